This is an optimization exercise on Yosys and OpenROAD, whose aim is small area, a short achievable clock period and few clock cycles, not a production implementation.
Function was checked by simulation only, so behaviour that the tests miss may differ from the original.
The runs stand in the order in which they began. Some may have run side by side, so a run need not build on the results above it, and the first need not be the original design.
Not every run is shown, and edits may drop behaviour that the tests do not exercise.
Power is estimated from default activity; no workload was simulated.

<file path="design/flow/config.mk">
export PLATFORM = sky130hd
export DESIGN_NAME = FemtoRV32
export DESIGN_NICKNAME = FemtoRV32
export VERILOG_FILES = /design/flow/design.v
export SDC_FILE = /design/flow/constraint.sdc
export NUM_CORES = 4
export LEC_CHECK = 0
export CAP_MARGIN = 20
export CORE_MARGIN = 2
export CORE_UTILIZATION = 45
export SETUP_SLACK_MARGIN = 0.3
export SLEW_MARGIN = 20
</file>
<file path="design/flow/constraint.sdc">
create_clock -name core_clock -period 14.0 [get_ports {clk}]
set_input_delay 2.8000 -clock core_clock [delete_from_list [all_inputs] [get_ports {clk}]]
set_output_delay 2.8000 -clock core_clock [all_outputs]
set_load 0.01 [all_outputs]
</file>
<file path="design/flow/design.v">
module FemtoRV32(
   input          clk,
   output [31:0] mem_addr,   
   output [31:0] mem_wdata,  
   output  [3:0] mem_wmask,  
   input  [31:0] mem_rdata,  
   output        mem_rstrb,  
   input         mem_rbusy,  
   input         mem_wbusy,  
   input         reset       
);
   parameter RESET_ADDR       = 32'h00000000;
   parameter ADDR_WIDTH       = 24;
   localparam ADDR_PAD = {(32-ADDR_WIDTH){1'b0}};  
   wire [4:0] rdId = instr[11:7];
   (* onehot *)
   wire [7:0] funct3Is = 8'b00000001 << instr[14:12];
   wire [31:0] Uimm={    instr[31],   instr[30:12], {12{1'b0}}};
   wire [31:0] Iimm={{21{instr[31]}}, instr[30:20]};
   /*verilator lint_off UNUSED*/  
   wire [31:0] Simm={{21{instr[31]}}, instr[30:25],instr[11:7]};
   wire [31:0] Bimm={{20{instr[31]}}, instr[7],instr[30:25],instr[11:8],1'b0};
   wire [31:0] Jimm={{12{instr[31]}}, instr[19:12],instr[20],instr[30:21],1'b0};
   /*verilator lint_on UNUSED*/
   wire isLoad    =  (instr[6:2] == 5'b00000);  
   wire isALUimm  =  (instr[6:2] == 5'b00100);  
   wire isAUIPC   =  (instr[6:2] == 5'b00101);  
   wire isStore   =  (instr[6:2] == 5'b01000);  
   wire isALUreg  =  (instr[6:2] == 5'b01100);  
   wire isLUI     =  (instr[6:2] == 5'b01101);  
   wire isBranch  =  (instr[6:2] == 5'b11000);  
   wire isJALR    =  (instr[6:2] == 5'b11001);  
   wire isJAL     =  (instr[6:2] == 5'b11011);  
   wire isALU = isALUimm | isALUreg;
   reg [31:0] rs1;
   reg [31:0] rs2;
   reg [31:0] registerFile [31:0];
   always @(posedge clk) begin
     if (writeBack)
       if (rdId != 0)
         registerFile[rdId] <= writeBackData;
   end
   wire [31:0] aluIn1 = rs1;
   wire [31:0] aluIn2 = isALUreg | isBranch ? rs2 : Iimm;
   wire aluWr;                
   wire [31:0] aluPlus = aluIn1 + aluIn2;
   wire [32:0] aluMinus = {1'b1, ~aluIn2} + {1'b0,aluIn1} + 33'b1;
   wire        LT  = (aluIn1[31] ^ aluIn2[31]) ? aluIn1[31] : aluMinus[32];
   wire        LTU = aluMinus[32];
   wire        EQ  = (aluMinus[31:0] == 0);
   wire [31:0] shifter_in = funct3Is[1] ?
     {aluIn1[ 0], aluIn1[ 1], aluIn1[ 2], aluIn1[ 3], aluIn1[ 4], aluIn1[ 5], 
      aluIn1[ 6], aluIn1[ 7], aluIn1[ 8], aluIn1[ 9], aluIn1[10], aluIn1[11], 
      aluIn1[12], aluIn1[13], aluIn1[14], aluIn1[15], aluIn1[16], aluIn1[17], 
      aluIn1[18], aluIn1[19], aluIn1[20], aluIn1[21], aluIn1[22], aluIn1[23],
      aluIn1[24], aluIn1[25], aluIn1[26], aluIn1[27], aluIn1[28], aluIn1[29], 
      aluIn1[30], aluIn1[31]} : aluIn1;
   /*verilator lint_off WIDTH*/
   wire [31:0] shifter = 
               $signed({instr[30] & aluIn1[31], shifter_in}) >>> aluIn2[4:0];
   /*verilator lint_on WIDTH*/
   wire [31:0] leftshift = {
     shifter[ 0], shifter[ 1], shifter[ 2], shifter[ 3], shifter[ 4], 
     shifter[ 5], shifter[ 6], shifter[ 7], shifter[ 8], shifter[ 9], 
     shifter[10], shifter[11], shifter[12], shifter[13], shifter[14], 
     shifter[15], shifter[16], shifter[17], shifter[18], shifter[19], 
     shifter[20], shifter[21], shifter[22], shifter[23], shifter[24], 
     shifter[25], shifter[26], shifter[27], shifter[28], shifter[29], 
     shifter[30], shifter[31]};
   wire funcM     = instr[25];
   wire isDivide  = isALUreg & funcM & instr[14];  
   wire aluBusy   = |quotient_msk;  
   wire isMULH   = funct3Is[1];
   wire isMULHSU = funct3Is[2];
   wire sign1 = aluIn1[31] &  isMULH;
   wire sign2 = aluIn2[31] & (isMULH | isMULHSU);
   wire signed [32:0] signed1 = {sign1, aluIn1};
   wire signed [32:0] signed2 = {sign2, aluIn2};
   wire signed [63:0] multiply = signed1 * signed2;
   wire [31:0] aluOut_base =
     (funct3Is[0]  ? instr[30] & instr[5] ? aluMinus[31:0] : aluPlus : 32'b0) |
     (funct3Is[1]  ? leftshift                                       : 32'b0) |
     (funct3Is[2]  ? {31'b0, LT}                                     : 32'b0) |
     (funct3Is[3]  ? {31'b0, LTU}                                    : 32'b0) |
     (funct3Is[4]  ? aluIn1 ^ aluIn2                                 : 32'b0) |
     (funct3Is[5]  ? shifter                                         : 32'b0) |
     (funct3Is[6]  ? aluIn1 | aluIn2                                 : 32'b0) |
     (funct3Is[7]  ? aluIn1 & aluIn2                                 : 32'b0) ;
   wire [31:0] aluOut_muldiv =
     (  funct3Is[0]   ?  multiply[31: 0] : 32'b0) |  
     ( |funct3Is[3:1] ?  multiply[63:32] : 32'b0) |  
     (  instr[14]     ?  div_sign ? -divResult : divResult : 32'b0) ; 
   wire [31:0] aluOut = isALUreg & funcM ? aluOut_muldiv : aluOut_base;
   reg [31:0] dividend;
   reg [62:0] divisor;
   reg [31:0] quotient;
   reg [31:0] quotient_msk;
   wire divstep_do = divisor <= {31'b0, dividend};
   wire [31:0] dividendN     = divstep_do ? dividend - divisor[31:0] : dividend;
   wire [31:0] quotientN     = divstep_do ? quotient | quotient_msk  : quotient;
   wire div_sign = ~instr[12] & (instr[13] ? aluIn1[31] : 
                    (aluIn1[31] != aluIn2[31]) & |aluIn2);
   always @(posedge clk) begin
      if (isDivide & aluWr) begin
	 dividend <=   ~instr[12] & aluIn1[31] ? -aluIn1 : aluIn1;
	 divisor  <= {(~instr[12] & aluIn2[31] ? -aluIn2 : aluIn2), 31'b0};
	 quotient <= 0;
	 quotient_msk <= 1 << 31;
      end else begin
	 dividend     <= dividendN;
	 divisor      <= divisor >> 1;
	 quotient     <= quotientN;
	 quotient_msk <= quotient_msk >> 1;
      end
   end
   reg  [31:0] divResult;
   always @(posedge clk) divResult <= instr[13] ? dividendN : quotientN;
   wire predicate =
        funct3Is[0] &  EQ  |  
        funct3Is[1] & !EQ  |  
        funct3Is[4] &  LT  |  
        funct3Is[5] & !LT  |  
        funct3Is[6] &  LTU |  
        funct3Is[7] & !LTU ;  
   reg  [ADDR_WIDTH-1:0] PC;  
   reg  [31:2] instr;         
   wire [ADDR_WIDTH-1:0] PCplus4 = PC + 4;
   wire [ADDR_WIDTH-1:0] PCplusImm = PC + ( instr[3] ? Jimm[ADDR_WIDTH-1:0] :
                                            instr[4] ? Uimm[ADDR_WIDTH-1:0] :
                                                       Bimm[ADDR_WIDTH-1:0] );
   wire [ADDR_WIDTH-1:0] loadstore_addr = rs1[ADDR_WIDTH-1:0] +
                   (instr[5] ? Simm[ADDR_WIDTH-1:0] : Iimm[ADDR_WIDTH-1:0]);
   assign mem_addr = {ADDR_PAD,
                       state[WAIT_INSTR_bit] | state[FETCH_INSTR_bit] ?
                       PC : loadstore_addr
                     };
   wire [31:0] writeBackData  =
      (isLUI               ? Uimm                 : 32'b0) |   
      (isALU               ? aluOut               : 32'b0) |   
      (isAUIPC             ? {ADDR_PAD,PCplusImm} : 32'b0) |   
      (isJALR   | isJAL    ? {ADDR_PAD,PCplus4  } : 32'b0) |   
      (isLoad              ? LOAD_data            : 32'b0);    
   wire mem_byteAccess     = instr[13:12] == 2'b00;  
   wire mem_halfwordAccess = instr[13:12] == 2'b01;  
   wire LOAD_sign =
        !instr[14] & (mem_byteAccess ? LOAD_byte[7] : LOAD_halfword[15]);
   wire [31:0] LOAD_data =
         mem_byteAccess ? {{24{LOAD_sign}},     LOAD_byte} :
     mem_halfwordAccess ? {{16{LOAD_sign}}, LOAD_halfword} :
                          mem_rdata ;
   wire [15:0] LOAD_halfword =
               loadstore_addr[1] ? mem_rdata[31:16] : mem_rdata[15:0];
   wire  [7:0] LOAD_byte =
               loadstore_addr[0] ? LOAD_halfword[15:8] : LOAD_halfword[7:0];
   assign mem_wdata[ 7: 0] = rs2[7:0];
   assign mem_wdata[15: 8] = loadstore_addr[0] ? rs2[7:0]  : rs2[15: 8];
   assign mem_wdata[23:16] = loadstore_addr[1] ? rs2[7:0]  : rs2[23:16];
   assign mem_wdata[31:24] = loadstore_addr[0] ? rs2[7:0]  :
                             loadstore_addr[1] ? rs2[15:8] : rs2[31:24];
   wire [3:0] STORE_wmask =
              mem_byteAccess      ?
                    (loadstore_addr[1] ?
                          (loadstore_addr[0] ? 4'b1000 : 4'b0100) :
                          (loadstore_addr[0] ? 4'b0010 : 4'b0001)
                    ) :
              mem_halfwordAccess ?
                    (loadstore_addr[1] ? 4'b1100 : 4'b0011) :
              4'b1111;
   localparam FETCH_INSTR_bit     = 0;
   localparam WAIT_INSTR_bit      = 1;
   localparam EXECUTE_bit         = 2;
   localparam WAIT_ALU_OR_MEM_bit = 3;
   localparam NB_STATES           = 4;
   localparam FETCH_INSTR     = 1 << FETCH_INSTR_bit;
   localparam WAIT_INSTR      = 1 << WAIT_INSTR_bit;
   localparam EXECUTE         = 1 << EXECUTE_bit;
   localparam WAIT_ALU_OR_MEM = 1 << WAIT_ALU_OR_MEM_bit;
   (* onehot *)
   reg [NB_STATES-1:0] state;
   wire writeBack = ~(isBranch | isStore ) &
                    (state[EXECUTE_bit] | state[WAIT_ALU_OR_MEM_bit]);
   assign mem_rstrb = state[EXECUTE_bit] & isLoad | state[FETCH_INSTR_bit];
   assign mem_wmask = {4{state[EXECUTE_bit] & isStore}} & STORE_wmask;
   assign aluWr = state[EXECUTE_bit] & isALU;
   wire jumpToPCplusImm = isJAL | (isBranch & predicate);
   wire needToWait = isLoad | isStore | isDivide;
   wire [ADDR_WIDTH-1:0] PC_new = 
			 isJALR           ? {aluPlus[ADDR_WIDTH-1:1],1'b0} :
                         jumpToPCplusImm  ? PCplusImm :
                         PCplus4;
   always @(posedge clk) begin
      if(!reset) begin
         state      <= WAIT_ALU_OR_MEM;  
         PC         <= RESET_ADDR[ADDR_WIDTH-1:0];
      end else
      case(1'b1)
        state[WAIT_INSTR_bit]: begin
           if(!mem_rbusy) begin  
              rs1 <= (mem_rdata[19:15] == 5'd0) ? 32'b0 :
                     registerFile[mem_rdata[19:15]];
              rs2 <= (mem_rdata[24:20] == 5'd0) ? 32'b0 :
                     registerFile[mem_rdata[24:20]];
              instr <= mem_rdata[31:2];  
              state <= EXECUTE;          
           end
        end
        state[EXECUTE_bit]: begin
           PC <= PC_new;
           state <= needToWait ? WAIT_ALU_OR_MEM : FETCH_INSTR;
        end
        state[WAIT_ALU_OR_MEM_bit]: begin
           if(!aluBusy & !mem_rbusy & !mem_wbusy) state <= FETCH_INSTR;
        end
        default: begin  
          state <= WAIT_INSTR;
        end
      endcase
   end
endmodule
</file>
<file path="design/flow/run.sh">
#!/bin/bash
# synth_recipe.tcl (not shown) runs the flow's synth.tcl, then flattens the netlist and writes it again
# the make line also repeats each setting of config.mk as NAME=value (left out here)
make -C /OpenROAD-flow-scripts/flow DESIGN_CONFIG=/design/flow/config.mk WORK_HOME=/design/flow/orfs CLKGATE_MAP_FILE= SYNTH_SCRIPT=/design/flow/synth_recipe.tcl finish
</file>
==> results.tsv, run 1 <==
stage	metric	value	unit
run_status	run status	no timing/DRC/antenna violations	
global_routing	number of antenna violations at the first check in global routing	29	
placed_design	detailed placer's ending HPWL	319000	µm
cells_and_area	final std cell area, no fill	0.123	mm²
detailed_routing	DRC violation count after routing	0	
cells_and_area	final layout net count	11343	
die	Die Footprint	0.252	mm²
pwr	sequential share of power	0.177	
critical_path	cell depth of the worst setup path	36	
critical_path	cell family contributing the most delay on the critical path	adder cells	
flow_run	max cap viols	0	
cells_and_area	area grow syn2layout	9.90	%
cells_and_area	Final Util	0.498	
detailed_routing	Via-to-Cell Ratio	6.32	
pwr	power after layout	25.5	mW
logic_synthesis	#FFs+latches synth	1336	
cts	CTS Buf Count	148	
critical_path	reg-to-reg critical path endpoint	registerFile[13][16]$_DFFE_PP_	
critical_path	Critical Path Sink Type	register	
logic_synthesis	flip-flop cell with the highest count after synthesis	sky130_fd_sc_hd__edfxtp_1	
cts	number of hold buffers added after CTS	0	
timing	final-report hold violation count	0	
cts	CTS-repair resized insts	0	
die	Placeable Area	0.246	mm²
timing	RSZ-0062 raised after global routing	no	
critical_path	cell with the most instances on the worst path	sky130_fd_sc_hd__fa_1	
global_routing	global route total overflow	0	
placed_design	placed instance count	12915	
logic_synthesis	sequential-to-total area share from yosys stat	0.340	
logic_synthesis	Avg Synthesized Cell Area	11.4	µm²
critical_path	Buf+Inv Stages, Crit Path	10	
logic_synthesis	async set or reset register ratio after synthesis	0	
pwr	worst supply voltage drop on vdd	648	µV
detailed_routing	Post-Route M1 WL	166000	µm
detailed_routing	topmost layer with routed signal wires	met5	
worst_hold_path	HP Start	divisor[33]$_DFF_P_	
global_routing	global-route total usage across every layer	0.363	
critical_path	Worst path slowest cell	sky130_fd_sc_hd__xor2_1	
pwr	Switching Share	0.511	
die	number of rows in the core area	182	
critical_path	Critical R2R Launch	instr[5]$_DFFE_PP_	
cts	number of H-tree levels	4	
logic_synthesis	Synth Warn #	1	
global_routing	pin count of the biggest net entering global routing	151	
worst_hold_path	type of the most critical hold path	register to register	
cts	Setup Buffers After CTS	0	
detailed_routing	First DRT Iteration DRCs	10428	
timing	Slew @ Worst Pin	1.23	ns
timing	post-route setup TNS	0	ns
global_routing	via count of the first global-routing pass	84865	
timing	worst clock skew	0.136	ns
detailed_routing	antenna-violating nets left	0	
cts	clock tree root buffer cell	sky130_fd_sc_hd__clkbuf_16	
timing	time the worst path needs with I/O delays and setup	13.03	ns
placed_design	worst slack at placement	1.38	ns
logic_synthesis	post-synth design cell area	0.112	mm²
timing	slack of the critical path	0.971	ns
critical_path	Worst Path Required	14.58	ns
logic_synthesis	number of enable-type register cells in the synthesized netlist	1118	
detailed_routing	routed via count	83403	
timing	Max-slew headroom	0.182	
pwr	relative contribution of combinational cells to total power	0.661	
logic_synthesis	synth unique cells	108	
cells_and_area	Final Instance Count excl. Fillers	13202	
timing	worst hold-check slack	0.414	ns
die	die extent in x	502	µm
critical_path	FF-to-FF setup slack	0.97	ns
die	die height	502	µm
global_routing	wire length of the first global-routing pass	639000	µm
timing	setup violation total in the final timing report	0	
critical_path	worst r2r path cells	36	
pwr	standby leakage power	48.8	nW
timing	max-slew violation count	0	
detailed_routing	Detail Route met2 WL	209000	µm
placed_design	instance area at placement	0.117	mm²
critical_path	data arrival time of the critical path	13.61	ns
detailed_routing	total detailed-routing wirelength	455000	µm
pwr	pwr/cell area	208	mW/mm²
cts	clock-pin transition on the worst setup and hold timing paths	0.10	ns
placed_design	routability congestion estimate from global placement	1.07	
worst_hold_path	hold path depth	2	
critical_path	peak per-stage delay on the critical path	0.94	ns
timing	final period utilization	0.931	
placed_design	quantity of I/O buffers inserted on ports	96	
detailed_routing	number of detailed-route iterations in the first pass	8	
pwr	clock network power share	0.162	
logic_synthesis	Post-Syn Instances	9764	
detailed_routing	routed wl met3	40900	µm
cts	TritonCTS clock tree	built	
critical_path	type of element launching the critical path	register	
critical_path	biggest fanout along the worst timing path	32	
die	initial core utilization	0.453	
detailed_routing	WL/cell	34.5	µm
cells_and_area	layout cells sized above 1	0.142	
cts	Clock Tree Buf Depth	3	
timing	f_max	76.7	MHz
pwr	switching power summed over all nets	13.0	mW
worst_hold_path	end point of the most critical hold path	divisor[32]$_DFF_P_	
cts	Clock Sink Count	1336	
critical_path	WS Path Type	register to register	
cts	clock insertion delay at the later pin of the skew report	0.90	ns
pwr	Internal	12.5	mW
die	boundary pin count	105	
==> cell families after synthesis <==
group / Yosys count / share of synthesized area
and+or+nand+nor: 2441 / 0.0930
buffers and inverters: 1957 / 0.0670
adders and majority gates: 1550 / 0.250
DFF: 1336 / 0.340
AOI/OAI and AO/OA: 1301 / 0.0750
muxes: 895 / 0.153
xor gates and xnor gates: 283 / 0.0223
other: 1 / 0.0000336
==> sequential cells by signal, indices dropped and copies added (netlist names) <==
| register | cells |
|---|---|
| PC | 23 |
| divResult | 32 |
| dividend | 32 |
| divisor | 63 |
| instr | 30 |
| quotient | 32 |
| quotient_msk | 32 |
| registerFile | 1024 |
| rs1 | 32 |
| rs2 | 32 |
| state | 4 |
==> cells in the mapped netlist, types with 13 or more instances <==
master / n / share of area
sky130_fd_sc_hd__or3_1: 20 / 0.0011
sky130_fd_sc_hd__nor4_1: 33 / 0.0018
sky130_fd_sc_hd__o21bai_1: 32 / 0.0022
sky130_fd_sc_hd__a21oi_1: 364 / 0.016
sky130_fd_sc_hd__a221oi_1: 49 / 0.0038
sky130_fd_sc_hd__nand2_1: 1106 / 0.037
sky130_fd_sc_hd__nor3_1: 76 / 0.0034
sky130_fd_sc_hd__or4_1: 14 / 0.00094
sky130_fd_sc_hd__mux2i_1: 201 / 0.018
sky130_fd_sc_hd__xnor2_1: 202 / 0.016
sky130_fd_sc_hd__edfxtp_1: 1118 / 0.30
sky130_fd_sc_hd__mux4_2: 643 / 0.13
sky130_fd_sc_hd__a21o_1: 87 / 0.0059
sky130_fd_sc_hd__fa_1: 1130 / 0.20
sky130_fd_sc_hd__and3_1: 33 / 0.0018
sky130_fd_sc_hd__buf_1: 111 / 0.0037
sky130_fd_sc_hd__a22o_1: 16 / 0.0013
sky130_fd_sc_hd__nor2b_1: 32 / 0.0018
sky130_fd_sc_hd__o21ai_0: 320 / 0.014
sky130_fd_sc_hd__o221ai_1: 22 / 0.0017
sky130_fd_sc_hd__o22ai_1: 36 / 0.0020
sky130_fd_sc_hd__or2_2: 15 / 0.00084
sky130_fd_sc_hd__and2_1: 63 / 0.0035
sky130_fd_sc_hd__a31oi_1: 43 / 0.0024
sky130_fd_sc_hd__o31ai_1: 37 / 0.0025
sky130_fd_sc_hd__inv_1: 1331 / 0.045
sky130_fd_sc_hd__a221o_1: 14 / 0.0013
sky130_fd_sc_hd__nand4_1: 38 / 0.0021
sky130_fd_sc_hd__dfxtp_1: 218 / 0.039
sky130_fd_sc_hd__nor2_1: 836 / 0.028
sky130_fd_sc_hd__buf_4: 18 / 0.0012
sky130_fd_sc_hd__clkbuf_1: 456 / 0.015
sky130_fd_sc_hd__ha_1: 420 / 0.047
sky130_fd_sc_hd__buf_2: 13 / 0.00058
sky130_fd_sc_hd__a211oi_1: 51 / 0.0034
sky130_fd_sc_hd__a22oi_1: 14 / 0.00094
sky130_fd_sc_hd__nand2b_1: 49 / 0.0027
sky130_fd_sc_hd__nand3_1: 77 / 0.0035
sky130_fd_sc_hd__o211ai_1: 30 / 0.0020
sky130_fd_sc_hd__o21a_1: 38 / 0.0026
sky130_fd_sc_hd__xor2_1: 80 / 0.0063
sky130_fd_sc_hd__mux2_2: 47 / 0.0047
==> power groups by stage <==
stage,registers [mW],clock network (mW),logic [mW]
2_1_floorplan,4.56,0,10.1
3_3_place_gp,4.60,0,16.2
3_5_place_dp,4.60,0,16.2
4_1_cts,4.52,4.18,16.3
5_1_grt,4.53,4.34,18.0
6_report,4.52,4.14,16.9
==> how the worst max path moves through the flow <==
| stage | slack, ns | from | endpoint |
|---|---|---|---|
| 2_1_floorplan | 1.41 | instr[2]$_DFFE_PP_ | registerFile[0][24]$_DFFE_PP_ |
| 3_3_place_gp | 1.14 | instr[3]$_DFFE_PP_ | registerFile[26][26]$_DFFE_PP_ |
| 3_5_place_dp | 1.38 | instr[3]$_DFFE_PP_ | registerFile[6][11]$_DFFE_PP_ |
| 4_1_cts | 1.30 | instr[3]$_DFFE_PP_ | registerFile[24][11]$_DFFE_PP_ |
| 5_1_grt | 0.85 | instr[5]$_DFFE_PP_ | registerFile[5][16]$_DFFE_PP_ |
| 6_report | 0.97 | instr[5]$_DFFE_PP_ | registerFile[13][16]$_DFFE_PP_ |
==> cells in the final DEF, fill, tap and decap left out, drive strengths merged, types with 40 or more instances in the layout <==
master and instances:
nand3 77, buf 322, edfxtp 1118, xnor2 202, clkinv 71, nor3 76, a221oi 50, nand2b 49
nand2 1106, ha 420, dfxtp 218, clkbuf 177, xor2 81, a21oi 369, mux2 49, conb 40
and2 63, nor2 836, a21o 87, inv 1349, mux4 643, mux2i 203, o21ai 333, a31oi 44
fa 1130, clkdlybuf4s50 86, a211oi 53
==> worst register-to-register path: cells and delay by family (launching register included) <==
family | cells | cell delay [ns]
adders and majority gates | 10 | 4.69
and+or+nand+nor | 7 | 2.86
buffers and inverters | 10 | 2.02
AOI/OAI and AO/OA | 8 | 1.95
xor gates and xnor gates | 1 | 0.94
DFF | 1 | 0.32
==> metal layers <==
layer	track usage	vias to the layer above
met1	0.453	43450
met3	0.0685	1382
li1	-	33604
met4	0.246	20
met5	0	-
met2	0.573	4947
==> final cells by class <==
cell class	count	area, µm²
clock inverter	94	1280
multi-input combinational	6510	66900
timing repair buffer	408	3430
inverter	1353	5080
tap	3312	4140
clock buffer	177	3850
antenna	12	30.0
sequential	1336	37900
fill	21864	124000
Testbench counts, summed over its fixed seeds: cycles 402,223.
==> inputs of run 2 (changes only) <==
==> design/flow/design.v (replaced) <==
module FemtoRV32(
   input          clk,
   output [31:0] mem_addr,   
   output [31:0] mem_wdata,  
   output  [3:0] mem_wmask,  
   input  [31:0] mem_rdata,  
   output        mem_rstrb,  
   input         mem_rbusy,  
   input         mem_wbusy,  
   input         reset       
);
   wire go = ~mem_rbusy & ~mem_wbusy;
   reg         ex;       
   reg         rr;       
   reg         wv;       
   reg  [23:2] pcW;      
   reg  [23:2] pcE;      
   reg  [31:2] instr;
   reg  [31:0] rs1;
   reg  [31:0] rs2;
   reg         pend_ld;  
   reg         pend_md;  
   reg   [4:0] prd;      
   reg   [2:0] pf3;      
   reg   [1:0] pa;       
   wire [4:0] rdId = instr[11:7];
   wire [7:0] funct3Is = 8'b00000001 << instr[14:12];
   wire [31:0] Uimm={    instr[31],   instr[30:12], {12{1'b0}}};
   wire [31:0] Iimm={{21{instr[31]}}, instr[30:20]};
   wire [31:0] Simm={{21{instr[31]}}, instr[30:25],instr[11:7]};
   wire [31:0] Bimm={{20{instr[31]}}, instr[7],instr[30:25],instr[11:8],1'b0};
   wire [31:0] Jimm={{12{instr[31]}}, instr[19:12],instr[20],instr[30:21],1'b0};
   wire isLoad    =  (instr[6:2] == 5'b00000);
   wire isALUimm  =  (instr[6:2] == 5'b00100);
   wire isAUIPC   =  (instr[6:2] == 5'b00101);
   wire isStore   =  (instr[6:2] == 5'b01000);
   wire isALUreg  =  (instr[6:2] == 5'b01100);
   wire isLUI     =  (instr[6:2] == 5'b01101);
   wire isBranch  =  (instr[6:2] == 5'b11000);
   wire isJALR    =  (instr[6:2] == 5'b11001);
   wire isJAL     =  (instr[6:2] == 5'b11011);
   wire isALU = isALUimm | isALUreg;
   wire isMD  = isALUreg & instr[25];
   wire [31:0] aluIn1 = rs1;
   wire [31:0] aluIn2 = isALUreg | isBranch ? rs2 : Iimm;
   wire [31:0] aluPlus = aluIn1 + aluIn2;
   wire [32:0] aluMinus = {1'b1, ~aluIn2} + {1'b0,aluIn1} + 33'b1;
   wire        LT  = (aluIn1[31] ^ aluIn2[31]) ? aluIn1[31] : aluMinus[32];
   wire        LTU = aluMinus[32];
   wire        EQ  = (aluIn1 == aluIn2);
   wire [31:0] shifter_in = funct3Is[1] ?
     {aluIn1[ 0], aluIn1[ 1], aluIn1[ 2], aluIn1[ 3], aluIn1[ 4], aluIn1[ 5],
      aluIn1[ 6], aluIn1[ 7], aluIn1[ 8], aluIn1[ 9], aluIn1[10], aluIn1[11],
      aluIn1[12], aluIn1[13], aluIn1[14], aluIn1[15], aluIn1[16], aluIn1[17],
      aluIn1[18], aluIn1[19], aluIn1[20], aluIn1[21], aluIn1[22], aluIn1[23],
      aluIn1[24], aluIn1[25], aluIn1[26], aluIn1[27], aluIn1[28], aluIn1[29],
      aluIn1[30], aluIn1[31]} : aluIn1;
   /*verilator lint_off WIDTH*/
   wire [31:0] shifter =
               $signed({instr[30] & aluIn1[31], shifter_in}) >>> aluIn2[4:0];
   /*verilator lint_on WIDTH*/
   wire [31:0] leftshift = {
     shifter[ 0], shifter[ 1], shifter[ 2], shifter[ 3], shifter[ 4],
     shifter[ 5], shifter[ 6], shifter[ 7], shifter[ 8], shifter[ 9],
     shifter[10], shifter[11], shifter[12], shifter[13], shifter[14],
     shifter[15], shifter[16], shifter[17], shifter[18], shifter[19],
     shifter[20], shifter[21], shifter[22], shifter[23], shifter[24],
     shifter[25], shifter[26], shifter[27], shifter[28], shifter[29],
     shifter[30], shifter[31]};
   wire [31:0] aluOut =
     (funct3Is[0]  ? instr[30] & instr[5] ? aluMinus[31:0] : aluPlus : 32'b0) |
     (funct3Is[1]  ? leftshift                                       : 32'b0) |
     (funct3Is[2]  ? {31'b0, LT}                                     : 32'b0) |
     (funct3Is[3]  ? {31'b0, LTU}                                    : 32'b0) |
     (funct3Is[4]  ? aluIn1 ^ aluIn2                                 : 32'b0) |
     (funct3Is[5]  ? shifter                                         : 32'b0) |
     (funct3Is[6]  ? aluIn1 | aluIn2                                 : 32'b0) |
     (funct3Is[7]  ? aluIn1 & aluIn2                                 : 32'b0) ;
   wire predicate =
        funct3Is[0] &  EQ  |
        funct3Is[1] & !EQ  |
        funct3Is[4] &  LT  |
        funct3Is[5] & !LT  |
        funct3Is[6] &  LTU |
        funct3Is[7] & !LTU ;
   wire [23:0] pcEfull = {pcE, 2'b00};
   wire [23:0] PCplusImm = pcEfull + ( instr[3] ? Jimm[23:0] :
                                   instr[4] ? Uimm[23:0] :
                                              Bimm[23:0] );
   wire [23:0] loadstore_addr = rs1[23:0] +
                   (instr[5] ? Simm[23:0] : Iimm[23:0]);
   wire redirect = ex & (isJAL | isJALR | (isBranch & predicate));
   wire exLS     = ex & (isLoad | isStore);
   wire exLong   = ex & (isLoad | isStore | isMD);   
   reg  [33:0] hi;        
   reg   [5:0] cnt;       
   reg         mdDiv;     
   reg         msA, msB;  
   reg         dsgn;      
   wire mdBusy = |cnt;
   wire mdStart = go & ex & isMD;
   wire mFirst = ~mdBusy;
   wire mLast  = (cnt == 6'd1);
   wire sA = mFirst ? (instr[14:12] == 3'd1) : msA;
   wire signed [32:0] mA = {sA & rs1[31], rs1};
   wire signed [8:0]  mB = {mLast & msB & rs2[7], rs2[7:0]};
   wire signed [41:0] mP = mA * mB;
   wire signed [41:0] mSum = (mFirst ? 42'sd0 : {{8{hi[33]}}, hi}) + mP;
   wire [31:0] dR = hi[31:0];
   wire        dSkip = (cnt[5:3] != 3'd0) & (dR[31:24] == 8'd0) &
                       ({dR[23:0], rs1[31:24]} < rs2);
   wire [32:0] dRs   = {dR, rs1[31]};
   wire [33:0] dDiff = {1'b0, dRs} - {2'b0, rs2};
   wire        dGe   = ~dDiff[33];
   wire dSigned = ~instr[12];
   wire [31:0] dA = dSigned & rs1[31] ? -rs1 : rs1;
   wire [31:0] dB = dSigned & rs2[31] ? -rs2 : rs2;
   wire        dBz = (rs2 == 32'b0);
   always @(posedge clk) begin
      if (!reset) begin
         cnt <= 6'd0;
      end else if (mdStart) begin
         mdDiv <= instr[14];
         msA   <= (instr[14:12] == 3'd1);
         msB   <= (instr[14:12] == 3'd1) | (instr[14:12] == 3'd2);
         dsgn  <= dSigned & (instr[13] ? rs1[31] : (rs1[31] ^ rs2[31]) & ~dBz);
         if (instr[14]) begin
            rs2 <= dB;
            if (dBz) begin
               hi  <= {2'b0, dA};
               rs1 <= 32'hffffffff;
               cnt <= 6'd0;
            end else begin
               hi  <= 34'b0;
               rs1 <= dA;
               cnt <= 6'd32;
            end
         end else begin
            hi  <= mSum[41:8];
            rs2 <= {mSum[7:0], rs2[31:8]};
            cnt <= 6'd3;
         end
      end else if (mdBusy) begin
         if (mdDiv) begin
            if (dSkip) begin
               hi  <= {2'b0, dR[23:0], rs1[31:24]};
               rs1 <= {rs1[23:0], 8'b0};
               cnt <= cnt - 6'd8;
            end else begin
               hi  <= {2'b0, dGe ? dDiff[31:0] : dRs[31:0]};
               rs1 <= {rs1[30:0], dGe};
               cnt <= cnt - 6'd1;
            end
         end else begin
            hi  <= mSum[41:8];
            rs2 <= {mSum[7:0], rs2[31:8]};
            cnt <= cnt - 6'd1;
         end
      end else if (rdOp) begin
         rs1 <= fwd1 ? wbData : rf1;
         rs2 <= fwd2 ? wbData : rf2;
      end
   end
   wire [31:0] divSel = pf3[1] ? dR : rs1;
   wire [31:0] mdResult = mdDiv ? (dsgn ? -divSel : divSel) :
                          (pf3 == 3'd0) ? rs2 : hi[31:0];
   wire ld_byte = pf3[1:0] == 2'b00;
   wire ld_half = pf3[1:0] == 2'b01;
   wire [15:0] LOAD_halfword = pa[1] ? mem_rdata[31:16] : mem_rdata[15:0];
   wire  [7:0] LOAD_byte     = pa[0] ? LOAD_halfword[15:8] : LOAD_halfword[7:0];
   wire LOAD_sign = !pf3[2] & (ld_byte ? LOAD_byte[7] : LOAD_halfword[15]);
   wire [31:0] LOAD_data =
         ld_byte ? {{24{LOAD_sign}},     LOAD_byte} :
         ld_half ? {{16{LOAD_sign}}, LOAD_halfword} :
                   mem_rdata ;
   wire rCycle = rr & ~(pend_md & mdBusy);
   wire [31:0] exResult =
      (isLUI               ? Uimm                 : 32'b0) |
      (isALU               ? aluOut               : 32'b0) |
      (isAUIPC             ? {8'b0, PCplusImm}    : 32'b0) |
      (isJALR   | isJAL    ? {8'b0, pcW, 2'b00}   : 32'b0);    
   wire exWb = ex & ~(isBranch | isStore | isLoad | isMD);
   wire rWb  = rCycle & (pend_ld | pend_md);
   wire wbEn = exWb | rWb;                  
   wire [4:0]  wbRd   = rr ? prd : rdId;
   wire [31:0] wbData = rr ? (pend_ld ? LOAD_data : mdResult) : exResult;
   reg [31:0] registerFile [1:31];
   always @(posedge clk) begin
      if (go & wbEn & (wbRd != 5'd0))
         registerFile[wbRd] <= wbData;
   end
   wire latchDirect = (ex & ~exLong & ~redirect) | (~ex & ~rr & wv);
   wire latchPark   = exLong;
   wire rdOp = go & (latchDirect | rCycle);
   wire [4:0] ri1 = rr ? instr[19:15] : mem_rdata[19:15];
   wire [4:0] ri2 = rr ? instr[24:20] : mem_rdata[24:20];
   wire [31:0] rf1 = (ri1 == 5'd0) ? 32'b0 : registerFile[ri1];
   wire [31:0] rf2 = (ri2 == 5'd0) ? 32'b0 : registerFile[ri2];
   wire fwd1 = wbEn & (wbRd == ri1) & (ri1 != 5'd0);
   wire fwd2 = wbEn & (wbRd == ri2) & (ri2 != 5'd0);
   wire fetch = (ex & ~exLong) | rCycle | (~ex & ~rr);
   wire [23:0] pcW4 = {pcW, 2'b00} + 24'd4;
   wire [23:0] target = isJALR ? {aluPlus[23:1], 1'b0} : PCplusImm;
   wire [23:0] fetchAddr = redirect ? target : pcW4;
   assign mem_addr  = {8'b0, exLS ? loadstore_addr : fetchAddr};
   assign mem_rstrb = go & (fetch | (ex & isLoad));
   wire mem_byteAccess     = instr[13:12] == 2'b00;
   wire mem_halfwordAccess = instr[13:12] == 2'b01;
   wire [3:0] STORE_wmask =
              mem_byteAccess      ?
                    (loadstore_addr[1] ?
                          (loadstore_addr[0] ? 4'b1000 : 4'b0100) :
                          (loadstore_addr[0] ? 4'b0010 : 4'b0001)
                    ) :
              mem_halfwordAccess ?
                    (loadstore_addr[1] ? 4'b1100 : 4'b0011) :
              4'b1111;
   assign mem_wmask = {4{go & ex & isStore}} & STORE_wmask;
   assign mem_wdata[ 7: 0] = rs2[7:0];
   assign mem_wdata[15: 8] = loadstore_addr[0] ? rs2[7:0]  : rs2[15: 8];
   assign mem_wdata[23:16] = loadstore_addr[1] ? rs2[7:0]  : rs2[23:16];
   assign mem_wdata[31:24] = loadstore_addr[0] ? rs2[7:0]  :
                             loadstore_addr[1] ? rs2[15:8] : rs2[31:24];
   always @(posedge clk) begin
      if (!reset) begin
         ex      <= 1'b0;
         rr      <= 1'b0;
         wv      <= 1'b0;
         pend_ld <= 1'b0;
         pend_md <= 1'b0;
         pcW     <= 22'h3fffff;    
      end else if (go) begin
         if (fetch) pcW <= fetchAddr[23:2];
         wv <= fetch;
         if (latchDirect | latchPark) begin
            instr <= mem_rdata[31:2];
            pcE   <= pcW;
         end
         if (latchPark) begin
            prd     <= rdId;
            pf3     <= instr[14:12];
            pa      <= loadstore_addr[1:0];
            pend_ld <= isLoad;
            pend_md <= isMD;
         end else if (rCycle) begin
            pend_ld <= 1'b0;
            pend_md <= 1'b0;
         end
         ex <= latchDirect | rCycle;
         rr <= latchPark | (rr & ~rCycle);
      end
   end
endmodule
==> results.tsv, run 2 <==
stage	metric	value	unit	change
run_status	run status	no timing/DRC/antenna violations		
global_routing	via count of the first global-routing pass	72254		-15%
logic_synthesis	flip-flop cell with the highest count after synthesis	sky130_fd_sc_hd__edfxtp_1		
logic_synthesis	async set or reset register ratio after synthesis	0		unchanged
cells_and_area	largest register by flop count	registerFile		
timing	time the worst path needs with I/O delays and setup	11.54	ns	-1.49 ns
timing	post-route setup TNS	0	ns	unchanged
detailed_routing	antenna-violating nets left	0		unchanged
detailed_routing	First DRT Iteration DRCs	11292		+8.3%
critical_path	data arrival time of the critical path	8.74	ns	-4.87 ns
timing	worst clock skew	0.0352	ns	-0.101 ns
logic_synthesis	post-synth design cell area	0.0870	mm²	-22%
logic_synthesis	Avg Synthesized Cell Area	10.2	µm²	-11%
cells_and_area	final layout net count	9058		-20%
critical_path	type of element launching the critical path	register		
detailed_routing	WL/cell	37.0	µm	+7.2%
critical_path	Worst path slowest cell	sky130_fd_sc_hd__or3b_1		
global_routing	wire length of the first global-routing pass	565000	µm	-12%
placed_design	quantity of I/O buffers inserted on ports	96		unchanged
critical_path	WS Path Type	register to output port		
worst_hold_path	type of the most critical hold path	register to register		
timing	RSZ-0062 raised after global routing	no		
global_routing	global-route total usage across every layer	0.408		+0.0455
detailed_routing	total detailed-routing wirelength	409000	µm	-10%
critical_path	crit-path cells	or3b_1 -> nor2_2 -> buf_4 -> a21o_1 -> inv_1 -> ha_1 -> inv_1 -> a21oi_1 -> o21ai_0 -> a21oi_1 -> o221ai_1 -> nor3_2 -> a211oi_1 -> o31ai_2 -> xnor2_2 -> a211o_1 -> nand2_2 -> mux2_2 -> o21ai_0 -> clkdlybuf4s50_1		
cts	clock-pin transition on the worst setup and hold timing paths	0.06	ns	-0.04 ns
logic_synthesis	Synth Warn #	1		unchanged
cells_and_area	area grow syn2layout	10.2	%	
detailed_routing	routed via count	75750		-9.2%
timing	f_max	86.6	MHz	+13%
cts	Clock Sink Count	1189		-11%
logic_synthesis	number of enable-type register cells in the synthesized netlist	1156		+3.4%
critical_path	worst r2r path cells	24		-33%
cts	Clock Tree Buf Depth	3		unchanged
cts	CTS-repair resized insts	0		unchanged
global_routing	pin count of the biggest net entering global routing	119		-21%
die	Die Footprint	0.197	mm²	-22%
logic_synthesis	synth unique cells	101		-6.5%
die	initial core utilization	0.452		-0.000564
logic_synthesis	most common cell in the synthesized netlist	sky130_fd_sc_hd__nand2_1		
cts	number of hold buffers added after CTS	0		unchanged
cts	CTS Buf Count	135		-8.8%
timing	Slew @ Worst Pin	1.30	ns	+0.0737 ns
cells_and_area	most frequent standard cell in the layout excluding fill and tap cells	sky130_fd_sc_hd__nand2_1		
logic_synthesis	sequential-to-total area share from yosys stat	0.406		+0.0665
timing	max-slew violation count	0		unchanged
die	die extent in x	444	µm	-12%
detailed_routing	Via-to-Cell Ratio	6.84		+8.3%
cells_and_area	leading registers by flop count	registerFile (992), hi (34)		
cells_and_area	Final Util	0.499		+0.000960
placed_design	routability congestion estimate from global placement	1.07		-0.13%
detailed_routing	Post-Route M1 WL	151000	µm	-8.8%
detailed_routing	number of detailed-route iterations in the first pass	6		-2
die	Placeable Area	0.192	mm²	-22%
flow_run	max cap viols	0		unchanged
cts	TritonCTS clock tree	built		
logic_synthesis	cell type contributing the most total cell area after synthesis	sky130_fd_sc_hd__edfxtp_1		
detailed_routing	topmost layer with routed signal wires	met5		
logic_synthesis	#FFs+latches synth	1189		-11%
logic_synthesis	share of Yosys cell area claimed by the top area cell type	0.399		+0.0980
timing	setup violation total in the final timing report	0		unchanged
cts	number of H-tree levels	4		unchanged
cts	clock insertion delay at the later pin of the skew report	0.82	ns	-0.08 ns
placed_design	detailed placer's ending HPWL	277000	µm	-13%
logic_synthesis	Post-Syn Instances	8555		-12%
detailed_routing	DRC violation count after routing	0		unchanged
timing	final period utilization	0.824		-0.106
die	number of rows in the core area	161		-12%
logic_synthesis	Area contributors post-synth	sky130_fd_sc_hd__edfxtp_1, sky130_fd_sc_hd__mux4_2, sky130_fd_sc_hd__fa_1		
critical_path	biggest fanout along the worst timing path	23		-28%
cts	Setup Buffers After CTS	0		unchanged
logic_synthesis	most used standard cells in the synthesized netlist	sky130_fd_sc_hd__nand2_1, sky130_fd_sc_hd__edfxtp_1, sky130_fd_sc_hd__nor2_1		
critical_path	Critical Path Sink Type	output port		
critical_path	peak per-stage delay on the critical path	0.81	ns	-0.13 ns
cells_and_area	max reg flops	992		-3.1%
critical_path	Worst Path Required	11.20	ns	-3.38 ns
detailed_routing	Detail Route met2 WL	179000	µm	-15%
timing	final-report hold violation count	0		unchanged
critical_path	Critical R2R Launch	rs2[0]$_DFFE_PP_		
timing	Max-slew headroom	0.124		-0.0583
critical_path	crit path launch	instr[3]$_DFFE_PP_		
critical_path	FF-to-FF setup slack	5.12	ns	+4.15 ns
cells_and_area	layout cells sized above 1	0.120		-0.0222
cts	clock tree root buffer cell	sky130_fd_sc_hd__clkbuf_16		
global_routing	number of antenna violations at the first check in global routing	24		-17%
critical_path	termination of the worst setup path	mem_addr[18]		
detailed_routing	routed wl met3	48000	µm	+17%
critical_path	reg-to-reg critical path endpoint	hi[29]$_DFFE_PP_		
die	die height	444	µm	-12%
die	boundary pin count	105		unchanged
cells_and_area	most used cells in the layout excluding fill and tap cells	sky130_fd_sc_hd__nand2_1, sky130_fd_sc_hd__edfxtp_1, sky130_fd_sc_hd__nor2_1		
global_routing	global route total overflow	0		unchanged
## run 2: changes by cell type in the layout (fill, tap and decap cells not counted), sizes merged, moves of 78 or more
cell,delta
fa,-851
inv,-837
nand3,+402
mux4,-268
nand2,+243
dfxtp,-185
a311oi,+172
nor2,-164
ha,-105
mux2i,-78
o21ai,+78
## run 2: worst min-delay path by stage
stage                          from                end  slack, ns  cells past startpoint
2_1_floorplan  pcW[17]$_SDFFE_PN1P_  pcE[17]$_DFFE_PP_       0.41                      0
3_3_place_gp        wv$_SDFFE_PN0P_    wv$_SDFFE_PN0P_       0.46                      2
3_5_place_dp        wv$_SDFFE_PN0P_    wv$_SDFFE_PN0P_       0.47                      2
4_1_cts             wv$_SDFFE_PN0P_    wv$_SDFFE_PN0P_       0.47                      2
5_1_grt             wv$_SDFFE_PN0P_    wv$_SDFFE_PN0P_       0.51                      2
6_report            wv$_SDFFE_PN0P_    wv$_SDFFE_PN0P_       0.48                      2
## run 2: stage by stage
stage                     instances  cell area (µm²)  hold WS [ns]  worst slack [ns]
after floorplan                8562            87100         0.406              6.09
after global placement        10814            91400         0.458              3.63
after detailed placement      10815            91400         0.467              3.48
after CTS                     11061            95900         0.475              2.59
after global routing          11064            95900         0.511              2.19
final                         11075            96000         0.478              2.46
## run 2: critical path: cells and delay by family, from the launching register on
| family | cells | cell delay [ns] |
|---|---|---|
| flops | 1 | 0.68 |
| xor+xnor | 1 | 0.21 |
| buf+inv | 4 | 1.34 |
| compound gates | 9 | 2.58 |
| mux | 1 | 0.43 |
| fa+ha+maj | 1 | 0.53 |
| simple gates | 4 | 2.09 |
## run 2: layout make-up
type / instances / area [µm²]
Fill cell: 17376 / 96400
Multi-Input combinational cell: 6184 / 47700
Sequential cell: 1189 / 35400
Clock buffer: 172 / 3560
Timing Repair Buffer: 391 / 3250
Tap cell: 2526 / 3160
Inverter: 527 / 1980
Clock inverter: 74 / 887
Antenna cell: 12 / 30.0
## run 2: routing by layer
metal  vias up  global-route usage
met1     37866               0.523
li1      31139                   -
met3      1295               0.111
met2      5426               0.613
met5         -                   0
met4        24               0.256
## run 2: kinds of logic after synthesis
logic type               after synthesis  share of synthesized area
adder cells (fa/ha/maj)              594                      0.109
multiplexers                         530                      0.115
other                                  1                  0.0000431
AO/OA/AOI/OAI                       1834                      0.141
AND/OR/NAND/NOR                     2944                      0.146
XOR/XNOR                             274                     0.0277
buffers and inverters               1189                     0.0533
flip-flops                          1189                      0.406
Testbench counts for the RTL of run 2, summed over its fixed seeds: cycles 164,664.
Power of run 2 is not shown: the default activity estimate is doubtful for this run.
==> inputs of run 3 (changes only) <==
--- a/design/flow/design.v
+++ b/design/flow/design.v
@@ -29,22 +29,40 @@
    wire [31:0] Iimm={{21{instr[31]}}, instr[30:20]};
-   wire [31:0] Simm={{21{instr[31]}}, instr[30:25],instr[11:7]};
    wire [31:0] Bimm={{20{instr[31]}}, instr[7],instr[30:25],instr[11:8],1'b0};
    wire [31:0] Jimm={{12{instr[31]}}, instr[19:12],instr[20],instr[30:21],1'b0};
-   wire isLoad    =  (instr[6:2] == 5'b00000);
-   wire isALUimm  =  (instr[6:2] == 5'b00100);
-   wire isAUIPC   =  (instr[6:2] == 5'b00101);
-   wire isStore   =  (instr[6:2] == 5'b01000);
-   wire isALUreg  =  (instr[6:2] == 5'b01100);
-   wire isLUI     =  (instr[6:2] == 5'b01101);
-   wire isBranch  =  (instr[6:2] == 5'b11000);
-   wire isJALR    =  (instr[6:2] == 5'b11001);
-   wire isJAL     =  (instr[6:2] == 5'b11011);
-   wire isALU = isALUimm | isALUreg;
-   wire isMD  = isALUreg & instr[25];
+   wire [31:2] nI = rr ? instr : mem_rdata[31:2];
+   wire nLoad    = (nI[6:2] == 5'b00000);
+   wire nALUimm  = (nI[6:2] == 5'b00100);
+   wire nStore   = (nI[6:2] == 5'b01000);
+   wire nALUreg  = (nI[6:2] == 5'b01100);
+   wire nBranch  = (nI[6:2] == 5'b11000);
+   wire nMD      = nALUreg & nI[25];
+   reg isLoad, isAUIPC, isStore, isALUreg, isLUI, isBranch, isJALR, isJAL;
+   reg isALU, isMD, aluSub, selRs2, exLongI, exWbI;
+   always @(posedge clk) begin
+      if (rdOp) begin
+         isLoad   <= nLoad;
+         isAUIPC  <= (nI[6:2] == 5'b00101);
+         isStore  <= nStore;
+         isALUreg <= nALUreg;
+         isLUI    <= (nI[6:2] == 5'b01101);
+         isBranch <= nBranch;
+         isJALR   <= (nI[6:2] == 5'b11001);
+         isJAL    <= (nI[6:2] == 5'b11011);
+         isALU    <= nALUimm | nALUreg;
+         isMD     <= nMD;
+         aluSub   <= nBranch | (nALUimm | nALUreg) & (nI[13] & ~nI[14] |
+                     ~nI[14] & ~nI[13] & ~nI[12] & nI[30] & nI[5]);
+         selRs2   <= nALUreg | nBranch;
+         exLongI  <= nLoad | nStore | nMD;
+         exWbI    <= ~(nBranch | nStore | nLoad | nMD);
+      end
+   end
    wire [31:0] aluIn1 = rs1;
-   wire [31:0] aluIn2 = isALUreg | isBranch ? rs2 : Iimm;
-   wire [31:0] aluPlus = aluIn1 + aluIn2;
-   wire [32:0] aluMinus = {1'b1, ~aluIn2} + {1'b0,aluIn1} + 33'b1;
-   wire        LT  = (aluIn1[31] ^ aluIn2[31]) ? aluIn1[31] : aluMinus[32];
-   wire        LTU = aluMinus[32];
+   wire [31:0] aluIn2 = selRs2 ? rs2 :
+                        {Iimm[31:5], isStore ? instr[11:7] : instr[24:20]};
+   wire [32:0] aluSum = {1'b0, aluIn1} + {1'b0, aluIn2 ^ {32{aluSub}}} +
+                        {32'b0, aluSub};
+   wire [31:0] aluPlus = aluSum[31:0];
+   wire        LTU = ~aluSum[32];
+   wire        LT  = (aluIn1[31] ^ aluIn2[31]) ? aluIn1[31] : LTU;
    wire        EQ  = (aluIn1 == aluIn2);
@@ -70,3 +88,3 @@
    wire [31:0] aluOut =
-     (funct3Is[0]  ? instr[30] & instr[5] ? aluMinus[31:0] : aluPlus : 32'b0) |
+     (funct3Is[0]  ? aluPlus                                         : 32'b0) |
      (funct3Is[1]  ? leftshift                                       : 32'b0) |
@@ -89,7 +107,6 @@
                                               Bimm[23:0] );
-   wire [23:0] loadstore_addr = rs1[23:0] +
-                   (instr[5] ? Simm[23:0] : Iimm[23:0]);
+   wire [23:0] loadstore_addr = aluPlus[23:0];
    wire redirect = ex & (isJAL | isJALR | (isBranch & predicate));
    wire exLS     = ex & (isLoad | isStore);
-   wire exLong   = ex & (isLoad | isStore | isMD);   
+   wire exLong   = ex & exLongI;   
    reg  [33:0] hi;        
@@ -181,3 +198,3 @@
       (isJALR   | isJAL    ? {8'b0, pcW, 2'b00}   : 32'b0);    
-   wire exWb = ex & ~(isBranch | isStore | isLoad | isMD);
+   wire exWb = ex & exWbI;
    wire rWb  = rCycle & (pend_ld | pend_md);
@@ -196,4 +213,12 @@
    wire [4:0] ri2 = rr ? instr[24:20] : mem_rdata[24:20];
-   wire [31:0] rf1 = (ri1 == 5'd0) ? 32'b0 : registerFile[ri1];
-   wire [31:0] rf2 = (ri2 == 5'd0) ? 32'b0 : registerFile[ri2];
+   reg [31:0] rf1, rf2;
+   integer k;
+   always @* begin
+      rf1 = 32'b0;
+      rf2 = 32'b0;
+      for (k = 1; k < 32; k = k + 1) begin
+         rf1 = rf1 | ({32{ri1 == k}} & registerFile[k]);
+         rf2 = rf2 | ({32{ri2 == k}} & registerFile[k]);
+      end
+   end
    wire fwd1 = wbEn & (wbRd == ri1) & (ri1 != 5'd0);
==> design/flow/flow/run.sh (new file) <==
#!/bin/bash
# Standard layout, with timing repair aiming well below the 14 ns clock period
# (setup margin 8 ns), so that the achieved period is as short as the design allows.
set -euo pipefail
bash standard.sh SETUP_SLACK_MARGIN=8 finish > standard_make.log 2>&1
==> design/flow/standard.sh (new file) <==
#!/bin/bash
# synth_recipe.tcl (not shown) runs the flow's synth.tcl, then flattens the netlist and writes it again
# the make line also repeats each setting of config.mk as NAME=value (left out here)
make -C /OpenROAD-flow-scripts/flow DESIGN_CONFIG=/design/flow/config.mk WORK_HOME=/design/flow/orfs CLKGATE_MAP_FILE= SYNTH_SCRIPT=/design/flow/synth_recipe.tcl "${@:-finish}"
--- a/design/flow/config.mk
+++ b/design/flow/config.mk
@@ -10,3 +10,2 @@
 export CORE_UTILIZATION = 45
-export SETUP_SLACK_MARGIN = 0.3
 export SLEW_MARGIN = 20
removed: design/flow/run.sh
==> results.tsv, run 3 <==
stage	metric	value	unit	change
cts	clock-pin transition on the worst setup and hold timing paths	0.05	ns	about the same
cells_and_area	final layout net count	8636		-4.7%
logic_synthesis	Synth Warn #	1		unchanged
detailed_routing	antenna-violating nets left	0		unchanged
critical_path	peak per-stage delay on the critical path	0.42	ns	-0.39 ns
cells_and_area	leading registers by flop count	registerFile (992), hi (34)		
detailed_routing	number of detailed-route iterations in the first pass	10		+4
critical_path	Worst Path Required	11.20	ns	about the same
timing	Max-slew headroom	0.112		-0.0122
global_routing	number of antenna violations at the first check in global routing	45		+88%
timing	RSZ-0062 raised after global routing	yes		
cells_and_area	Final Instance Count excl. Fillers	10516		-5.0%
cells_and_area	largest register by flop count	registerFile		
flow_run	max cap viols	0		unchanged
critical_path	worst r2r path cells	29		+21%
die	initial core utilization	0.454		+0.00117
critical_path	FF-to-FF setup slack	7.10	ns	+1.98 ns
logic_synthesis	#FFs+latches synth	1202		+1.1%
cells_and_area	Reg area	0.0358	mm²	+1.1%
die	die extent in x	428	µm	-3.5%
die	Placeable Area	0.179	mm²	-7.2%
cts	clock tree root buffer cell	sky130_fd_sc_hd__clkbuf_16		
cells_and_area	layout cells sized above 1	0.180		+0.0601
timing	setup violation total in the final timing report	0		unchanged
placed_design	routability congestion estimate from global placement	1.08		+1.1%
worst_hold_path	end point of the most critical hold path	wv$_SDFFE_PN0P_		
critical_path	type of element launching the critical path	register		
cts	TritonCTS clock tree	built		
logic_synthesis	number of enable-type register cells in the synthesized netlist	1169		+1.1%
logic_synthesis	flip-flop cell with the highest count after synthesis	sky130_fd_sc_hd__edfxtp_1		
logic_synthesis	cell type contributing the most total cell area after synthesis	sky130_fd_sc_hd__edfxtp_1		
critical_path	reg-to-reg critical path endpoint	hi[30]$_DFFE_PP_		
critical_path	Critical R2R Launch	rs2[7]$_DFFE_PP_		
critical_path	WS Path Type	register to output port		
critical_path	Critical Path Sink Type	output port		
detailed_routing	Via-to-Cell Ratio	7.69		+12%
global_routing	global route total overflow	0		unchanged
critical_path	biggest fanout along the worst timing path	8		-65%
critical_path	Buf+Inv Stages, Crit Path	7		+3
logic_synthesis	async set or reset register ratio after synthesis	0		unchanged
logic_synthesis	Avg Synthesized Cell Area	10.4	µm²	+2.2%
timing	time the worst path needs with I/O delays and setup	7.99	ns	-3.55 ns
cells_and_area	most frequent standard cell in the layout excluding fill and tap cells	sky130_fd_sc_hd__edfxtp_1		
worst_hold_path	HP Start	wv$_SDFFE_PN0P_		
logic_synthesis	share of Yosys cell area claimed by the top area cell type	0.433		+0.0344
die	number of rows in the core area	155		-3.7%
critical_path	cell depth of the worst setup path	22		+10%
critical_path	crit-path cells	buf_6 -> buf_12 -> mux2_4 -> o21ai_4 -> buf_12 -> xnor2_4 -> inv_2 -> fa_2 -> nor2b_4 -> o21bai_4 -> a21oi_4 -> o31ai_4 -> o211a_1 -> or2_4 -> a211oi_4 -> nor2_4 -> buf_12 -> buf_12 -> mux2_4 -> nand2_2 -> o21ai_2 -> buf_2		
logic_synthesis	Area contributors post-synth	sky130_fd_sc_hd__edfxtp_1, sky130_fd_sc_hd__fa_1, sky130_fd_sc_hd__a22oi_1		
critical_path	cell family contributing the most delay on the critical path	compound AO/OA/AOI/OAI gates		
cts	Clock Sink Count	1202		+1.1%
logic_synthesis	most common cell in the synthesized netlist	sky130_fd_sc_hd__edfxtp_1		
detailed_routing	DRC violation count after routing	0		unchanged
logic_synthesis	post-synth design cell area	0.0810	mm²	-6.9%
run_status	run status	no timing/DRC/antenna violations		
cts	number of H-tree levels	4		unchanged
cells_and_area	most used cells in the layout excluding fill and tap cells	sky130_fd_sc_hd__edfxtp_1, sky130_fd_sc_hd__nand2_1, sky130_fd_sc_hd__a22oi_1		
placed_design	placed instance count	9989		-7.6%
timing	final-report hold violation count	0		unchanged
critical_path	cell with the most instances on the worst path	sky130_fd_sc_hd__buf_12		
logic_synthesis	most used standard cells in the synthesized netlist	sky130_fd_sc_hd__edfxtp_1, sky130_fd_sc_hd__nand2_1, sky130_fd_sc_hd__a22oi_1		
timing	f_max	125	MHz	+44%
die	Die Footprint	0.183	mm²	-6.9%
cts	CTS Buf Count	133		-1.5%
cells_and_area	area taken by multi-input logic gates	0.0446	mm²	-6.4%
global_routing	wire length of the first global-routing pass	613000	µm	+8.5%
cells_and_area	max reg flops	992		unchanged
detailed_routing	routed via count	80833		+6.7%
logic_synthesis	Post-Syn Instances	7795		-8.9%
placed_design	detailed placer's ending HPWL	281000	µm	+1.6%
cells_and_area	area grow syn2layout	19.0	%	
logic_synthesis	sequential-to-total area share from yosys stat	0.441		+0.0350
detailed_routing	total detailed-routing wirelength	459000	µm	+12%
timing	worst clock skew	0.0650	ns	+0.0298 ns
critical_path	Worst path slowest cell	sky130_fd_sc_hd__edfxtp_1		
cts	clock insertion delay at the later pin of the skew report	0.83	ns	about the same
placed_design	quantity of I/O buffers inserted on ports	96		unchanged
cts	Clock Tree Buf Depth	3		unchanged
cells_and_area	number of fill cells	15409		-11%
timing	final period utilization	0.571		-0.254
timing	Slew @ Worst Pin	1.32	ns	+0.0225 ns
detailed_routing	First DRT Iteration DRCs	17289		+53%
timing	post-route setup TNS	0	ns	unchanged
global_routing	global-route total usage across every layer	0.480		+0.0719
logic_synthesis	synth unique cells	112		+11%
critical_path	data arrival time of the critical path	5.19	ns	-3.55 ns
timing	max-slew violation count	0		unchanged
die	boundary pin count	105		unchanged
global_routing	pin count of the biggest net entering global routing	84		-29%
worst_hold_path	hold path depth	2		unchanged
worst_hold_path	type of the most critical hold path	register to register		
detailed_routing	WL/cell	43.6	µm	+18%
global_routing	via count of the first global-routing pass	74699		+3.4%
die	die height	428	µm	-3.5%
cts	number of hold buffers added after CTS	0		unchanged
[run 3: timing repair]
action | CTS | global route
pin swaps | 88 | 123
endpoints found under the hold margin | 0 | 0
cloned | 26 | 7
resized for setup | 672 | 266
setup buffers | 163 | 64
setup endpoints to repair | 1040 | 215
[run 3: through the flow]
| stage | util | hold WS [ns] | cell area [µm²] | setup WS, ns |
|---|---|---|---|---|
| 2_1_floorplan | - | 0.406 | 81700 | 7.05 |
| 3_3_place_gp | 0.482 | 0.435 | 86100 | 4.89 |
| 3_5_place_dp | 0.482 | 0.448 | 86100 | 4.83 |
| 4_1_cts | 0.530 | 0.493 | 94700 | 5.98 |
| 5_1_grt | 0.540 | 0.535 | 96400 | 5.92 |
| 6_report | 0.540 | 0.493 | 96400 | 6.01 |
[run 3: final cells by class]
class | instances | share of cell area
multi-input combinational | 5559 | 0.463
sequential | 1202 | 0.371
timing repair buffer | 675 | 0.0688
clock buffer | 153 | 0.0355
tap | 2355 | 0.0306
inverter | 457 | 0.0188
clock inverter | 85 | 0.0110
antenna | 26 | 0.000675
timing repair inverter | 4 | 0.000636
[run 3: worst max-delay path by stage]
stage,end,startpoint
2_1_floorplan,mem_addr[22],isStore$_DFFE_PP_
3_3_place_gp,mem_addr[22],isStore$_DFFE_PP_
3_5_place_dp,mem_addr[22],isStore$_DFFE_PP_
4_1_cts,mem_addr[22],selRs2$_DFFE_PP_
5_1_grt,mem_addr[5],isStore$_DFFE_PP_
6_report,mem_addr[5],isStore$_DFFE_PP_
[run 3: kinds of logic (layout without fill, tap and decap cells)]
logic type,Yosys count,after routing,share of synthesized area
AO/OA/AOI/OAI,2512,2512,0.224
XOR/XNOR,263,263,0.0284
adder cells (fa/ha/maj),568,568,0.113
buffers and inverters,1044,1374,0.0520
flip-flops,1202,1202,0.441
multiplexers,156,158,0.0213
other,1,34,0.0000463
AND/OR/NAND/NOR,2049,2050,0.120
[run 3: per-layer routing]
layer / track usage / wire length, µm
met3: 0.213 / 76000
met2: 0.665 / 182000
met5: 0.00364 / 405
met1: 0.570 / 151000
met4: 0.399 / 49700
[run 3: worst min-delay path, cell delays in order, from the launching register on]
cell and delay, ns:
sky130_fd_sc_hd__dfxtp_1 0.31, sky130_fd_sc_hd__o21ai_0 0.07, sky130_fd_sc_hd__a21oi_1 0.06
Testbench counts for the RTL of run 3, summed over its fixed seeds: cycles 164,664.
Power of run 3 is not shown: default switching activity piles up to over one toggle a cycle in this logic, so the estimate is an artifact.
==> inputs of run 4 (changes only) <==
--- a/design/flow/design.v
+++ b/design/flow/design.v
@@ -16,3 +16,2 @@
    reg  [23:2] pcW;      
-   reg  [23:2] pcE;      
    reg  [31:2] instr;
@@ -29,4 +28,2 @@
    wire [31:0] Iimm={{21{instr[31]}}, instr[30:20]};
-   wire [31:0] Bimm={{20{instr[31]}}, instr[7],instr[30:25],instr[11:8],1'b0};
-   wire [31:0] Jimm={{12{instr[31]}}, instr[19:12],instr[20],instr[30:21],1'b0};
    wire [31:2] nI = rr ? instr : mem_rdata[31:2];
@@ -40,3 +37,10 @@
    reg isALU, isMD, aluSub, selRs2, exLongI, exWbI;
+   reg [4:0]  imm5;     
+   reg [23:2] tgt;      
+   wire [23:0] nImm = nI[3] ? {{4{nI[31]}}, nI[19:12], nI[20], nI[30:21], 1'b0} :
+                      nI[4] ? {nI[23:12], 12'b0} :
+                              {{12{nI[31]}}, nI[7], nI[30:25], nI[11:8], 1'b0};
+   wire [23:0] nTgt = {pcW, 2'b00} + nImm;
    always @(posedge clk) begin
+      if (rdOp & ~brTakenNow) tgt <= nTgt[23:2];
       if (rdOp) begin
@@ -57,2 +61,3 @@
          exWbI    <= ~(nBranch | nStore | nLoad | nMD);
+         imm5     <= nStore ? nI[11:7] : nI[24:20];
       end
@@ -60,4 +65,3 @@
    wire [31:0] aluIn1 = rs1;
-   wire [31:0] aluIn2 = selRs2 ? rs2 :
-                        {Iimm[31:5], isStore ? instr[11:7] : instr[24:20]};
+   wire [31:0] aluIn2 = selRs2 ? rs2 : {Iimm[31:5], imm5};
    wire [32:0] aluSum = {1'b0, aluIn1} + {1'b0, aluIn2 ^ {32{aluSub}}} +
@@ -67,3 +71,6 @@
    wire        LT  = (aluIn1[31] ^ aluIn2[31]) ? aluIn1[31] : LTU;
-   wire        EQ  = (aluIn1 == aluIn2);
+   wire [32:0] bDiff = {1'b0, rs1} - {1'b0, rs2};
+   wire        bLTU  = bDiff[32];
+   wire        bLT   = (rs1[31] ^ rs2[31]) ? rs1[31] : bLTU;
+   wire        bEQ   = (rs1 == rs2);
    wire [31:0] shifter_in = funct3Is[1] ?
@@ -97,16 +104,28 @@
    wire predicate =
-        funct3Is[0] &  EQ  |
-        funct3Is[1] & !EQ  |
-        funct3Is[4] &  LT  |
-        funct3Is[5] & !LT  |
-        funct3Is[6] &  LTU |
-        funct3Is[7] & !LTU ;
-   wire [23:0] pcEfull = {pcE, 2'b00};
-   wire [23:0] PCplusImm = pcEfull + ( instr[3] ? Jimm[23:0] :
-                                   instr[4] ? Uimm[23:0] :
-                                              Bimm[23:0] );
-   wire [23:0] loadstore_addr = aluPlus[23:0];
-   wire redirect = ex & (isJAL | isJALR | (isBranch & predicate));
-   wire exLS     = ex & (isLoad | isStore);
-   wire exLong   = ex & exLongI;   
+        funct3Is[0] &  bEQ  |
+        funct3Is[1] & !bEQ  |
+        funct3Is[4] &  bLT  |
+        funct3Is[5] & !bLT  |
+        funct3Is[6] &  bLTU |
+        funct3Is[7] & !bLTU ;
+   wire [23:0] PCplusImm = {tgt, 2'b00};
+   wire [12:0] lsLo    = {1'b0, rs1[11:0]} + {1'b0, Iimm[11:5], imm5};
+   reg  [11:0] lsHiInc, lsHiDec;
+   integer q;
+   always @* begin
+      for (q = 0; q < 12; q = q + 1) begin
+         lsHiInc[q] = rs1[12+q] ^ ((rs1[23:12] & ((12'd1 << q) - 12'd1)) ==
+                                   ((12'd1 << q) - 12'd1));
+         lsHiDec[q] = rs1[12+q] ^ ((rs1[23:12] & ((12'd1 << q) - 12'd1)) == 12'd0);
+      end
+   end
+   wire [11:0] lsHi    = (instr[31] ^ lsLo[12]) ? (lsLo[12] ? lsHiInc : lsHiDec) :
+                                                  rs1[23:12];
+   wire [23:0] loadstore_addr = {lsHi, lsLo[11:0]};
+   reg  kill;
+   wire exV      = ex & ~kill;     
+   wire brTakenNow = exV & isBranch & predicate;
+   wire redirect = exV & (isJAL | isJALR) | kill;
+   wire exLS     = exV & (isLoad | isStore);
+   wire exLong   = exV & exLongI;   
    reg  [33:0] hi;        
@@ -116,4 +135,5 @@
    reg         dsgn;      
+   reg         dbneg;     
    wire mdBusy = |cnt;
-   wire mdStart = go & ex & isMD;
+   wire mdStart = go & exV & isMD;
    wire mFirst = ~mdBusy;
@@ -121,19 +141,62 @@
    wire sA = mFirst ? (instr[14:12] == 3'd1) : msA;
-   wire signed [32:0] mA = {sA & rs1[31], rs1};
-   wire signed [8:0]  mB = {mLast & msB & rs2[7], rs2[7:0]};
-   wire signed [41:0] mP = mA * mB;
-   wire signed [41:0] mSum = (mFirst ? 42'sd0 : {{8{hi[33]}}, hi}) + mP;
+   wire [32:0] mA = {sA & rs1[31], rs1};
+   wire        mS = mLast & msB & rs2[7];
+   wire [10:0] mb = {mS, mS, rs2[7:0], 1'b0};    
+   wire [34:0] mAe = {{2{mA[32]}}, mA};
+   wire [34:0] mA2 = {mA[32], mA, 1'b0};
+   reg  [34:0] pp [0:4];
+   reg   [4:0] pneg;
+   integer j;
+   always @* begin
+      for (j = 0; j < 5; j = j + 1) begin
+         pneg[j] = mb[2*j+2];
+         pp[j] = ((mb[2*j+1] ^ mb[2*j]) ? mAe :
+                  (mb[2*j+2] ^ mb[2*j+1]) ? mA2 : 35'b0) ^ {35{mb[2*j+2]}};
+         pp[j][34] = ~pp[j][34];
+      end
+   end
+   wire [33:0] hiS = mFirst ? 34'b0 : hi;
+   localparam [41:0] MK = - (42'h1 << 33) - (42'h1 << 34) - (42'h1 << 36)
+                          - (42'h1 << 38) - (42'h1 << 40);
+   wire [41:0] mO0 = {8'b0, ~hiS[33], hiS[32:0]};
+   wire [41:0] mO1 = {7'b0, pp[0]};
+   wire [41:0] mO2 = {5'b0, pp[1], 1'b0, pneg[0]};
+   wire [41:0] mO3 = {3'b0, pp[2], 1'b0, pneg[1], 2'b0};
+   wire [41:0] mO4 = {1'b0, pp[3], 1'b0, pneg[2], 4'b0};
+   wire [41:0] mO5 = {pp[4][33:0], 1'b0, pneg[3], 6'b0};
+   wire [41:0] mO6 = MK | {33'b0, pneg[4], 8'b0};
+   wire [41:0] mS1 = mO0 ^ mO1 ^ mO2;
+   wire [41:0] mM1 = mO0 & mO1 | mO0 & mO2 | mO1 & mO2;
+   wire [41:0] mC1 = {mM1[40:0], 1'b0};
+   wire [41:0] mS2 = mO3 ^ mO4 ^ mO5;
+   wire [41:0] mM2 = mO3 & mO4 | mO3 & mO5 | mO4 & mO5;
+   wire [41:0] mC2 = {mM2[40:0], 1'b0};
+   wire [41:0] mS3 = mS1 ^ mC1 ^ mS2;
+   wire [41:0] mM3 = mS1 & mC1 | mS1 & mS2 | mC1 & mS2;
+   wire [41:0] mC3 = {mM3[40:0], 1'b0};
+   wire [41:0] mS4 = mS3 ^ mC3 ^ mC2;
+   wire [41:0] mM4 = mS3 & mC3 | mS3 & mC2 | mC3 & mC2;
+   wire [41:0] mC4 = {mM4[40:0], 1'b0};
+   wire [41:0] mS5 = mS4 ^ mC4 ^ mO6;
+   wire [41:0] mM5 = mS4 & mC4 | mS4 & mO6 | mC4 & mO6;
+   wire [41:0] mC5 = {mM5[40:0], 1'b0};
+   wire [41:0] mSum = mS5 + mC5;
    wire [31:0] dR = hi[31:0];
-   wire        dSkip = (cnt[5:3] != 3'd0) & (dR[31:24] == 8'd0) &
-                       ({dR[23:0], rs1[31:24]} < rs2);
+   wire [33:0] dBop  = dbneg ? {2'b11, rs2} : ~{2'b00, rs2};
+   wire [33:0] dSkD  = {2'b00, dR[23:0], rs1[31:24]} + dBop + {33'b0, ~dbneg};
+   wire        dSkip = (cnt[5:3] != 3'd0) & (dR[31:24] == 8'd0) & dSkD[33];
    wire [32:0] dRs   = {dR, rs1[31]};
-   wire [33:0] dDiff = {1'b0, dRs} - {2'b0, rs2};
+   wire [33:0] dDiff = {1'b0, dRs} + dBop + {33'b0, ~dbneg};
    wire        dGe   = ~dDiff[33];
+   wire        dRemLast = pf3[1] & (dSkip ? (cnt == 6'd8) : (cnt == 6'd1));
+   wire [31:0] negRs1 = -rs1;
    wire dSigned = ~instr[12];
-   wire [31:0] dA = dSigned & rs1[31] ? -rs1 : rs1;
-   wire [31:0] dB = dSigned & rs2[31] ? -rs2 : rs2;
+   wire [31:0] dA = dSigned & rs1[31] ? negRs1 : rs1;
    wire        dBz = (rs2 == 32'b0);
+   wire [5:0] cntN = !reset ? 6'd0 :
+                     mdStart ? (instr[14] ? (dBz ? 6'd0 : 6'd32) : 6'd3) :
+                     mdBusy ? cnt - ((mdDiv & dSkip) ? 6'd8 : 6'd1) : cnt;
    always @(posedge clk) begin
+      cnt <= cntN;
       if (!reset) begin
-         cnt <= 6'd0;
       end else if (mdStart) begin
@@ -143,8 +206,6 @@
          dsgn  <= dSigned & (instr[13] ? rs1[31] : (rs1[31] ^ rs2[31]) & ~dBz);
+         dbneg <= dSigned & rs2[31];
          if (instr[14]) begin
-            rs2 <= dB;
             if (dBz) begin
-               hi  <= {2'b0, dA};
-               rs1 <= 32'hffffffff;
-               cnt <= 6'd0;
+               rs1 <= instr[13] ? dA : 32'hffffffff;
             end else begin
@@ -152,3 +213,2 @@
                rs1 <= dA;
-               cnt <= 6'd32;
             end
@@ -157,3 +217,2 @@
             rs2 <= {mSum[7:0], rs2[31:8]};
-            cnt <= 6'd3;
          end
@@ -163,8 +222,7 @@
                hi  <= {2'b0, dR[23:0], rs1[31:24]};
-               rs1 <= {rs1[23:0], 8'b0};
-               cnt <= cnt - 6'd8;
+               rs1 <= dRemLast ? {dR[23:0], rs1[31:24]} : {rs1[23:0], 8'b0};
             end else begin
                hi  <= {2'b0, dGe ? dDiff[31:0] : dRs[31:0]};
-               rs1 <= {rs1[30:0], dGe};
-               cnt <= cnt - 6'd1;
+               rs1 <= dRemLast ? (dGe ? dDiff[31:0] : dRs[31:0]) :
+                                 {rs1[30:0], dGe};
             end
@@ -173,5 +231,5 @@
             rs2 <= {mSum[7:0], rs2[31:8]};
-            cnt <= cnt - 6'd1;
          end
-      end else if (rdOp) begin
+      end
+      if (rdOp) begin
          rs1 <= fwd1 ? wbData : rf1;
@@ -180,4 +238,3 @@
    end
-   wire [31:0] divSel = pf3[1] ? dR : rs1;
-   wire [31:0] mdResult = mdDiv ? (dsgn ? -divSel : divSel) :
+   wire [31:0] mdResult = mdDiv ? (dsgn ? negRs1 : rs1) :
                           (pf3 == 3'd0) ? rs2 : hi[31:0];
@@ -198,3 +255,3 @@
       (isJALR   | isJAL    ? {8'b0, pcW, 2'b00}   : 32'b0);    
-   wire exWb = ex & exWbI;
+   wire exWb = exV & exWbI;
    wire rWb  = rCycle & (pend_ld | pend_md);
@@ -208,3 +265,3 @@
    end
-   wire latchDirect = (ex & ~exLong & ~redirect) | (~ex & ~rr & wv);
+   wire latchDirect = (exV & ~exLong & ~redirect) | (~ex & ~rr & wv);
    wire latchPark   = exLong;
@@ -225,8 +282,9 @@
    wire fwd2 = wbEn & (wbRd == ri2) & (ri2 != 5'd0);
-   wire fetch = (ex & ~exLong) | rCycle | (~ex & ~rr);
+   wire fetch = (exV & ~exLong) | rCycle | (~ex & ~rr) | kill;
    wire [23:0] pcW4 = {pcW, 2'b00} + 24'd4;
-   wire [23:0] target = isJALR ? {aluPlus[23:1], 1'b0} : PCplusImm;
-   wire [23:0] fetchAddr = redirect ? target : pcW4;
-   assign mem_addr  = {8'b0, exLS ? loadstore_addr : fetchAddr};
-   assign mem_rstrb = go & (fetch | (ex & isLoad));
+   wire useLS  = exV & (isJALR | isLoad | isStore);
+   wire useTgt = exV & isJAL | kill;
+   wire [23:0] fetchAddr = useLS ? loadstore_addr : useTgt ? PCplusImm : pcW4;
+   assign mem_addr  = {8'b0, fetchAddr};
+   assign mem_rstrb = go & rqWant;
    wire mem_byteAccess     = instr[13:12] == 2'b00;
@@ -242,8 +300,21 @@
               4'b1111;
-   assign mem_wmask = {4{go & ex & isStore}} & STORE_wmask;
-   assign mem_wdata[ 7: 0] = rs2[7:0];
-   assign mem_wdata[15: 8] = loadstore_addr[0] ? rs2[7:0]  : rs2[15: 8];
-   assign mem_wdata[23:16] = loadstore_addr[1] ? rs2[7:0]  : rs2[23:16];
-   assign mem_wdata[31:24] = loadstore_addr[0] ? rs2[7:0]  :
-                             loadstore_addr[1] ? rs2[15:8] : rs2[31:24];
+   assign mem_wmask = {4{go & wqWant}} & STORE_wmask;
+   assign mem_wdata = mem_byteAccess     ? {4{rs2[7:0]}}  :
+                      mem_halfwordAccess ? {2{rs2[15:0]}} : rs2;
+   reg rqWant, wqWant;
+   wire exN     = !reset ? 1'b0 : go ? latchDirect | rCycle : ex;
+   wire killN   = !reset ? 1'b0 : go ? brTakenNow : kill;
+   wire rrN     = !reset ? 1'b0 : go ? latchPark | (rr & ~rCycle) : rr;
+   wire pendMdN = !reset ? 1'b0 : go ? (latchPark ? isMD : ~rCycle & pend_md) :
+                                       pend_md;
+   wire rdOpN   = reset & rdOp;
+   wire nLongN  = rdOpN ? nLoad | nStore | nMD : exLongI;
+   wire nLoadN  = rdOpN ? nLoad : isLoad;
+   wire nStoreN = rdOpN ? nStore : isStore;
+   always @(posedge clk) begin
+      rqWant <= killN | (exN ? ~nLongN | nLoadN :
+                                ~rrN | ~(pendMdN & (cntN != 6'd0)));
+      wqWant <= ~killN & exN & nStoreN;
+      kill   <= killN;
+   end
    always @(posedge clk) begin
@@ -261,3 +332,2 @@
             instr <= mem_rdata[31:2];
-            pcE   <= pcW;
          end
--- a/design/flow/config.mk
+++ b/design/flow/config.mk
@@ -7,3 +7,3 @@
 export LEC_CHECK = 0
-export CAP_MARGIN = 20
+export CAP_MARGIN = 30
 export CORE_MARGIN = 2
==> results.tsv, run 4 <==
stage	metric	value	unit	change
global_routing	number of antenna violations at the first check in global routing	47		+4.4%
cells_and_area	most frequent standard cell in the layout excluding fill and tap cells	sky130_fd_sc_hd__edfxtp_1		
logic_synthesis	#FFs+latches synth	1211		+0.75%
worst_hold_path	type of the most critical hold path	register to register		
logic_synthesis	share of Yosys cell area claimed by the top area cell type	0.447		+0.0135
global_routing	pin count of the biggest net entering global routing	67		-20%
cells_and_area	final layout net count	8224		-4.8%
timing	final period utilization	0.501		-0.0701
logic_synthesis	cell type contributing the most total cell area after synthesis	sky130_fd_sc_hd__edfxtp_1		
critical_path	FF-to-FF setup slack	6.99	ns	-0.11 ns
critical_path	peak per-stage delay on the critical path	0.41	ns	about the same
critical_path	worst r2r path cells	47		+62%
cts	number of H-tree levels	4		unchanged
worst_hold_path	end point of the most critical hold path	wv$_SDFFE_PN0P_		
detailed_routing	antenna-violating nets left	0		unchanged
timing	slack of the critical path	6.99	ns	+0.981 ns
die	die height	423	µm	-1.3%
logic_synthesis	sequential-to-total area share from yosys stat	0.456		+0.0145
critical_path	WS Path Type	register to register		
logic_synthesis	flip-flop cell with the highest count after synthesis	sky130_fd_sc_hd__edfxtp_1		
detailed_routing	WL/cell	43.7	µm	+0.14%
detailed_routing	DRC violation count after routing	0		unchanged
cts	Clock Tree Buf Depth	3		unchanged
detailed_routing	First DRT Iteration DRCs	17364		+0.43%
worst_hold_path	HP Start	wv$_SDFFE_PN0P_		
logic_synthesis	most used standard cells in the synthesized netlist	sky130_fd_sc_hd__edfxtp_1, sky130_fd_sc_hd__nand2_1, sky130_fd_sc_hd__nor2_1		
cts	clock insertion delay at the later pin of the skew report	0.83	ns	about the same
placed_design	detailed placer's ending HPWL	268000	µm	-4.6%
timing	time the worst path needs with I/O delays and setup	7.01	ns	-0.981 ns
critical_path	cell with the most instances on the worst path	sky130_fd_sc_hd__buf_4		
cts	clock-pin transition on the worst setup and hold timing paths	0.07	ns	+0.02 ns
logic_synthesis	most common cell in the synthesized netlist	sky130_fd_sc_hd__edfxtp_1		
cts	number of hold buffers added after CTS	0		unchanged
flow_run	max cap viols	0		unchanged
critical_path	Critical R2R Launch	rs1[0]$_DFFE_PP_		
cells_and_area	most used cells in the layout excluding fill and tap cells	sky130_fd_sc_hd__edfxtp_1, sky130_fd_sc_hd__nand2_1, sky130_fd_sc_hd__a22oi_1		
critical_path	biggest fanout along the worst timing path	4		-4
critical_path	reg-to-reg critical path endpoint	pcW[15]$_SDFFE_PN1P_		
placed_design	worst slack at placement	6.25	ns	+1.42 ns
die	boundary pin count	105		unchanged
logic_synthesis	Avg Synthesized Cell Area	10.6	µm²	+1.5%
cells_and_area	largest register by flop count	registerFile		
cells_and_area	leading registers by flop count	registerFile (992), hi (34)		
die	Placeable Area	0.174	mm²	-2.5%
timing	post-route setup TNS	0	ns	unchanged
detailed_routing	routed via count	78944		-2.3%
die	number of rows in the core area	153		-1.3%
timing	RSZ-0062 raised after global routing	yes		
logic_synthesis	Synth Warn #	2		+1
detailed_routing	number of detailed-route iterations in the first pass	14		+4
global_routing	global route total overflow	0		unchanged
placed_design	routability congestion estimate from global placement	1.09		+1.2%
cts	CTS Buf Count	136		+2.3%
global_routing	wire length of the first global-routing pass	592000	µm	-3.4%
logic_synthesis	synth unique cells	92		-18%
run_status	run status	no timing/DRC/antenna violations		
timing	worst clock skew	0.0555	ns	-0.00947 ns
global_routing	global-route total usage across every layer	0.476		-0.00427
timing	Slew @ Worst Pin	1.33	ns	+0.0117 ns
critical_path	data arrival time of the critical path	7.74	ns	+2.55 ns
die	die extent in x	423	µm	-1.3%
critical_path	Worst path slowest cell	sky130_fd_sc_hd__edfxtp_1		
timing	Max-slew headroom	0.110		-0.00144
logic_synthesis	Post-Syn Instances	7484		-4.0%
critical_path	Worst Path Required	14.72	ns	+3.52 ns
placed_design	quantity of I/O buffers inserted on ports	96		unchanged
logic_synthesis	post-synth design cell area	0.0790	mm²	-2.5%
cts	Clock Sink Count	1211		+0.75%
critical_path	type of element launching the critical path	register		
die	initial core utilization	0.453		about the same
cells_and_area	area grow syn2layout	19.0	%	about the same
cts	clock tree root buffer cell	sky130_fd_sc_hd__clkbuf_16		
die	Die Footprint	0.179	mm²	-2.5%
timing	setup violation total in the final timing report	0		unchanged
global_routing	via count of the first global-routing pass	72487		-3.0%
timing	max-slew violation count	0		unchanged
logic_synthesis	Area contributors post-synth	sky130_fd_sc_hd__edfxtp_1, sky130_fd_sc_hd__ha_1, sky130_fd_sc_hd__a22oi_1		
worst_hold_path	hold path depth	2		unchanged
logic_synthesis	async set or reset register ratio after synthesis	0		unchanged
detailed_routing	Via-to-Cell Ratio	7.75		+0.89%
logic_synthesis	number of enable-type register cells in the synthesized netlist	1175		+0.51%
cells_and_area	max reg flops	992		unchanged
detailed_routing	total detailed-routing wirelength	445000	µm	-3.1%
cts	TritonCTS clock tree	built		
cells_and_area	layout cells sized above 1	0.178		-0.00189
timing	f_max	143	MHz	+14%
timing	final-report hold violation count	0		unchanged
critical_path	Critical Path Sink Type	register		
## run 4: changes by cell type in the layout (fill, tap and decap cells not counted), moves of 43 or more
cell,delta
sky130_fd_sc_hd__a22oi_1,-99
sky130_fd_sc_hd__a31oi_1,+79
sky130_fd_sc_hd__fa_1,-141
sky130_fd_sc_hd__inv_1,-68
sky130_fd_sc_hd__mux4_2,+50
sky130_fd_sc_hd__nand2_1,-96
sky130_fd_sc_hd__nand3_1,-82
sky130_fd_sc_hd__nand4_1,+51
sky130_fd_sc_hd__o211ai_1,-43
sky130_fd_sc_hd__xnor2_1,+143
## run 4: cell families (layout without fill, tap and decap cells)
logic type	Yosys count	in the layout	share of synthesized area
other cells	1	34	0.0000475
simple gates	1755	1757	0.105
buf+inv	964	1300	0.0474
compound gates	2463	2463	0.222
xor+xnor	412	412	0.0457
fa+ha+maj	456	456	0.0850
flops	1211	1211	0.456
mux	222	222	0.0397
## run 4: layout make-up
class / count / area (µm²)
diodes: 26 / 65.1
clock buffers: 161 / 3550
clock inverters: 74 / 855
fillers: 15040 / 80200
inverters: 383 / 1550
multi-input cells: 5318 / 42500
flip-flops and latches: 1211 / 36000
well taps: 2325 / 2910
repair buffers: 680 / 6520
repair inverters: 2 / 25.0
## run 4: worst max-delay path by stage
| stage | depth (start not counted) | slack [ns] | start | end |
|---|---|---|---|---|
| floorplan | 9 | 7.81 | mem_rdata[15] | registerFile[10][16]$_DFFE_PP_ |
| finish | 47 | 6.99 | rs1[0]$_DFFE_PP_ | pcW[15]$_SDFFE_PN1P_ |
| global placement | 25 | 6.28 | rs2[1]$_DFFE_PP_ | hi[33]$_DFFE_PP_ |
| CTS | 16 | 7.02 | rs1[0]$_DFFE_PP_ | mem_addr[17] |
| global route | 47 | 6.88 | rs1[0]$_DFFE_PP_ | pcW[15]$_SDFFE_PN1P_ |
| detailed placement | 22 | 6.25 | rs2[1]$_DFFE_PP_ | hi[33]$_DFFE_PP_ |
## run 4: per-stage QoR
| step | instance area, µm² | hold WS [ns] | cells | util |
|---|---|---|---|---|
| 5_1_grt | 94000 | 0.495 | 10155 | 0.539 |
| 4_1_cts | 92100 | 0.471 | 10069 | 0.528 |
| 3_3_place_gp | 84100 | 0.462 | 9630 | 0.483 |
| 6_report | 94000 | 0.479 | 10180 | 0.540 |
| 3_5_place_dp | 84200 | 0.462 | 9640 | 0.483 |
| 2_1_floorplan | 79400 | 0.443 | 7491 | - |
## run 4: routing by layer
| metal | wire, µm | up-vias | global-route usage |
|---|---|---|---|
| li1 | - | 29686 | - |
| met1 | 146000 | 37896 | 0.565 |
| met2 | 175000 | 8501 | 0.658 |
| met3 | 74100 | 2823 | 0.214 |
| met4 | 49400 | 38 | 0.391 |
| met5 | 402 | - | 0.00403 |
## run 4: worst max-delay path: cells and delay by family (launching register included)
kind	cells	cell delay (ns)
DFF	1	0.41
buffers and inverters	34	4.04
and+or+nand+nor	2	0.30
xor gates and xnor gates	1	0.19
AOI/OAI and AO/OA	7	1.17
adders and majority gates	2	0.50
muxes	1	0.27
## run 4: repair_timing
| action | 4_1_cts | 5_1_grt |
|---|---|---|
| gates cloned | 19 | 4 |
| setup buffers | 175 | 67 |
| gates resized for setup | 455 | 262 |
| pin swaps | 125 | 164 |
| endpoints found under the hold margin | 0 | 0 |
| setup endpoints to repair | 308 | 312 |
Testbench counts for the RTL of run 4, summed over its fixed seeds: cycles 169,644.
Power of run 4 is not shown: the default activity estimate is doubtful for this run.
==> inputs of run 5 (changes only) <==
--- a/design/flow/design.v
+++ b/design/flow/design.v
@@ -11,3 +11,4 @@
 );
-   wire go = ~mem_rbusy & ~mem_wbusy;
+   wire goIn = ~mem_rbusy & ~mem_wbusy;
+   wire go   = goIn & ~lsStall;
    reg         ex;       
@@ -112,2 +113,5 @@
    wire [12:0] lsLo    = {1'b0, rs1[11:0]} + {1'b0, Iimm[11:5], imm5};
+   reg         retry, dirUp;
+   wire        lsStall = exV & (isLoad | isStore | isJALR) & ~retry &
+                         (instr[31] ^ lsLo[12]);
    reg  [11:0] lsHiInc, lsHiDec;
@@ -121,4 +125,11 @@
    end
-   wire [11:0] lsHi    = (instr[31] ^ lsLo[12]) ? (lsLo[12] ? lsHiInc : lsHiDec) :
-                                                  rs1[23:12];
+   wire [11:0] lsHi    = retry ? (dirUp ? lsHiInc : lsHiDec) : rs1[23:12];
+   always @(posedge clk) begin
+      if (!reset) begin
+         retry <= 1'b0;
+      end else if (goIn) begin
+         retry <= lsStall;
+         dirUp <= lsLo[12];
+      end
+   end
    wire [23:0] loadstore_addr = {lsHi, lsLo[11:0]};
@@ -288,3 +299,5 @@
    assign mem_addr  = {8'b0, fetchAddr};
-   assign mem_rstrb = go & rqWant;
+   wire lsCand = exV & (isLoad | isStore | isJALR);
+   wire lsOK   = retry | ~(instr[31] ^ lsLo[12]);
+   assign mem_rstrb = goIn & rqWant & (~lsCand | lsOK);
    wire mem_byteAccess     = instr[13:12] == 2'b00;
@@ -300,3 +313,3 @@
               4'b1111;
-   assign mem_wmask = {4{go & wqWant}} & STORE_wmask;
+   assign mem_wmask = {4{goIn & wqWant & lsOK}} & STORE_wmask;
    assign mem_wdata = mem_byteAccess     ? {4{rs2[7:0]}}  :
--- a/design/flow/config.mk
+++ b/design/flow/config.mk
@@ -9,3 +9,4 @@
 export CORE_MARGIN = 2
-export CORE_UTILIZATION = 45
+export CORE_UTILIZATION = 38
 export SLEW_MARGIN = 20
+export TNS_END_PERCENT = 10
==> results.tsv, run 5 <==
stage	metric	value	unit	change
critical_path	data arrival time of the critical path	7.45	ns	-0.29 ns
timing	Max-slew headroom	0.203		+0.0931
global_routing	wire length of the first global-routing pass	593000	µm	about the same
detailed_routing	total detailed-routing wirelength	440000	µm	-0.92%
detailed_routing	WL/cell	42.5	µm	-2.7%
cts	clock-pin transition on the worst setup and hold timing paths	0.06	ns	about the same
worst_hold_path	type of the most critical hold path	register to register		
detailed_routing	number of detailed-route iterations in the first pass	13		-1
cells_and_area	number of fill cells	19228		+28%
logic_synthesis	flip-flop cell with the highest count after synthesis	sky130_fd_sc_hd__edfxtp_1		
cts	clock insertion delay at the later pin of the skew report	0.87	ns	+0.04 ns
placed_design	quantity of I/O buffers inserted on ports	96		unchanged
timing	RSZ-0062 raised after global routing	yes		
logic_synthesis	post-synth design cell area	0.0787	mm²	-0.40%
die	die extent in x	459	µm	+8.5%
logic_synthesis	#FFs+latches synth	1213		+0.17%
worst_hold_path	end point of the most critical hold path	wv$_SDFFE_PN0P_		
timing	worst clock skew	0.0911	ns	+0.0356 ns
critical_path	type of element launching the critical path	input port		
logic_synthesis	complex-gate fraction of the synthesized area	0.231		+0.00945
detailed_routing	Via-to-Cell Ratio	7.43		-4.1%
timing	time the worst path needs with I/O delays and setup	6.78	ns	-0.229 ns
logic_synthesis	number of enable-type register cells in the synthesized netlist	1176		+0.085%
worst_hold_path	hold path depth	2		unchanged
logic_synthesis	Synth Warn #	2		unchanged
cts	number of hold buffers added after CTS	0		unchanged
detailed_routing	Detail Route met2 WL	174000	µm	-0.29%
global_routing	pin count of the biggest net entering global routing	66		-1.5%
die	Placeable Area	0.206	mm²	+19%
detailed_routing	routed wl met3	73200	µm	-1.2%
placed_design	routability congestion estimate from global placement	1.04		-4.7%
placed_design	detailed placer's ending HPWL	275000	µm	+2.7%
timing	post-route setup TNS	0	ns	unchanged
worst_hold_path	HP Start	wv$_SDFFE_PN0P_		
global_routing	number of antenna violations at the first check in global routing	37		-21%
cells_and_area	final layout net count	8021		-2.5%
critical_path	Critical R2R Launch	dbneg$_DFFE_PP_		
logic_synthesis	synth unique cells	96		+4.3%
timing	max-slew violation count	0		unchanged
cts	Clock Tree Buf Depth	3		unchanged
run_status	run status	no timing/DRC/antenna violations		
timing	final period utilization	0.485		-0.0163
logic_synthesis	share of synthesized cell area in full adder, half adder and majority cells	0.0853		+0.000341
cells_and_area	max reg flops	992		unchanged
detailed_routing	DRC violation count after routing	0		unchanged
logic_synthesis	most common cell in the synthesized netlist	sky130_fd_sc_hd__edfxtp_1		
die	number of rows in the core area	167		+9.2%
logic_synthesis	sequential-to-total area share from yosys stat	0.458		+0.00246
critical_path	Critical Path Sink Type	register		
logic_synthesis	dominant combinational cell family by area after synthesis	compound AO/OA/AOI/OAI gates		
global_routing	global-route total usage across every layer	0.404		-0.0712
cells_and_area	area grow syn2layout	15.9	%	
cts	Clock Sink Count	1213		+0.17%
detailed_routing	First DRT Iteration DRCs	18000		+3.7%
timing	Slew @ Worst Pin	1.20	ns	-0.140 ns
die	initial core utilization	0.381		-0.0723
detailed_routing	routed via count	77055		-2.4%
cts	CTS Buf Count	133		-2.2%
cells_and_area	layout cells sized above 1	0.132		-0.0463
cells_and_area	most frequent standard cell in the layout excluding fill and tap cells	sky130_fd_sc_hd__edfxtp_1		
cts	clock tree root buffer cell	sky130_fd_sc_hd__clkbuf_16		
die	boundary pin count	105		unchanged
timing	worst hold-check slack	0.457	ns	-0.0219 ns
global_routing	global route total overflow	0		unchanged
critical_path	worst r2r path cells	13		-72%
critical_path	reg-to-reg critical path endpoint	rs1[23]$_DFFE_PP_		
timing	f_max	147	MHz	+3.4%
detailed_routing	Post-Route M1 WL	148000	µm	+1.9%
logic_synthesis	simple-gate area share of the yosys netlist	0.102		-0.00279
flow_run	max cap viols	0		unchanged
logic_synthesis	async set or reset register ratio after synthesis	0		unchanged
cells_and_area	largest register by flop count	registerFile		
die	die height	459	µm	+8.5%
timing	final-report hold violation count	0		unchanged
logic_synthesis	Post-Synth XOR/XNOR Area	0.0451		-0.000596
cells_and_area	leading registers by flop count	registerFile (992), hi (34)		
logic_synthesis	Avg Synthesized Cell Area	10.6	µm²	+0.34%
logic_synthesis	Post-Syn Instances	7429		-0.73%
detailed_routing	antenna-violating nets left	0		unchanged
logic_synthesis	cell type contributing the most total cell area after synthesis	sky130_fd_sc_hd__edfxtp_1		
logic_synthesis	Area contributors post-synth	sky130_fd_sc_hd__edfxtp_1, sky130_fd_sc_hd__ha_1, sky130_fd_sc_hd__a22oi_1		
cts	number of H-tree levels	4		unchanged
detailed_routing	topmost layer with routed signal wires	met5		
cells_and_area	most used cells in the layout excluding fill and tap cells	sky130_fd_sc_hd__edfxtp_1, sky130_fd_sc_hd__nand2_1, sky130_fd_sc_hd__a22oi_1		
critical_path	WS Path Type	input port to register		
critical_path	biggest fanout along the worst timing path	28		+24
logic_synthesis	most used standard cells in the synthesized netlist	sky130_fd_sc_hd__edfxtp_1, sky130_fd_sc_hd__nand2_1, sky130_fd_sc_hd__clkbuf_1		
critical_path	FF-to-FF setup slack	7.40	ns	+0.41 ns
logic_synthesis	multiplexer share of the synthesized area	0.0310		-0.00870
die	Die Footprint	0.211	mm²	+18%
critical_path	Worst Path Required	14.67	ns	-0.05 ns
logic_synthesis	share of Yosys cell area claimed by the top area cell type	0.449		+0.00217
cts	TritonCTS clock tree	built		
timing	setup violation total in the final timing report	0		unchanged
global_routing	via count of the first global-routing pass	71521		-1.3%
-- run 5: cells by family (layout without fill, tap and decap cells) --
group | Yosys count | after routing
and+or+nand+nor | 1698 | 1698
adders and majority gates | 456 | 456
muxes | 178 | 178
AOI/OAI and AO/OA | 2527 | 2527
DFF | 1213 | 1213
other | 1 | 34
buffers and inverters | 951 | 1151
xor gates and xnor gates | 405 | 405
-- run 5: layout make-up --
cell class,instances,area (µm²),share of cell area
timing repair inverter,3,21.3,0.000233
inverter,381,1520,0.0167
clock inverter,87,1090,0.0120
clock buffer,155,3420,0.0375
multi-input combinational,5272,40800,0.448
tap,2704,3380,0.0371
sequential,1213,36100,0.396
timing repair buffer,525,4790,0.0525
antenna,26,65.1,0.000714
-- run 5: how the worst max path moves through the flow --
stage                startpoint           endpoint  cells past startpoint
2_1_floorplan     mem_rdata[15]  rs1[21]$_DFFE_PP_                      9
3_3_place_gp   rs2[0]$_DFFE_PP_   hi[16]$_DFFE_PP_                     22
3_5_place_dp   rs2[0]$_DFFE_PP_   hi[16]$_DFFE_PP_                     22
4_1_cts        rs1[0]$_DFFE_PP_       mem_wmask[0]                     13
5_1_grt        rs1[0]$_DFFE_PP_       mem_wmask[0]                     13
6_report          mem_rdata[15]  rs1[27]$_DFFE_PP_                      9
-- run 5: layer usage --
metal,track usage,vias up
met4,0.307,36
met1,0.491,36862
met2,0.565,8307
li1,-,29273
met3,0.172,2577
met5,0.00735,-
-- run 5: critical path, stage by stage --
cell and delay, ns:
sky130_fd_sc_hd__clkdlybuf4s50_1 0.83, sky130_fd_sc_hd__nand3b_1 0.80, sky130_fd_sc_hd__a221oi_4 0.83, sky130_fd_sc_hd__buf_4 0.79, sky130_fd_sc_hd__a221oi_1 0.21, sky130_fd_sc_hd__and4_1 0.28, sky130_fd_sc_hd__a21oi_1 0.53, sky130_fd_sc_hd__a21boi_1 0.25
sky130_fd_sc_hd__a21o_1 0.10
-- run 5: through the flow --
step / worst slack [ns] / instances / utilization / area, µm²
6_report: 7.22 / 10366 / 0.441 / 91100
5_1_grt: 7.23 / 10343 / 0.441 / 91100
4_1_cts: 7.39 / 10315 / 0.440 / 90800
3_5_place_dp: 6.05 / 10004 / 0.410 / 84600
3_3_place_gp: 6.07 / 9993 / 0.409 / 84400
2_1_floorplan: 7.67 / 7436 / - / 78700
-- run 5: timing repair --
item,CTS,global route
cloned,9,2
resized for setup,275,20
setup endpoints to repair,302,181
pin swaps,50,9
buffers inserted,60,5
Testbench counts for the RTL of run 5, summed over its fixed seeds: cycles 169,644.
Power of run 5 is not shown: the default activity estimate is doubtful for this run.

[port drivers added, routing unchanged]
The flow's constraints put no driver on any port. The routed layouts listed below were extracted and timed again, unchanged, in two steps. Step 1, drivers: a clkbuf_16 drives clk and a buf_2 each remaining input, both assumed. Step 2 times the ports against the registers' clock, not the clock port: input delays grow and output delays shrink by t, the midpoint of the rising clock arrivals with the driver on. a / b / c = ideal ports / drivers / drivers and shift; a / b = the first two.
run	t (ns)	slack for setup (ns)	worst hold slack (ns)	worst data-port slew with drivers (ns)	pins driven straight from the clock port
run 1	0.930	0.971 / 0.971 / 0.971	0.414 / 0.414 / 0.414	0.06	1
run 2	0.895	2.457 / 2.364 / 3.260	0.478 / 0.478 / 0.478	0.06	1
run 3	0.873	6.007 / 5.925 / 6.797	0.493 / 0.493 / 0.493	0.06	1
run 4	0.894	6.988 / 6.909 / 6.963	0.479 / 0.479 / 0.479	0.08	1
run 5	0.908	7.217 / 7.243 / 6.353	0.457 / 0.457 / 0.457	0.05	1
After both steps every run listed still meets setup and hold. The setup slack of run 5, which loses most, moves by +0.026 ns with the drivers and by -0.864 ns with both steps.
